This design comes from an exercise in tuning for small area, a short achievable clock period and few clock cycles on the open sky130 flow, not from production work. RTL that was checked went through simulation tests only; none was proved equivalent to the original. The runs stand in the order in which they began. Some may have run side by side, so a run need not build on the results above it, and the first need not be the original design. The series may have gaps, and a smaller design here may also do less where the tests do not look. Function not checked in runs 2 to 7, 9 to 12 and 14: the RTL went through the layout flow alone. No activity file was given, so power comes from the tool's default toggle rates.

File: flow/config.mk
export PLATFORM = sky130hd
export DESIGN_NAME = axi_lite_slave
export DESIGN_NICKNAME = axi_lite_slave
export VERILOG_FILES = /design/flow/design.v
export SDC_FILE = /design/flow/constraint.sdc
export NUM_CORES = 4
export LEC_CHECK = 0
export CAP_MARGIN = 20
export CORE_MARGIN = 2
export CORE_UTILIZATION = 40
export SLEW_MARGIN = 20
File: flow/constraint.sdc
create_clock -name core_clock -period 5.0 [get_ports {clk}]
set_input_delay 1.0000 -clock core_clock [delete_from_list [all_inputs] [get_ports {clk}]]
set_output_delay 1.0000 -clock core_clock [all_outputs]
set_load 0.01 [all_outputs]
File: flow/design.v
module axi_lite_slave #(
    parameter ADDR_WIDTH = 6,
    parameter DATA_WIDTH = 32
)(
    input  logic                   clk,
    input  logic                   resetn,
    input  logic [ADDR_WIDTH-1:0]  AWADDR,
    input  logic                   AWVALID,
    output logic                   AWREADY,
    input  logic [DATA_WIDTH-1:0]  WDATA,
    input  logic                   WVALID,
    output logic                   WREADY,
    output logic [1:0]             BRESP,
    output logic                   BVALID,
    input  logic                   BREADY,
    input  logic [ADDR_WIDTH-1:0]  ARADDR,
    input  logic                   ARVALID,
    output logic                   ARREADY,
    output logic [DATA_WIDTH-1:0]  RDATA,
    output logic [1:0]             RRESP,
    output logic                   RVALID,
    input  logic                   RREADY
);
    logic [DATA_WIDTH-1:0] mem[0:(1<<ADDR_WIDTH)-1];
    assign BRESP = 2'b00;
    assign RRESP = 2'b00;
    logic [ADDR_WIDTH-1:0] wa_q;
    logic [DATA_WIDTH-1:0] wd_q;
    logic                  wa_v, wd_v;
    logic [2:0]            bcnt;        
    wire aw_hs = AWVALID && AWREADY;
    wire w_hs  = WVALID && WREADY;
    wire b_hs  = BVALID && BREADY;
    wire wgo   = wa_v && wd_v;          
    wire wa_v_n = aw_hs || (wa_v && !wgo);
    wire wd_v_n = w_hs  || (wd_v && !wgo);
    wire [2:0] bcnt_n = bcnt + {2'b00, wa_v_n && wd_v_n} - {2'b00, b_hs};
    always_ff @(posedge clk) begin
        if (aw_hs) wa_q <= AWADDR;
        if (w_hs)  wd_q <= WDATA;
        if (wgo)   mem[wa_q] <= wd_q;
    end
    always_ff @(posedge clk or negedge resetn) begin
        if (!resetn) begin
            wa_v    <= 1'b0;
            wd_v    <= 1'b0;
            bcnt    <= 3'd0;
            BVALID  <= 1'b0;
            AWREADY <= 1'b0;
            WREADY  <= 1'b0;
        end else begin
            wa_v    <= wa_v_n;
            wd_v    <= wd_v_n;
            bcnt    <= bcnt_n;
            BVALID  <= (bcnt_n != 3'd0);
            AWREADY <= (!wa_v_n || wd_v_n) && (bcnt_n < 3'd4);
            WREADY  <= (!wd_v_n || wa_v_n) && (bcnt_n < 3'd4);
        end
    end
    logic [ADDR_WIDTH-1:0] q0, q1;
    logic                  q0_v, q1_v;
    wire ar_hs = ARVALID && ARREADY;
    wire rload = q0_v && (!RVALID || RREADY);
    wire q0_v_n = rload ? (q1_v || ar_hs) : (q0_v || ar_hs);
    wire q1_v_n = rload ? (q1_v && ar_hs) : (q1_v || (q0_v && ar_hs));
    wire rvalid_n = rload || (RVALID && !RREADY);
    wire [1:0] occ_n = {1'b0, q0_v_n} + {1'b0, q1_v_n} + {1'b0, rvalid_n};
    always_ff @(posedge clk) begin
        if (rload) RDATA <= mem[q0];
        if (rload || !q0_v) q0 <= q1_v ? q1 : ARADDR;
        if (ar_hs) q1 <= ARADDR;
    end
    always_ff @(posedge clk or negedge resetn) begin
        if (!resetn) begin
            q0_v    <= 1'b0;
            q1_v    <= 1'b0;
            RVALID  <= 1'b0;
            ARREADY <= 1'b0;
        end else begin
            q0_v    <= q0_v_n;
            q1_v    <= q1_v_n;
            RVALID  <= rvalid_n;
            ARREADY <= (occ_n != 2'd3);
        end
    end
endmodule
File: flow/run.sh
#!/bin/bash
# synth_recipe.tcl (not shown) runs the flow's synth.tcl, then flattens the netlist and writes it again
# the make line also repeats each setting of config.mk as NAME=value (left out here)
make -C /OpenROAD-flow-scripts/flow DESIGN_CONFIG=/design/flow/config.mk WORK_HOME=/design/flow/orfs CLKGATE_MAP_FILE= SYNTH_SCRIPT=/design/flow/synth_recipe.tcl finish
==> summary.txt, run 1 <==
Power
  – Static Leak: between 20 and 30 nW
  – Pwr Density: between 500 and 600 mW/mm^2
  – Maximum vdd ir drop: between 0.3 and 0.4 mV

Synth
  – Ys flop type: edfxtp_1
  – Syn Std Cell Area: around 0.081 sq mm
  – Yosys reg bits: between 2,000 and 2,500
  – Yosys top cell by area: edfxtp_1
  – Post-synthesis sequential area ratio: 79.2%
  – Post-synth EDFFs: about 2,100
  – Synthesized area per cell: 23.8 sq um
  – Yosys cell types: 46
  – Yosys warning total: 1
  – Top post-synthesis cells by area: edfxtp_1 79%, mux4_2 15%, mux2i_1 0.70%
  – Synth async-reset ratio: less than 1%
  – Mapped Cells: between 3,000 and 4,000
  – Synth top area share: 78.9%

Clock tree
  – Clock transition at path regs: 0.06 ns
  – Hold-fix buffers at CTS: 0
  – CTS Root Cell: clkbuf_16
  – CTS H-tree depth: 4
  – CTS tree: built
  – CTS buffer count: about 210
  – Clock Tree Buf Depth: 3
  – Clock insertion delay at the later pin of the skew report: approximately 0.87 ns
  – Post-CTS Resized: 0
  – Clock sinks: approximately 2,100
  – Post-CTS Setup Bufs: 0

Worst setup path
  – CP Class: reg -> reg
  – Slowest stage delay, CP: between 0.8 and 0.9 ns
  – Critical path's top delay family: multiplexers
  – Buf+Inv Stages, Crit Path: 2
  – Crit-path slowest cell: edfxtp_1
  – Worst path most repeated cell: mux4_2
  – CP Launch Type: flop
  – CP Capture Type: flop
  – CP cell instances: buf_12, buf_4, mux4_2, mux4_2, o22ai_1, nor2_1
  – WP data required: 5.57 ns
  – Critical path arrival: about 4.2 ns
  – CP max FO: 40

Hold path
  – HP Class: reg -> reg

STA
  – Final Max Tran Viols: 0
  – Slew Limit Headroom: between 20% and 30%
  – Setup TNS: 0 ns
  – Final setup viols: 0
  – Slack of the critical path: roughly 1.4 ns
  – Worst Skew: slightly below 0.08 ns
  – Maximum clock rate: 278 MHz
  – Min cycle time layout: 3.60 ns
  – Worst-Margin Slew: around 1.2 ns
  – Hold Vio Cnt, Final: 0
  – Fin crit share: between 70% and 80%
  – RSZ-0062 raised after global routing: no

Placement
  – Final GP Congestion: just over 0.8
  – Pre-CTS setup slack: 1.21 ns
  – Number of port buffers: 87
  – Post-DP HPWL: 119 mm

Floorplanning
  – DIE HEIGHT: between 400 and 500 um
  – I/O pin total: 92
  – Initial Util: between 40% and 50%
  – # rows: 165
  – Core area: a little over 0.2 sq mm
  – Die width: ~450 um
  – Die area: 0.206 sq mm

Final layout
  – Nets: about 3,800
  – Fillers: 16,500
  – Share of layout cells above drive strength 1: 29.3%
  – P&R area growth vs syn: 14.9%

Global routing
  – GRT Total Usage: between 20% and 30%
  – Largest net degree at the start of global routing: 65
  – Initial antenna violation count: 10
  – First-pass GRT wire length: between 200 and 300 mm
  – Vias in the first global route: approximately 38,000
  – Remaining Overflow, GRT: 0

Detailed routing
  – Via Count: roughly 38,000
  – First-pass DRT Iterations: 7
  – Drt drc: 0
  – Via density: ~5.7
  – Initial detailed-routing violation count: around 4,500
  – Antenna Nets Post-Route: 0
  – Drt wl/cell: between 30 and 40 um
  – Total routed wirelength: between 200 and 250 mm

Run
  – Max-cap viol count: 0

Status
  – Status: no timing/DRC/antenna violations
cell families (layout without fill, tap and decap cells):
kind of cell,count (synthesis),in the layout,share of synthesized area [%]
other cells,1,5,0.00462
buf+inv,192,677,1.36
simple gates,224,224,1.25
compound gates,205,205,1.62
mux,632,632,16.4
flops,2142,2142,79.2
fa+ha+maj,4,4,0.0802
xor+xnor,2,2,0.0216
Yosys cell counts (13+ instances only):
| master | n |
|---|---|
| buf_1 | 22 |
| nand2_1 | 31 |
| buf_4 | 27 |
| buf_2 | 47 |
| mux4_2 | 557 |
| mux2_2 | 18 |
| mux2i_1 | 57 |
| edfxtp_1 | 2130 |
| nor2b_1 | 13 |
| clkbuf_1 | 57 |
| buf_6 | 25 |
| o22ai_1 | 91 |
| nor2_1 | 127 |
| o221ai_1 | 29 |
| a21oi_1 | 58 |
layout by cell type, fill, tap and decap left out, drive strengths merged, types with 4 or more instances in the layout:
| cell type | instances |
|---|---|
| edfxtp | 2130 |
| mux4 | 557 |
| clkbuf | 258 |
| buf | 195 |
| nor2 | 127 |
| clkinv | 98 |
| o22ai | 91 |
| clkdlybuf4s50 | 87 |
| a21oi | 58 |
| mux2i | 57 |
| nand2 | 31 |
| o221ai | 29 |
| mux2 | 18 |
| bufinv | 18 |
| inv | 15 |
| nor2b | 13 |
| dfrtp | 12 |
| nand2b | 12 |
| nand3 | 8 |
| nand3b | 6 |
| or3b | 6 |
| clkinvlp | 6 |
| or2 | 5 |
| and2 | 5 |
| o2111ai | 4 |
| o21ai | 4 |
| conb | 4 |
| nor3 | 4 |
path summary, 6_finish.rpt:
path / end / slack (ns) / start / cells past startpoint
setup / recovery: RDATA[21] / 1.40 / q0[1] / 6
hold / removal: bcnt[0] / 0.50 / bcnt[0] / 1
setup reg to reg: RDATA[21] / 1.40 / q0[1] / 6
hold reg to reg: bcnt[0] / 0.50 / bcnt[0] / 1
max in group asynchronous: q1_v / 4.08 / resetn / 1
min in group asynchronous: BVALID / 0.53 / resetn / 1
per-layer routing:
layer	share of wire, %	routed length [um]	vias up	track usage, %
li1	-	-	15200	-
met1	39	81400	20500	27.3
met2	50	104000	1627	33.4
met3	7.2	14800	285	3.06
met4	3.5	7260	0	7.05
met5	0	0	-	0
sequential cells by signal, summed over array words and instances (netlist names):
| register | count |
|---|---|
| ARREADY | 1 |
| AWREADY | 1 |
| BVALID | 1 |
| RDATA | 32 |
| RVALID | 1 |
| WREADY | 1 |
| bcnt | 3 |
| mem | 2048 |
| q0 | 6 |
| q0_v | 1 |
| q1 | 6 |
| q1_v | 1 |
| wa_q | 6 |
| wa_v | 1 |
| wd_q | 32 |
| wd_v | 1 |
area by class of cell:
| type | count | area (sq um) | share of cell area (%) |
|---|---|---|---|
| Sequential cell | 2142 | 64300 | 68.9 |
| Multi-Input combinational cell | 1071 | 16200 | 17.4 |
| Clock buffer | 258 | 5440 | 5.83 |
| Tap cell | 2672 | 3340 | 3.59 |
| Timing Repair Buffer | 282 | 2650 | 2.85 |
| Clock inverter | 126 | 1230 | 1.32 |
| Inverter | 11 | 41.3 | 0.0443 |
| Antenna cell | 1 | 2.50 | 0.00268 |
stage by stage:
step | util (%) | std cells | hold WS (ns) | total power [W] | instance area, sq um
6_report | 46.2 | 6563 | 0.501 | 0.0489 | 93200
5_1_grt | 46.2 | 6563 | 0.520 | 0.0504 | 93200
3_3_place_gp | 42.8 | 6169 | 0.496 | 0.0340 | 86400
3_5_place_dp | 42.8 | 6172 | 0.491 | 0.0340 | 86400
2_1_floorplan | - | 3405 | 0.471 | 0.0290 | 81100
4_1_cts | 46.1 | 6556 | 0.493 | 0.0493 | 93100
where the power goes:
part	total, W	switching, W	leakage [nW]	internal (W)
sequential	0.0213	0.000487	19.3	0.0208
combinational	0.0122	0.00716	6.18	0.00509
clock	0.0154	0.00670	3.24	0.00866
Testbench counts, summed over its fixed seeds: cycles 3,216.
==> run 2, diff against run 1 <==
--- a/flow/design.v
+++ b/flow/design.v
@@ -22,5 +22,6 @@
     input  logic                   RREADY
 );
-    logic [DATA_WIDTH-1:0] mem[0:(1<<ADDR_WIDTH)-1];
+    localparam NWORDS = 1 << ADDR_WIDTH;
+    logic [DATA_WIDTH-1:0] mem[0:NWORDS-1];
     assign BRESP = 2'b00;
     assign RRESP = 2'b00;
@@ -35,10 +36,24 @@
     wire wa_v_n = aw_hs || (wa_v && !wgo);
     wire wd_v_n = w_hs  || (wd_v && !wgo);
-    wire [2:0] bcnt_n = bcnt + {2'b00, wa_v_n && wd_v_n} - {2'b00, b_hs};
+    wire pair   = wa_v_n && wd_v_n;     
+    logic [2:0] bcnt_n;
+    always_comb begin
+        case ({pair, b_hs})
+            2'b10:   bcnt_n = bcnt + 3'd1;
+            2'b01:   bcnt_n = bcnt - 3'd1;
+            default: bcnt_n = bcnt;
+        endcase
+    end
     always_ff @(posedge clk) begin
         if (aw_hs) wa_q <= AWADDR;
         if (w_hs)  wd_q <= WDATA;
-        if (wgo)   mem[wa_q] <= wd_q;
     end
+    genvar gi;
+    generate
+        for (gi = 0; gi < NWORDS; gi = gi + 1) begin : g_word
+            always_ff @(posedge clk)
+                if (wgo && wa_q == gi) mem[gi] <= wd_q;
+        end
+    endgenerate
     always_ff @(posedge clk or negedge resetn) begin
         if (!resetn) begin
@@ -54,9 +69,10 @@
             bcnt    <= bcnt_n;
             BVALID  <= (bcnt_n != 3'd0);
-            AWREADY <= (!wa_v_n || wd_v_n) && (bcnt_n < 3'd4);
-            WREADY  <= (!wd_v_n || wa_v_n) && (bcnt_n < 3'd4);
+            AWREADY <= (!wa_v_n || wd_v_n) && !bcnt_n[2];
+            WREADY  <= (!wd_v_n || wa_v_n) && !bcnt_n[2];
         end
     end
-    logic [ADDR_WIDTH-1:0] q0, q1;
+    logic [NWORDS-1:0]     q0_oh;
+    logic [ADDR_WIDTH-1:0] q1;
     logic                  q0_v, q1_v;
     wire ar_hs = ARVALID && ARREADY;
@@ -66,7 +82,16 @@
     wire rvalid_n = rload || (RVALID && !RREADY);
     wire [1:0] occ_n = {1'b0, q0_v_n} + {1'b0, q1_v_n} + {1'b0, rvalid_n};
+    wire [ADDR_WIDTH-1:0] q0_src = q1_v ? q1 : ARADDR;
+    logic [DATA_WIDTH-1:0] rd;
+    always_comb begin
+        rd = '0;
+        for (int i = 0; i < NWORDS; i++)
+            rd = rd | ({DATA_WIDTH{q0_oh[i]}} & mem[i]);
+    end
     always_ff @(posedge clk) begin
-        if (rload) RDATA <= mem[q0];
-        if (rload || !q0_v) q0 <= q1_v ? q1 : ARADDR;
+        if (rload) RDATA <= rd;
+        if (rload || !q0_v)
+            for (int i = 0; i < NWORDS; i++)
+                q0_oh[i] <= (q0_src == i);
         if (ar_hs) q1 <= ARADDR;
     end
--- a/flow/config.mk
+++ b/flow/config.mk
@@ -6,6 +6,8 @@
 export NUM_CORES = 4
 export LEC_CHECK = 0
+export ABC_CLOCK_PERIOD_IN_PS = 2400
 export CAP_MARGIN = 20
 export CORE_MARGIN = 2
 export CORE_UTILIZATION = 40
+export SETUP_SLACK_MARGIN = 2.6
 export SLEW_MARGIN = 20
==> run 2 against run 1 <==
Compared with the run above:
- still clean
- clock power decreased by 3%
- setup slack improved by 0.61 ns
- clock skew decreased by 0.025 ns
- clock-buffer cell count is 1 higher
- total power shrank 3.1%
- synthesized cell count grew 13%
- maximum frequency is 20% higher
- highest routed layer is now met5
==> summary.txt, run 2 <==
Final layout
  – Largest regs: mem x2048, q0_oh x64
  – Area of the multi-input gates: around 0.013 sq mm
  – Number of flip-flops in the largest register: 2,048
  – Fin cells: between 7,000 and 8,000
  – FF+latch area: between 0.06 and 0.07 sq mm
  – Core Util, Final: between 40% and 50%
  – Nets: 4,365
  – Commonest non-fill, non-tap cells in the layout: 2,188 x edfxtp_1, 512 x a22o_1, 403 x a221oi_1
  – Share of layout cells above drive strength 1: roughly a fifth
  – Biggest register: mem
  – Fillers: around 16,000
  – P&R area growth vs syn: 19.3%
  – Most common cell after layout, fill and taps aside: edfxtp_1

Detailed routing
  – Antenna Nets Post-Route: 0
  – Drt drc: 0
  – Total routed wirelength: approximately 240 mm
  – Via Count: approximately 44,000
  – Via density: between 6 and 7
  – Initial detailed-routing violation count: between 5,000 and 6,000
  – Drt wl/cell: ~33 um
  – First-pass DRT Iterations: 6

STA
  – Worst Skew: roughly 0.054 ns
  – Min Hold Slack: slightly above 0.5 ns
  – Min cycle time layout: ~3 ns
  – Fin crit share: between 50 and 60%
  – Hold Vio Cnt, Final: 0
  – Worst-Margin Slew: between 1 and 1.5 ns
  – Setup TNS: 0 ns
  – Slack of the critical path: 2.01 ns
  – Final setup viols: 0
  – Slew Limit Headroom: approximately a third
  – Maximum clock rate: roughly 330 MHz
  – RSZ-0062 raised after global routing: yes
  – Final Max Tran Viols: 0

Worst setup path
  – RR Endpoint: RDATA[9]
  – Critical path's top delay family: simple AND/OR/NAND/NOR gates
  – CP cell instances: buf_12, buf_4, a22o_1, a221oi_1, nand4_1, or4_1
  – Internal reg-to-reg setup slack: around 2 ns
  – CP Class: reg -> reg
  – CP Launch Type: flop
  – Reg2reg start: q0_oh[59]
  – Buf+Inv Stages, Crit Path: 2
  – Slowest stage delay, CP: between 0.7 and 0.8 ns
  – Critical path arrival: roughly 3.6 ns
  – CP Capture Type: flop
  – Crit-path slowest cell: or4_1
  – CP max FO: 6
  – Worst Reg-to-Reg Cells: 6
  – WP data required: around 5.6 ns

Hold path
  – Hold endpoint: bcnt[0]
  – HP Class: reg -> reg
  – WHS Path Cells: 1
  – Hold Startpoint: bcnt[0]

Floorplanning
  – Core area: slightly below 0.2 sq mm
  – Die area: around 0.2 sq mm
  – Die width: around 450 um
  – Initial Util: between 40% and 50%
  – DIE HEIGHT: between 400 and 500 um
  – # rows: approximately 160
  – I/O pin total: 92

Synth
  – Post-synth EDFFs: around 2,200
  – Synth Area in Adders: less than 1%
  – Yosys warning total: 2
  – Proportion of synthesized area in mux cells: 0.0128%
  – Compound-Gate Fraction of Synth Area: about an eighth
  – Largest family of logic cells by synthesized area: compound AO/OA/AOI/OAI gates
  – Ys flop type: edfxtp_1
  – Most common cell in the netlist: edfxtp_1
  – Synth top area share: around 84%
  – Post-synthesis sequential area ratio: a little over four fifths
  – Yosys reg bits: ~2,200
  – Mapped Cells: around 3,800
  – Synth top cells by count: 2,188 x edfxtp_1, 512 x a22o_1, 511 x a221oi_1, 134 x nor2_1, 130 x nand4_1
  – XOR/XNOR share of the synthesized area: 0.0336%
  – Yosys cell types: 42
  – Syn Std Cell Area: between 0.07 and 0.08 sq mm
  – Synth async-reset ratio: less than 1%
  – Post-synthesis simple-gate area fraction: 2.36%
  – Yosys top cell by area: edfxtp_1
  – Synthesized area per cell: just over 20 sq um
  – Top post-synthesis cells by area: edfxtp_1 84%, a22o_1 5.7%, a221oi_1 5.7%

Power
  – Maximum vdd ir drop: between 0.5 and 0.6 mV
  – Static Leak: roughly 29 nW
  – Pwr Density: 508 mW/mm^2

Clock tree
  – CTS tree: built
  – Hold-fix buffers at CTS: 0
  – CTS H-tree depth: 4
  – Clock Tree Buf Depth: 3
  – CTS Root Cell: clkbuf_16
  – Clock insertion delay at the later pin of the skew report: 0.87 ns
  – CTS buffer count: 205
  – Clock transition at path regs: 0.06 ns
  – Clock sinks: around 2,200

Run
  – Max-cap viol count: 0

Global routing
  – Vias in the first global route: 41,800
  – GRT Total Usage: between 20% and 30%
  – Remaining Overflow, GRT: 0
  – Largest net degree at the start of global routing: between 60 and 70
  – Initial antenna violation count: 22
  – First-pass GRT wire length: 328 mm

Placement
  – Placed Instances: about 6,500
  – Final GP Congestion: roughly 0.9
  – Post-DP HPWL: approximately 130 mm
  – Pre-CTS setup slack: between 1 and 1.5 ns
  – Number of port buffers: between 80 and 90

Status
  – Status: no timing/DRC/antenna violations
## run 2: changes by cell type after synthesis, moves of 56 or more
cell,delta
a221oi_1,+509
a22o_1,+512
clkbuf_1,+56
edfxtp_1,+58
mux2i_1,-56
mux4_2,-557
nand4_1,+130
o22ai_1,-87
## run 2: what timing repair did
action,4_1_cts,5_1_grt
cloned,31,0
setup buffers,169,18
setup endpoints to repair,1799,1150
gates resized for setup,421,52
pin swaps,163,49
## run 2: worst max path at each step
stage	from	to	slack, ns	cells past startpoint
after detailed placement	WVALID	BVALID	1.47	11
after global placement	WVALID	BVALID	1.36	11
after global routing	q0_oh[30]	RDATA[9]	2.00	6
after CTS	q0_oh[38]	RDATA[6]	2.15	6
final	q0_oh[59]	RDATA[9]	2.01	6
after floorplan	wa_v	mem[15][0]	2.10	4
## run 2: through the flow
step                area (sq um)  power, W
finish                     93400    0.0474
detailed placement         83300    0.0310
global placement           83000    0.0309
global route               93400    0.0486
floorplan                  78500    0.0267
CTS                        93000    0.0472
## run 2: cells by family (layout without fill, tap and decap cells)
| logic type | Yosys count | in the layout |
|---|---|---|
| AO/OA/AOI/OAI | 1044 | 1044 |
| XOR/XNOR | 3 | 3 |
| adder cells (fa/ha/maj) | 3 | 3 |
| buffers and inverters | 223 | 858 |
| flip-flops | 2200 | 2200 |
| multiplexers | 1 | 1 |
| other | 1 | 14 |
| AND/OR/NAND/NOR | 356 | 367 |
## run 2: per-layer routing
layer	share of wire (%)	track usage (%)
met1	38	31.1
met2	47	36.9
met3	9.7	4.93
met4	5.9	12.5
met5	0.043	0
## run 2: final cells by class
class	count	area share, %
Antenna cell	10	0.0268
Multi-Input combinational cell	1422	13.4
Clock inverter	117	1.08
Sequential cell	2200	70.7
Tap cell	2624	3.51
Inverter	16	0.0643
Timing Repair Buffer	466	5.47
Clock buffer	259	5.78
## run 2: report_power, final
part,switching (W),leakage [nW],internal (W),total (W)
logic,0.00735,6.27,0.00349,0.0108
clock network,0.00676,3.10,0.00823,0.0150
registers,0.000275,19.9,0.0213,0.0216
total,0.0144,29.3,0.0330,0.0474
==> run 3, diff against run 2 <==
--- a/flow/config.mk
+++ b/flow/config.mk
@@ -6,8 +6,6 @@
 export NUM_CORES = 4
 export LEC_CHECK = 0
-export ABC_CLOCK_PERIOD_IN_PS = 2400
 export CAP_MARGIN = 20
 export CORE_MARGIN = 2
 export CORE_UTILIZATION = 40
-export SETUP_SLACK_MARGIN = 2.6
 export SLEW_MARGIN = 20
==> run 3 against run 2 <==
Compared with the run above:
- critical endpoint is now mem[9][1]
- first-iteration DRC count shrank 5.9%
- total power decreased by 2.4%
- clock skew fell by 0.012 ns
- sequential power is essentially flat
- hold slack got worse by 0.016 ns
- largest power group unchanged
==> summary.txt, run 3 <==
Status
  – Status: no timing/DRC/antenna violations

Placement
  – Number of port buffers: 87
  – Final GP Congestion: 0.852
  – Post-DP HPWL: between 100 and 150 mm

Global routing
  – Met3 Use GR: approximately 4.0%
  – Largest net degree at the start of global routing: between 60 and 70
  – Remaining Overflow, GRT: 0
  – Met1 Resource Use GR: 30.9%
  – GRT Total Usage: approximately a fifth
  – Met2 usage: 33.1%
  – Busiest grt layer: met2
  – First-pass GRT wire length: 302 mm
  – Vias in the first global route: 39,500
  – Initial antenna violation count: 27

Hold path
  – Hold Startpoint: bcnt[0]
  – HP Class: reg -> reg
  – Hold endpoint: bcnt[0]
  – WHS Path Cells: 1

Worst setup path
  – CP Capture Type: flop
  – CP max FO: 18
  – Slowest stage delay, CP: roughly 1.1 ns
  – RR Endpoint: mem[9][1]
  – CP Launch Type: flop
  – CP cell instances: inv_2, or4_2, nor2_4, buf_4
  – Crit-path slowest cell: or4_2
  – Internal reg-to-reg setup slack: approximately 1.8 ns
  – Critical path arrival: 3.70 ns
  – WP data required: ~5.5 ns
  – Worst Reg-to-Reg Cells: 4
  – Reg2reg start: wa_v
  – CP Class: reg -> reg

STA
  – RSZ-0062 raised after global routing: no
  – Fin crit share: 63.5%
  – Final setup viols: 0
  – Final Max Tran Viols: 0
  – Maximum clock rate: ~310 MHz
  – Min cycle time layout: 3.18 ns
  – Hold Vio Cnt, Final: 0
  – Worst Skew: roughly 0.042 ns
  – Slew Limit Headroom: approximately 22%
  – Worst-Margin Slew: ~1.2 ns
  – Setup TNS: 0 ns

Synth
  – Syn Std Cell Area: roughly 0.078 sq mm
  – Synth top area share: 83.9%
  – Largest family of logic cells by synthesized area: compound AO/OA/AOI/OAI gates
  – Post-synthesis simple-gate area fraction: about 2.4%
  – Synth async-reset ratio: less than 1%
  – Yosys cell types: 42
  – XOR/XNOR share of the synthesized area: 0.0336%
  – Proportion of synthesized area in mux cells: less than 1%
  – Yosys warning total: 2
  – Synth top cells by count: 2,188 x edfxtp_1, 512 x a22o_1, 511 x a221oi_1, 134 x nor2_1, 130 x nand4_1
  – Most common cell in the netlist: edfxtp_1
  – Mapped Cells: ~3,800
  – Compound-Gate Fraction of Synth Area: 11.7%
  – Top post-synthesis cells by area: edfxtp_1 84%, a22o_1 5.7%, a221oi_1 5.7%
  – Post-synthesis sequential area ratio: between 80% and 90%
  – Yosys reg bits: about 2,200
  – Synth Area in Adders: 0.0671%
  – Synthesized area per cell: about 20 sq um
  – Yosys top cell by area: edfxtp_1
  – Post-synth EDFFs: around 2,200
  – Ys flop type: edfxtp_1

Clock tree
  – Hold-fix buffers at CTS: 0
  – CTS H-tree depth: 4
  – Post-CTS Resized: 0
  – CTS Root Cell: clkbuf_16
  – Clock Tree Buf Depth: 3
  – Clock sinks: between 2,000 and 2,500
  – Clock insertion delay at the later pin of the skew report: ~0.85 ns
  – Post-CTS Setup Bufs: 0
  – Clock transition at path regs: about 0.060 ns
  – CTS buffer count: 213
  – CTS tree: built

Final layout
  – Biggest register: mem
  – Number of flip-flops in the largest register: about 2,000
  – P&R area growth vs syn: 15.0%
  – Largest regs: mem x2048, q0_oh x64
  – Most common cell after layout, fill and taps aside: edfxtp_1
  – Core Util, Final: roughly 46%
  – Commonest non-fill, non-tap cells in the layout: 2,188 x edfxtp_1, 512 x a22o_1, 511 x a221oi_1
  – Share of layout cells above drive strength 1: roughly an eighth
  – Nets: 4,153

Floorplanning
  – Die width: 446 um
  – Initial Util: 40.2%
  – DIE HEIGHT: between 400 and 500 um
  – I/O pin total: slightly above 90
  – # rows: between 150 and 200
  – Die area: about 0.2 sq mm
  – Core area: slightly below 0.2 sq mm

Detailed routing
  – Via Count: between 40,000 and 50,000
  – Antenna Nets Post-Route: 0
  – Initial detailed-routing violation count: about 5,600
  – Drt drc: 0
  – Via density: ~6
  – First-pass DRT Iterations: 6
  – Total routed wirelength: ~220 mm
  – Drt wl/cell: approximately 31 um

Power
  – Combinational power share: between 10% and 20%
  – Total internal power: between 0.03 and 0.04 W
  – Net switching power: between 0.01 and 0.015 W
  – Static Leak: 27.7 nW
  – Clk pwr share: 33.9%
  – Switching share of power: between 20% and 30%
  – Pwr Density: 514 mW/mm^2
  – Reg power frac: 46.6%
  – Maximum vdd ir drop: ~0.33 mV

Run
  – Max-cap viol count: 0
==> run 3: worst max path at each step <==
| stage | cells past startpoint | endpoint | start |
|---|---|---|---|
| 4_1_cts | 4 | mem[4][2] | wa_v |
| 6_report | 4 | mem[9][1] | wa_v |
| 5_1_grt | 4 | mem[9][5] | wa_v |
| 3_5_place_dp | 11 | BVALID | AWVALID |
| 2_1_floorplan | 10 | BVALID | WVALID |
| 3_3_place_gp | 11 | BVALID | AWVALID |
==> run 3: power groups by stage <==
stage	clock [W]	combinational, W	sequential [W]
global route	0.0166	0.00939	0.0216
global placement	0	0.00886	0.0219
detailed placement	0	0.00893	0.0219
floorplan	0	0.00438	0.0223
finish	0.0157	0.00903	0.0215
CTS	0.0159	0.00894	0.0216
==> run 3: critical path: cells and delay by family, from the launching register on <==
family,cells,cell delay [ns]
buf+inv,2,0.48
flops,1,0.42
simple gates,2,1.90
==> run 3: layout make-up <==
type | count | area (sq um)
tap | 2624 | 3280
clock inverter | 136 | 1280
inverter | 16 | 60.1
multi-input combinational | 1411 | 11600
antenna | 3 | 7.51
fill | 16100 | 105000
clock buffer | 258 | 5560
sequential | 2200 | 66000
timing repair buffer | 257 | 2290
==> run 3: kinds of logic after synthesis <==
logic type               after synthesis
XOR/XNOR                               3
AO/OA/AOI/OAI                       1044
multiplexers                           1
flip-flops                          2200
other                                  1
buffers and inverters                223
adder cells (fa/ha/maj)                3
AND/OR/NAND/NOR                      356
==> run 3: per-stage QoR <==
| stage | hold WS [ns] | total power [W] | setup WS, ns | cell area [sq um] | cells |
|---|---|---|---|---|---|
| global placement | 0.468 | 0.0308 | 1.49 | 83000 | 6499 |
| floorplan | 0.450 | 0.0267 | 1.72 | 78300 | 3834 |
| CTS | 0.499 | 0.0464 | 1.79 | 89900 | 6896 |
| finish | 0.499 | 0.0463 | 1.82 | 90000 | 6905 |
| detailed placement | 0.499 | 0.0309 | 1.54 | 83100 | 6502 |
| global route | 0.521 | 0.0476 | 1.74 | 90000 | 6902 |
==> run 3: per-layer routing <==
| layer | vias up | wire [um] |
|---|---|---|
| li1 | 17200 | - |
| met3 | 325 | 20100 |
| met5 | - | 42 |
| met4 | 6 | 5650 |
| met2 | 2138 | 101000 |
| met1 | 21800 | 89700 |
==> run 4, diff against run 3 <==
--- a/flow/design.v
+++ b/flow/design.v
@@ -90,9 +90,16 @@
     end
     always_ff @(posedge clk) begin
-        if (rload) RDATA <= rd;
-        if (rload || !q0_v)
-            for (int i = 0; i < NWORDS; i++)
-                q0_oh[i] <= (q0_src == i);
         if (ar_hs) q1 <= ARADDR;
+    end
+    always_ff @(posedge clk or negedge resetn) begin
+        if (!resetn) begin
+            RDATA <= '0;
+            q0_oh <= '0;
+        end else begin
+            if (rload) RDATA <= rd;
+            if (rload || !q0_v)
+                for (int i = 0; i < NWORDS; i++)
+                    q0_oh[i] <= (q0_src == i);
+        end
     end
     always_ff @(posedge clk or negedge resetn) begin
--- a/flow/config.mk
+++ b/flow/config.mk
@@ -6,6 +6,8 @@
 export NUM_CORES = 4
 export LEC_CHECK = 0
+export ABC_CLOCK_PERIOD_IN_PS = 2300
 export CAP_MARGIN = 20
 export CORE_MARGIN = 2
 export CORE_UTILIZATION = 40
+export SETUP_SLACK_MARGIN = 2.7
 export SLEW_MARGIN = 20
==> run 4 against run 3 <==
Compared with the run above:
- still clean on timing, DRC and antenna
- non-clock buffer count up 277
- sequential power about the same
- area after synthesis increased by 0.33%
- final cell count up 7.8%
- setup slack gained 0.54 ns
- total power shrank 9.1%
==> summary.txt, run 4 <==
Detailed routing
  – Total routed wirelength: around 340 mm
  – Drt drc: 0
  – Via Count: ~52,000
  – M1 wire length: between 100 and 150 mm
  – Antenna Nets Post-Route: 0
  – Met2 routed WL: around 140 mm
  – Via density: approximately 7.0
  – Met3 Wirelength: between 50 and 60 mm
  – Top routing layer in use: met5
  – First-pass DRT Iterations: 6
  – Drt wl/cell: roughly 46 um
  – Initial detailed-routing violation count: 10,600

Final layout
  – Final instance area: around 0.094 sq mm
  – Fillers: 15,900
  – Share of layout cells above drive strength 1: a little over a fifth
  – Number of flip-flops in the largest register: around 2,000
  – Commonest non-fill, non-tap cells in the layout: 2,092 x edfxtp_1, 511 x a22oi_1, 303 x buf_4
  – Nets: ~4,700
  – Largest regs: mem x2048, q0_oh x64
  – Biggest register: mem
  – P&R area growth vs syn: 19.7%
  – Most common cell after layout, fill and taps aside: edfxtp_1

Hold path
  – HP Class: in -> async

Placement
  – Placement Cell Area: between 0.08 and 0.09 sq mm
  – Post-DP HPWL: 186 mm
  – Final GP Congestion: 0.888
  – Number of port buffers: 87
  – Pre-CTS setup slack: approximately 1.5 ns

Worst setup path
  – CP cell instances: buf_6
  – Critical path origin: RDATA[3]
  – CP Capture Type: output pin
  – Slowest stage delay, CP: about 0.60 ns
  – Worst Reg-to-Reg Cells: 6
  – Critical path arrival: around 1.6 ns
  – Crit-path slowest cell: dfrtp_2
  – Internal reg-to-reg setup slack: 2.57 ns
  – RR Endpoint: RDATA[5]
  – CP Launch Type: flop
  – WP data required: about 4 ns
  – Reg2reg start: q0_oh[33]
  – CP Class: reg -> out
  – CP max FO: 3
  – Buf+Inv Stages, Crit Path: 1
  – Critical path's top delay family: flip-flops

Clock tree
  – Clock insertion delay at the later pin of the skew report: slightly below 0.9 ns
  – CTS tree: built
  – Clock transition at path regs: around 0.06 ns
  – Hold-fix buffers at CTS: 0
  – CTS H-tree depth: 4
  – Clock sinks: between 2,000 and 2,500
  – CTS buffer count: 208
  – Clock Tree Buf Depth: 3
  – CTS Root Cell: clkbuf_16

Synth
  – Yosys top cell by area: edfxtp_1
  – Most common cell in the netlist: edfxtp_1
  – Synth top area share: 80.0%
  – Post-synthesis sequential area ratio: between 80 and 90%
  – Yosys reg bits: 2,200
  – Synth async-reset ratio: under 10%
  – Synthesized area per cell: roughly 19 sq um
  – Yosys cell types: 46
  – Post-synth EDFFs: about 2,100
  – Yosys warning total: 2
  – Mapped Cells: just over 4,000
  – Top post-synthesis cells by area: edfxtp_1 80%, a22oi_1 4.9%, dfrtp_1 3.4%
  – Ys flop type: edfxtp_1
  – Synth top cells by count: 2,092 x edfxtp_1, 512 x a22oi_1, 277 x a22o_1, 230 x a221oi_1, 130 x nand4_1
  – Syn Std Cell Area: around 0.08 sq mm

STA
  – Min Hold Slack: between 0.15 and 0.2 ns
  – Worst-Margin Slew: 1.13 ns
  – Fin crit share: around 53%
  – Hold Vio Cnt, Final: 0
  – Final Max Tran Viols: 0
  – Worst Skew: between 0.05 and 0.06 ns
  – Setup TNS: 0 ns
  – Slew Limit Headroom: between 20% and 30%
  – RSZ-0062 raised after global routing: yes
  – Slack of the critical path: about 2.4 ns
  – Maximum clock rate: roughly 380 MHz
  – Final setup viols: 0
  – Min cycle time layout: 2.64 ns

Power
  – Total Power: roughly 0.042 W
  – Maximum vdd ir drop: 0.359 mV
  – Static Leak: 29.8 nW
  – Pwr Density: 448 mW/mm^2

Floorplanning
  – I/O pin total: 92
  – DIE HEIGHT: roughly 450 um
  – # rows: roughly 160
  – Initial Util: 40.3%
  – Die area: approximately 0.2 sq mm
  – Die width: 447 um
  – Core area: ~0.2 sq mm

Global routing
  – Largest net degree at the start of global routing: 70
  – Initial antenna violation count: 19
  – Remaining Overflow, GRT: 0
  – First-pass GRT wire length: ~440 mm
  – GRT Total Usage: around a third
  – Vias in the first global route: about 47,000

Run
  – Max-cap viol count: 0

Status
  – Status: no timing/DRC/antenna violations
==> run 4: changes by cell type after synthesis, moves of 39 or more <==
cell      before   now
o21ai_0        1    40
a221oi_1     511   230
dfrtp_1       12   108
nand3_1        6   102
edfxtp_1    2188  2092
a22o_1       512   277
buf_2         49   117
a22oi_1        1   512
nand2_1       33    74
==> run 4: power breakdown <==
part | leakage, nW | total [W] | internal (W) | switching [W]
clock network | 3.21 | 0.0155 | 0.00854 | 0.00697
registers | 20.1 | 0.0218 | 0.0211 | 0.000674
logic | 6.50 | 0.00475 | 0.00145 | 0.00330
==> run 4: layer usage <==
metal | track usage, % | vias up
li1 | - | 18500
met1 | 42.3 | 26300
met2 | 49.0 | 5735
met3 | 12.1 | 1310
met4 | 23.6 | 10
met5 | 0 | -
==> run 4: layout make-up <==
class / count / area [sq um] / share of cell area, %
sequential: 2200 / 65700 / 69.9
multi-input combinational: 1656 / 12600 / 13.4
clock buffer: 290 / 5750 / 6.11
timing repair buffer: 534 / 5670 / 6.03
tap: 2624 / 3280 / 3.49
clock inverter: 100 / 868 / 0.924
inverter: 18 / 67.6 / 0.0719
antenna: 21 / 52.6 / 0.0559
==> run 4: metrics by stage <==
| step | instances | utilization (%) |
|---|---|---|
| after floorplan | 4110 | - |
| after global placement | 6821 | 43.2 |
| after detailed placement | 6830 | 43.3 |
| after CTS | 7371 | 47.8 |
| after global routing | 7424 | 48.2 |
| final | 7443 | 48.2 |
==> run 4: worst max-delay path by stage <==
stage,cells after the start,endpoint
floorplan,10,BVALID
global placement,11,BVALID
finish,1,RDATA[3]
CTS,1,RDATA[3]
global route,1,RDATA[3]
detailed placement,5,mem[14][27]
==> run 4: cells by family after synthesis <==
logic type      count (synthesis)  synth area share, %
buf+inv                       254                 1.49
compound gates               1137                 11.7
flops                        2200                 83.4
xor+xnor                        3               0.0335
fa+ha+maj                       3               0.0669
simple gates                  508                 3.26
mux                             1               0.0127
other cells                     1              0.00478
==> run 4: worst register-to-register path: stages (launching register included) <==
cell,delay [ns]
dfrtp_2,0.62
buf_4,0.38
a22o_1,0.30
a221oi_1,0.33
nand3_1,0.23
nor4_4,0.37
a21oi_1,0.11
==> run 4: timing repair <==
action                                  in CTS  in global routing
endpoints found under the setup margin    1753                813
gates cloned                                 0                  2
gates resized for setup                    314                 95
pin swaps                                   57                 15
buffers inserted                           151                 49
==> run 5, diff against run 4 <==
--- a/flow/design.v
+++ b/flow/design.v
@@ -49,9 +49,25 @@
         if (w_hs)  wd_q <= WDATA;
     end
+    localparam LO_W = ADDR_WIDTH / 2;
+    localparam HI_W = ADDR_WIDTH - LO_W;
+    wire [ADDR_WIDTH-1:0] wa_n = aw_hs ? AWADDR : wa_q;
+    logic [(1<<HI_W)-1:0] we_hi;        
+    logic [(1<<LO_W)-1:0] we_lo;        
+    always_ff @(posedge clk or negedge resetn) begin
+        if (!resetn) begin
+            we_hi <= '0;
+            we_lo <= '0;
+        end else begin
+            for (int j = 0; j < (1<<HI_W); j++)
+                we_hi[j] <= pair && (wa_n[ADDR_WIDTH-1:LO_W] == j);
+            for (int j = 0; j < (1<<LO_W); j++)
+                we_lo[j] <= (wa_n[LO_W-1:0] == j);
+        end
+    end
     genvar gi;
     generate
         for (gi = 0; gi < NWORDS; gi = gi + 1) begin : g_word
             always_ff @(posedge clk)
-                if (wgo && wa_q == gi) mem[gi] <= wd_q;
+                if (we_hi[gi >> LO_W] && we_lo[gi % (1<<LO_W)]) mem[gi] <= wd_q;
         end
     endgenerate
--- a/flow/config.mk
+++ b/flow/config.mk
@@ -9,5 +9,7 @@
 export CAP_MARGIN = 20
 export CORE_MARGIN = 2
-export CORE_UTILIZATION = 40
+export CORE_UTILIZATION = 70
+export CTS_CLUSTER_DIAMETER = 50
+export CTS_CLUSTER_SIZE = 30
 export SETUP_SLACK_MARGIN = 2.7
 export SLEW_MARGIN = 20
==> run 5 against run 4 <==
Compared with the run above:
- largest cell class unchanged
- core utilization up 31 points
- clock power down 13%
- still clean on timing, DRC and antenna
- via count up 1.7%
- critical path depth unchanged
- total power down 3.6%
==> summary.txt, run 5 <==
Placement
  – Post-DP HPWL: 169 mm
  – Final GP Congestion: ~0.9
  – Number of port buffers: 87
  – Placed Instances: 5,675
  – Pre-CTS setup slack: 1.53 ns

Floorplanning
  – Initial Util: a little over two thirds
  – DIE HEIGHT: between 300 and 400 um
  – I/O pin total: between 90 and 100
  – Die area: around 0.12 sq mm
  – # rows: approximately 120
  – Core area: about 0.11 sq mm
  – Die width: 340 um

Power
  – Net switching power: approximately 0.011 W
  – Maximum vdd ir drop: 0.477 mV
  – Static Leak: 28.5 nW
  – Reg power frac: between 50% and 60%
  – Combinational power share: 12.0%
  – Clk pwr share: about a third
  – Total internal power: 0.0295 W
  – Switching share of power: between 20% and 30%
  – Pwr Density: between 400 and 500 mW/mm^2
  – Total Power: 0.0406 W

Final layout
  – Most common cell after layout, fill and taps aside: edfxtp_1
  – Number of flip-flops in the largest register: between 2,000 and 2,500
  – P&R area growth vs syn: 13.0%
  – Biggest register: mem
  – Core Util, Final: roughly four fifths
  – Share of layout cells above drive strength 1: between 15 and 20%
  – Fin cells: roughly 6,000
  – Commonest non-fill, non-tap cells in the layout: 2,086 x edfxtp_1, 513 x a22oi_1, 277 x a22o_1
  – Nets: between 4,000 and 5,000
  – Largest regs: mem x2048, q0_oh x64

Worst setup path
  – WP data required: roughly 4 ns
  – Internal reg-to-reg setup slack: approximately 2.6 ns
  – Slowest stage delay, CP: between 0.5 and 0.6 ns
  – CP Launch Type: flop
  – Worst Reg-to-Reg Cells: 2
  – CP Capture Type: output pin
  – RR Endpoint: mem[49][28]
  – Buf+Inv Stages, Crit Path: 1
  – CP Class: reg -> out
  – CP max FO: 2
  – Crit-path slowest cell: dfrtp_2
  – Critical path origin: RDATA[2]
  – Critical path arrival: 1.53 ns
  – Reg2reg start: we_hi[6]
  – Critical path's top delay family: flip-flops
  – CP cell instances: buf_6

Clock tree
  – Clock sinks: 2,216
  – Clock transition at path regs: roughly 0.09 ns
  – Hold-fix buffers at CTS: 0
  – CTS Root Cell: clkbuf_16
  – CTS buffer count: about 150
  – CTS tree: built
  – Clock Tree Buf Depth: 3
  – Clock insertion delay at the later pin of the skew report: 0.81 ns
  – CTS H-tree depth: 4

Synth
  – Ys flop type: edfxtp_1
  – Synth top area share: slightly below 80%
  – Yosys top cell by area: edfxtp_1
  – Post-synthesis sequential area ratio: a little over four fifths
  – Synthesized area per cell: around 19 sq um
  – Post-synth EDFFs: 2,086
  – Top post-synthesis cells by area: edfxtp_1 79%, a22oi_1 4.9%, dfrtp_1 3.9%
  – Yosys cell types: 46
  – Yosys reg bits: ~2,200
  – Syn Std Cell Area: ~0.08 sq mm
  – Synth async-reset ratio: 5.60%
  – Yosys warning total: 2
  – Mapped Cells: ~4,100
  – Most common cell in the netlist: edfxtp_1
  – Synth top cells by count: 2,086 x edfxtp_1, 513 x a22oi_1, 277 x a22o_1, 239 x a221oi_1, 128 x nand4_1

Run
  – Max-cap viol count: 0

STA
  – Hold Vio Cnt, Final: 0
  – Fin crit share: between 50% and 60%
  – Maximum clock rate: roughly 400 MHz
  – Setup TNS: 0 ns
  – RSZ-0062 raised after global routing: yes
  – Worst-Margin Slew: 1.20 ns
  – Final Max Tran Viols: 0
  – Slack of the critical path: approximately 2.5 ns
  – Min cycle time layout: around 2.5 ns
  – Slew Limit Headroom: about a fifth
  – Worst Skew: around 0.030 ns
  – Final setup viols: 0

Hold path
  – HP Class: in -> async

Detailed routing
  – Total routed wirelength: approximately 320 mm
  – Via density: 8.67
  – Antenna Nets Post-Route: 0
  – First-pass DRT Iterations: 10
  – Via Count: between 50,000 and 60,000
  – Drt drc: 0
  – Initial detailed-routing violation count: ~13,000
  – Drt wl/cell: ~53 um

Global routing
  – Largest net degree at the start of global routing: 73
  – Initial antenna violation count: 16
  – GRT Total Usage: between 50% and 60%
  – Vias in the first global route: between 40,000 and 50,000
  – Remaining Overflow, GRT: 0
  – First-pass GRT wire length: approximately 420 mm

Status
  – Status: no timing/DRC/antenna violations
-- run 5: power groups by stage --
stage / Combinational [W] / Sequential, W / Clock [W]
CTS: 0.00428 / 0.0221 / 0.0133
floorplan: 0.00174 / 0.0224 / 0
global route: 0.00488 / 0.0221 / 0.0140
global placement: 0.00385 / 0.0225 / 0
detailed placement: 0.00398 / 0.0225 / 0
finish: 0.00488 / 0.0221 / 0.0135
-- run 5: timing repair --
action	CTS	global route
setup buffers	56	53
cloned	1	1
resized for setup	297	47
pin swaps	4	10
endpoints found under the setup margin	323	247
-- run 5: layer usage --
layer  share of wire, %  global-route usage [%]  up-vias
li1                   -                       -    18100
met1                 28                    70.0    25400
met2                 40                    74.8     7202
met3                 22                    28.2     2006
met4                 10                    40.4       20
met5               0.10                       0        -
-- run 5: area by class of cell --
type	instances	area, sq um
sequential	2216	66100
fill	5620	22900
multi-input combinational	1661	12300
clock buffer	166	4050
timing repair buffer	388	3590
tap	1500	1880
clock inverter	103	1300
inverter	21	78.8
antenna	26	65.1
-- run 5: stage by stage --
stage                     cell area (sq um)  hold WS (ns)
after global placement                82400         0.469
final                                 89300         0.279
after CTS                             88500         0.322
after global routing                  89200         0.317
after floorplan                       79100         0.450
after detailed placement              82400         0.476
-- run 5: logic make-up (layout without fill, tap and decap cells) --
logic type               after synthesis  count (layout)  synth area share [%]
multiplexers                           7               7                0.0902
buffers and inverters                251             678                  1.52
AND/OR/NAND/NOR                      505             506                  3.39
other                                  1              30               0.00474
adder cells (fa/ha/maj)                3               3                0.0665
AO/OA/AOI/OAI                       1138            1138                  11.6
flip-flops                          2216            2216                  83.3
XOR/XNOR                               3               3                0.0333
-- run 5: worst max path at each step --
stage                endpoint  slack, ns  depth (start not counted)
finish               RDATA[2]       2.47                          1
global route        RDATA[18]       2.49                          1
CTS                 RDATA[18]       2.49                          1
detailed placement   RDATA[8]       1.53                          7
global placement       BVALID       1.46                         12
floorplan              BVALID       2.27                         11
==> run 6, diff against run 5 <==
--- a/flow/config.mk
+++ b/flow/config.mk
@@ -9,7 +9,7 @@
 export CAP_MARGIN = 20
 export CORE_MARGIN = 2
-export CORE_UTILIZATION = 70
-export CTS_CLUSTER_DIAMETER = 50
-export CTS_CLUSTER_SIZE = 30
+export CORE_UTILIZATION = 65
+export CTS_CLUSTER_DIAMETER = 60
+export CTS_CLUSTER_SIZE = 20
 export SETUP_SLACK_MARGIN = 2.7
 export SLEW_MARGIN = 20
==> run 6 against run 5 <==
Compared with the run above:
- flip-flop and latch count unchanged
- cell area down 0.94%
- total power fell by 3.6%
- via count fell by 1.7%
- largest power group unchanged
- combinational power shrank 3%
- final cell count up 1.1%
- die area increased by 7.6%
- clock-buffer cell count up 27
- non-clock buffer count is 16 lower
- highest routed layer unchanged
- area after synthesis is the same
- register-to-register slack about the same
- sequential power barely moved
- still clean
==> summary.txt, run 6 <==
Status
  – Status: no timing/DRC/antenna violations

Power
  – Combinational power share: approximately 12%
  – Switching share of power: approximately a quarter
  – Static Leak: ~28 nW
  – Reg power frac: 56.7%
  – Clk pwr share: a little under a third
  – Total Power: between 0.03 and 0.04 W
  – Total internal power: around 0.029 W
  – Pwr Density: roughly 440 mW/mm^2
  – Maximum vdd ir drop: about 0.41 mV
  – Net switching power: 0.0103 W

Clock tree
  – Clock transition at path regs: roughly 0.090 ns
  – Clock sinks: 2,216
  – CTS tree: built
  – Clock Tree Buf Depth: 3
  – Hold-fix buffers at CTS: 0
  – Clock insertion delay at the later pin of the skew report: 0.80 ns
  – CTS buffer count: 143
  – CTS Root Cell: clkbuf_16
  – CTS H-tree depth: 4

Worst setup path
  – Reg2reg start: q0_oh[9]
  – Crit-path slowest cell: dfrtp_2
  – WP data required: 4.00 ns
  – CP Launch Type: flop
  – Buf+Inv Stages, Crit Path: 1
  – RR Endpoint: RDATA[24]
  – CP cell instances: buf_6
  – CP Class: reg -> out
  – Internal reg-to-reg setup slack: around 2.6 ns
  – Critical path's top delay family: flip-flops
  – Stages on worst setup path: 1
  – CP Capture Type: output pin
  – CP max FO: 2
  – Slowest stage delay, CP: a little under 0.6 ns
  – Critical path arrival: about 1.5 ns
  – Worst Reg-to-Reg Cells: 5

Detailed routing
  – Drt wl/cell: around 53 um
  – First-pass DRT Iterations: 7
  – Via density: roughly 8.4
  – Drt drc: 0
  – Initial detailed-routing violation count: 12,600
  – Via Count: 51,800
  – Antenna Nets Post-Route: 0
  – Total routed wirelength: approximately 330 mm

STA
  – Maximum clock rate: 396 MHz
  – Worst Skew: roughly 0.023 ns
  – Final setup viols: 0
  – Slack of the critical path: about 2.5 ns
  – Fin crit share: 50.5%
  – Hold Vio Cnt, Final: 0
  – Worst-Margin Slew: 1.17 ns
  – Slew Limit Headroom: between 20 and 25%
  – Final Max Tran Viols: 0
  – RSZ-0062 raised after global routing: yes
  – Min cycle time layout: approximately 2.5 ns
  – Setup TNS: 0 ns

Final layout
  – Most common cell after layout, fill and taps aside: edfxtp_1
  – P&R area growth vs syn: 11.9%
  – Largest regs: mem x2048, q0_oh x64
  – Number of flip-flops in the largest register: 2,048
  – Nets: 4,468
  – Biggest register: mem
  – Share of layout cells above drive strength 1: 16.0%
  – Core Util, Final: about 74%
  – Commonest non-fill, non-tap cells in the layout: 2,086 x edfxtp_1, 513 x a22oi_1, 277 x a22o_1

Placement
  – Final GP Congestion: approximately 0.9
  – Post-DP HPWL: 172 mm
  – Pre-CTS setup slack: approximately 1.5 ns
  – Number of port buffers: 87

Hold path
  – HP Class: in -> async

Global routing
  – Vias in the first global route: around 47,000
  – Initial antenna violation count: 17
  – First-pass GRT wire length: approximately 420 mm
  – Largest net degree at the start of global routing: 90
  – Remaining Overflow, GRT: 0
  – GRT Total Usage: around 52%

Floorplanning
  – DIE HEIGHT: between 300 and 400 um
  – Core area: 0.120 sq mm
  – Die width: roughly 350 um
  – Die area: roughly 0.12 sq mm
  – Initial Util: about two thirds
  – I/O pin total: 92
  – # rows: about 130

Synth
  – Synth async-reset ratio: 5.60%
  – Syn Std Cell Area: 0.0790 sq mm
  – Synthesized area per cell: about 19 sq um
  – Post-synth EDFFs: about 2,100
  – Post-synthesis sequential area ratio: between 80% and 90%
  – Synth top area share: between 70% and 80%
  – Yosys warning total: 2
  – Yosys cell types: 46
  – Most common cell in the netlist: edfxtp_1
  – Ys flop type: edfxtp_1
  – Yosys reg bits: 2,216
  – Yosys top cell by area: edfxtp_1
  – Mapped Cells: between 4,000 and 5,000
  – Synth top cells by count: 2,086 x edfxtp_1, 513 x a22oi_1, 277 x a22o_1, 239 x a221oi_1, 128 x nand4_1
  – Top post-synthesis cells by area: edfxtp_1 79%, a22oi_1 4.9%, dfrtp_1 3.9%

Run
  – Max-cap viol count: 0
run 6: cell counts after synthesis:
No cell type changed its count.
run 6: how the worst max path moves through the flow:
stage | from | end | slack (ns)
6_report | RDATA[23] | RDATA[23] | 2.47
5_1_grt | RDATA[23] | RDATA[23] | 2.49
4_1_cts | RDATA[23] | RDATA[23] | 2.49
3_5_place_dp | AWVALID | BVALID | 1.55
3_3_place_gp | AWVALID | BVALID | 1.46
2_1_floorplan | AWVALID | BVALID | 2.27
run 6: logic make-up (layout without fill, tap and decap cells):
group	Yosys count	after routing	synth area share [%]
flops	2216	2216	83.3
compound gates	1138	1138	11.6
simple gates	505	505	3.39
buf+inv	251	640	1.52
mux	7	7	0.0902
fa+ha+maj	3	3	0.0665
xor+xnor	3	3	0.0333
other cells	1	21	0.00474
run 6: final cells by class:
| cell class | count | area (sq um) |
|---|---|---|
| well taps | 1612 | 2020 |
| clock buffers | 193 | 4010 |
| multi-input cells | 1660 | 12200 |
| diodes | 17 | 42.5 |
| fillers | 7204 | 31800 |
| inverters | 21 | 78.8 |
| clock inverters | 54 | 498 |
| repair buffers | 372 | 3540 |
| flip-flops and latches | 2216 | 66100 |
run 6: metal layers:
| metal | track usage, % | wire length [um] | vias to the layer above |
|---|---|---|---|
| met2 | 70.2 | 132000 | 6444 |
| met3 | 24.2 | 68600 | 1706 |
| li1 | - | - | 17900 |
| met5 | 0.269 | 203 | - |
| met1 | 67.7 | 97200 | 25700 |
| met4 | 35.7 | 30600 | 26 |
run 6: power by group through the flow:
| stage | logic (W) | clock network (W) | registers, W |
|---|---|---|---|
| floorplan | 0.00174 | 0 | 0.0224 |
| global placement | 0.00385 | 0 | 0.0225 |
| detailed placement | 0.00397 | 0 | 0.0225 |
| CTS | 0.00414 | 0.0120 | 0.0221 |
| global route | 0.00479 | 0.0127 | 0.0221 |
| finish | 0.00474 | 0.0122 | 0.0222 |
run 6: metrics by stage:
step | cells | hold WS, ns | cell area (sq um)
after global placement | 5790 | 0.469 | 82600
after detailed placement | 5791 | 0.484 | 82600
after global routing | 6128 | 0.325 | 88400
after CTS | 6073 | 0.303 | 87700
final | 6145 | 0.264 | 88500
after floorplan | 4127 | 0.450 | 79100
run 6: repair_timing:
item                       CTS  global route
cloned                       0             2
setup endpoints to repair  284           204
pin swaps                    5             8
setup buffers               35            52
gates resized for setup    272            58
==> run 7, diff against run 6 <==
--- a/flow/design.v
+++ b/flow/design.v
@@ -89,14 +89,18 @@
         end
     end
+    logic [ADDR_WIDTH-1:0] q0, q1;
     logic [NWORDS-1:0]     q0_oh;
-    logic [ADDR_WIDTH-1:0] q1;
     logic                  q0_v, q1_v;
+    logic [DATA_WIDTH-1:0] rd_q;
+    logic                  rd_v;
     wire ar_hs = ARVALID && ARREADY;
-    wire rload = q0_v && (!RVALID || RREADY);
+    wire rmove = rd_v && (!RVALID || RREADY);      
+    wire rload = q0_v && (!rd_v || rmove);         
     wire q0_v_n = rload ? (q1_v || ar_hs) : (q0_v || ar_hs);
     wire q1_v_n = rload ? (q1_v && ar_hs) : (q1_v || (q0_v && ar_hs));
-    wire rvalid_n = rload || (RVALID && !RREADY);
-    wire [1:0] occ_n = {1'b0, q0_v_n} + {1'b0, q1_v_n} + {1'b0, rvalid_n};
-    wire [ADDR_WIDTH-1:0] q0_src = q1_v ? q1 : ARADDR;
+    wire rd_v_n = rload || (rd_v && !rmove);
+    wire rvalid_n = rmove || (RVALID && !RREADY);
+    wire [2:0] occ_n = {2'b00, q0_v_n} + {2'b00, q1_v_n} + {2'b00, rd_v_n} + {2'b00, rvalid_n};
+    wire [ADDR_WIDTH-1:0] q0_n = (rload || !q0_v) ? (q1_v ? q1 : ARADDR) : q0;
     logic [DATA_WIDTH-1:0] rd;
     always_comb begin
@@ -106,16 +110,15 @@
     end
     always_ff @(posedge clk) begin
+        q0 <= q0_n;
+        for (int i = 0; i < NWORDS; i++)
+            q0_oh[i] <= (q0_n == i);
         if (ar_hs) q1 <= ARADDR;
+        if (rload) rd_q <= rd;
     end
     always_ff @(posedge clk or negedge resetn) begin
-        if (!resetn) begin
+        if (!resetn)
             RDATA <= '0;
-            q0_oh <= '0;
-        end else begin
-            if (rload) RDATA <= rd;
-            if (rload || !q0_v)
-                for (int i = 0; i < NWORDS; i++)
-                    q0_oh[i] <= (q0_src == i);
-        end
+        else if (rmove)
+            RDATA <= rd_q;
     end
     always_ff @(posedge clk or negedge resetn) begin
@@ -123,4 +126,5 @@
             q0_v    <= 1'b0;
             q1_v    <= 1'b0;
+            rd_v    <= 1'b0;
             RVALID  <= 1'b0;
             ARREADY <= 1'b0;
@@ -128,6 +132,7 @@
             q0_v    <= q0_v_n;
             q1_v    <= q1_v_n;
+            rd_v    <= rd_v_n;
             RVALID  <= rvalid_n;
-            ARREADY <= (occ_n != 2'd3);
+            ARREADY <= (occ_n != 3'd4);
         end
     end
==> run 7 against run 6 <==
Compared with the run above:
- clock power barely moved
- total power rose by 6.1%
- final cell count fell by 2.6%
==> summary.txt, run 7 <==
Synth
  – Syn Std Cell Area: slightly below 0.08 sq mm
  – Yosys cell types: 43
  – Synth top area share: 80.0%
  – Largest family of logic cells by synthesized area: compound AO/OA/AOI/OAI gates
  – Mapped Cells: just under 4,000
  – XOR/XNOR share of the synthesized area: less than 1%
  – Most common cell in the netlist: edfxtp_1
  – Yosys reg bits: ~2,300
  – Ys flop type: edfxtp_1
  – Post-synthesis sequential area ratio: 83.9%
  – Yosys warning total: 2
  – Yosys top cell by area: edfxtp_1
  – Synth async-reset ratio: under 10%
  – Proportion of synthesized area in mux cells: 0.664%
  – Synth top cells by count: 2,118 x edfxtp_1, 512 x a221oi_1, 512 x a22o_1, 128 x nand4_1, 110 x clkbuf_1
  – Post-synthesis simple-gate area fraction: roughly 2.6%
  – Top post-synthesis cells by area: edfxtp_1 80%, a221oi_1 5.6%, a22o_1 5.6%
  – Compound-Gate Fraction of Synth Area: 11.5%
  – Synthesized area per cell: just over 20 sq um
  – Synth Area in Adders: 0.0976%
  – Post-synth EDFFs: 2,118

Clock tree
  – Clock Tree Buf Depth: 3
  – Clock sinks: around 2,300
  – CTS buffer count: 143
  – CTS Root Cell: clkbuf_16
  – Clock insertion delay at the later pin of the skew report: 0.79 ns
  – CTS H-tree depth: 4
  – CTS tree: built
  – Clock transition at path regs: roughly 0.08 ns
  – Hold-fix buffers at CTS: 0

Power
  – Static Leak: about 29 nW
  – Maximum vdd ir drop: 0.480 mV
  – Pwr Density: roughly 460 mW/mm^2

Placement
  – Final GP Congestion: 0.897
  – Number of port buffers: slightly below 90
  – Pre-CTS setup slack: between 1.5 and 2 ns
  – Post-DP HPWL: about 150 mm

Detailed routing
  – Drt drc: 0
  – Via density: roughly 8.6
  – Total routed wirelength: 325 mm
  – First-pass DRT Iterations: 7
  – Initial detailed-routing violation count: between 10,000 and 15,000
  – Antenna Nets Post-Route: 0
  – Via Count: about 50,000
  – Drt wl/cell: ~54 um

STA
  – Hold Vio Cnt, Final: 0
  – Worst-Margin Slew: approximately 1.3 ns
  – Min cycle time layout: around 2.6 ns
  – Fin crit share: just over 50%
  – RSZ-0062 raised after global routing: yes
  – Maximum clock rate: 392 MHz
  – Final setup viols: 0
  – Final Max Tran Viols: 0
  – Setup TNS: 0 ns
  – Slew Limit Headroom: between 10% and 20%
  – Slack of the critical path: about 2.4 ns
  – Worst Skew: roughly 0.022 ns

Worst setup path
  – Crit path to: mem[55][7]
  – Critical path arrival: 2.98 ns
  – Reg2reg start: we_hi[6]
  – CP Class: reg -> reg
  – WP data required: 5.43 ns
  – CP Capture Type: flop
  – CP Launch Type: flop
  – CP max FO: 20
  – RR Endpoint: mem[55][7]
  – Internal reg-to-reg setup slack: approximately 2.4 ns
  – Worst Reg-to-Reg Cells: 2
  – Critical path origin: we_hi[6]

Floorplanning
  – Die area: ~0.13 sq mm
  – Die width: about 350 um
  – # rows: about 130
  – I/O pin total: 92
  – Initial Util: 65.4%
  – DIE HEIGHT: between 300 and 400 um
  – Core area: around 0.12 sq mm

Global routing
  – Largest net degree at the start of global routing: 65
  – Initial antenna violation count: 20
  – Remaining Overflow, GRT: 0
  – GRT Total Usage: 51.3%
  – Vias in the first global route: 46,700
  – First-pass GRT wire length: roughly 420 mm

Final layout
  – P&R area growth vs syn: 12.9%
  – Commonest non-fill, non-tap cells in the layout: 2,118 x edfxtp_1, 511 x a22o_1, 468 x a221oi_1
  – Most common cell after layout, fill and taps aside: edfxtp_1
  – Nets: about 4,300
  – Biggest register: mem
  – Share of layout cells above drive strength 1: ~17%
  – Largest regs: mem x2048, q0_oh x64
  – Number of flip-flops in the largest register: around 2,000

Run
  – Max-cap viol count: 0

Hold path
  – HP Class: in -> async

Status
  – Status: no timing/DRC/antenna violations
[run 7: cell count changes after synthesis, sizes merged, moves of 32 or more]
cell    before   now
o21ai       45     1
dfrtp      124    61
or4          0    32
mux2         1    37
nor4        32     0
buf        141    99
dfxtp        6    76
nand2       72    12
a221oi     256   512
a22oi      513     0
nand3       97     0
edfxtp    2086  2118
a22o       277   512
[run 7: critical path: stages, from the launching register on]
cell,delay [ns]
dfrtp_1,0.75
and2_4,0.81
buf_4,0.54
[run 7: repair_timing]
action / in CTS / in global routing
cloned: 4 / 8
pin swaps: 16 / 18
gates resized for setup: 384 / 105
setup endpoints to repair: 501 / 261
buffers inserted: 41 / 35
[run 7: per-stage QoR]
stage	cell area, sq um	std cells	hold slack, ns	power (W)	util (%)
floorplan	79600	3948	0.432	0.0257	-
global placement	83000	5619	0.448	0.0286	68.3
detailed placement	83000	5622	0.465	0.0287	68.3
CTS	88600	5906	0.196	0.0405	72.9
global route	89700	5954	0.205	0.0419	73.8
finish	89800	5986	0.193	0.0415	73.8
[run 7: area by class of cell]
type / count / area [sq um]
inverters: 15 / 58.8
well taps: 1625 / 2030
diodes: 37 / 92.6
flip-flops and latches: 2255 / 66800
clock buffers: 187 / 3840
fillers: 6920 / 31800
multi-input cells: 1469 / 12400
clock inverters: 52 / 507
repair buffers: 346 / 3980
[run 7: worst min path at each step]
stage | from | end | cells past startpoint
finish | resetn | WREADY | 1
global route | resetn | WREADY | 1
CTS | resetn | bcnt[0] | 1
detailed placement | rd_q[0] | RDATA[0] | 1
global placement | rd_q[6] | RDATA[6] | 1
floorplan | rd_q[6] | RDATA[6] | 1
[run 7: where the power goes]
group	switching [W]	leakage (nW)	internal (W)
clock network	0.00618	2.11	0.00583
logic	0.00461	6.03	0.00224
registers	0.000551	20.5	0.0221
[run 7: logic make-up after synthesis]
kind of cell               after synthesis
DFF                                   2255
AOI/OAI and AO/OA                     1052
and+or+nand+nor                        357
buffers and inverters                  225
muxes                                   47
adders and majority gates                5
xor gates and xnor gates                 3
other                                    1
[run 7: layer usage]
metal	global-route usage (%)	vias up	wire length [um]
met4	32.1	16	28600
met1	68.0	25300	97500
li1	-	17600	-
met5	0.566	-	410
met2	69.3	6805	131000
met3	23.7	1655	68100
==> run 8, diff against run 7 <==
--- a/flow/design.v
+++ b/flow/design.v
@@ -92,14 +92,10 @@
     logic [NWORDS-1:0]     q0_oh;
     logic                  q0_v, q1_v;
-    logic [DATA_WIDTH-1:0] rd_q;
-    logic                  rd_v;
     wire ar_hs = ARVALID && ARREADY;
-    wire rmove = rd_v && (!RVALID || RREADY);      
-    wire rload = q0_v && (!rd_v || rmove);         
+    wire rload = q0_v && (!RVALID || RREADY);
     wire q0_v_n = rload ? (q1_v || ar_hs) : (q0_v || ar_hs);
     wire q1_v_n = rload ? (q1_v && ar_hs) : (q1_v || (q0_v && ar_hs));
-    wire rd_v_n = rload || (rd_v && !rmove);
-    wire rvalid_n = rmove || (RVALID && !RREADY);
-    wire [2:0] occ_n = {2'b00, q0_v_n} + {2'b00, q1_v_n} + {2'b00, rd_v_n} + {2'b00, rvalid_n};
+    wire rvalid_n = rload || (RVALID && !RREADY);
+    wire [1:0] occ_n = {1'b0, q0_v_n} + {1'b0, q1_v_n} + {1'b0, rvalid_n};
     wire [ADDR_WIDTH-1:0] q0_n = (rload || !q0_v) ? (q1_v ? q1 : ARADDR) : q0;
     logic [DATA_WIDTH-1:0] rd;
@@ -114,11 +110,10 @@
             q0_oh[i] <= (q0_n == i);
         if (ar_hs) q1 <= ARADDR;
-        if (rload) rd_q <= rd;
     end
     always_ff @(posedge clk or negedge resetn) begin
         if (!resetn)
             RDATA <= '0;
-        else if (rmove)
-            RDATA <= rd_q;
+        else if (rload)
+            RDATA <= rd;
     end
     always_ff @(posedge clk or negedge resetn) begin
@@ -126,5 +121,4 @@
             q0_v    <= 1'b0;
             q1_v    <= 1'b0;
-            rd_v    <= 1'b0;
             RVALID  <= 1'b0;
             ARREADY <= 1'b0;
@@ -132,7 +126,6 @@
             q0_v    <= q0_v_n;
             q1_v    <= q1_v_n;
-            rd_v    <= rd_v_n;
             RVALID  <= rvalid_n;
-            ARREADY <= (occ_n != 3'd4);
+            ARREADY <= (occ_n != 2'd3);
         end
     end
==> run 8 against run 7 <==
Compared with the run above:
- setup slack gained 0.054 ns
- clock power is 7% higher
- wire length shrank 1.2%
- still clean on timing, DRC and antenna
- area after synthesis decreased by 0.91%
- global-route usage up 0.37 points
- total power about the same
- sequential share of layout area increased by 0.46 points
- synthesized cell count grew 3.1%
- combinational power shrank 14%
==> summary.txt, run 8 <==
Worst setup path
  – CP max FO: 2
  – CP cell instances: buf_6
  – RR Endpoint: RDATA[27]
  – Worst Reg-to-Reg Cells: 6
  – WP data required: 4.00 ns
  – CP Capture Type: output pin
  – CP Launch Type: flop
  – Slowest stage delay, CP: between 0.5 and 0.6 ns
  – Internal reg-to-reg setup slack: roughly 2.6 ns
  – Critical path arrival: ~1.5 ns
  – Buf+Inv Stages, Crit Path: 1
  – Reg2reg start: q0_oh[19]
  – Crit-path slowest cell: dfrtp_2
  – Critical path's top delay family: flip-flops
  – CP Class: reg -> out

Detailed routing
  – Total routed wirelength: around 320 mm
  – Initial detailed-routing violation count: around 12,000
  – First-pass DRT Iterations: 6
  – Via Count: between 50,000 and 60,000
  – Via density: roughly 8.4
  – Antenna Nets Post-Route: 0
  – Drt wl/cell: between 50 and 60 um
  – Drt drc: 0

Floorplanning
  – Core area: about 0.12 sq mm
  – Initial Util: 65.6%
  – Die area: 0.124 sq mm
  – I/O pin total: around 90
  – DIE HEIGHT: approximately 350 um
  – # rows: 127
  – Die width: 352 um

Final layout
  – Largest regs: mem x2048, q0_oh x64
  – Most common cell after layout, fill and taps aside: edfxtp_1
  – P&R area growth vs syn: 11.6%
  – Share of layout cells above drive strength 1: roughly 16%
  – Commonest non-fill, non-tap cells in the layout: 2,086 x edfxtp_1, 512 x a22oi_1, 256 x a22o_1
  – Number of flip-flops in the largest register: between 2,000 and 2,500
  – Biggest register: mem
  – Nets: ~4,400

Clock tree
  – Hold-fix buffers at CTS: 0
  – Clock transition at path regs: roughly 0.080 ns
  – Clock sinks: between 2,000 and 2,500
  – CTS tree: built
  – CTS buffer count: between 100 and 150
  – Clock Tree Buf Depth: 3
  – Clock insertion delay at the later pin of the skew report: about 0.8 ns
  – CTS Root Cell: clkbuf_16
  – CTS H-tree depth: 4

Synth
  – Most common cell in the netlist: edfxtp_1
  – Synth top cells by count: 2,086 x edfxtp_1, 512 x a22oi_1, 256 x a22o_1, 216 x a221oi_1, 128 x nand4_1
  – Yosys cell types: 44
  – Yosys reg bits: 2,222
  – Yosys top cell by area: edfxtp_1
  – Post-synth EDFFs: between 2,000 and 2,500
  – Synth top area share: 79.5%
  – Synthesized area per cell: 19.4 sq um
  – Mapped Cells: roughly 4,000
  – Yosys warning total: 2
  – Syn Std Cell Area: 0.0788 sq mm
  – Post-synthesis sequential area ratio: roughly 83%
  – Ys flop type: edfxtp_1
  – Synth async-reset ratio: under 10%
  – Top post-synthesis cells by area: edfxtp_1 80%, a22oi_1 4.9%, a22o_1 2.8%

STA
  – Setup TNS: 0 ns
  – Fin crit share: between 40 and 50%
  – Maximum clock rate: 400 MHz
  – Worst Skew: about 0.030 ns
  – Slack of the critical path: ~2.5 ns
  – RSZ-0062 raised after global routing: yes
  – Final Max Tran Viols: 0
  – Worst-Margin Slew: about 1.2 ns
  – Min cycle time layout: between 2 and 2.5 ns
  – Slew Limit Headroom: roughly a fifth
  – Final setup viols: 0
  – Hold Vio Cnt, Final: 0

Power
  – Reg power frac: around 55%
  – Switching share of power: approximately 28%
  – Combinational power share: between 10 and 15%
  – Pwr Density: between 400 and 500 mW/mm^2
  – Total internal power: approximately 0.03 W
  – Static Leak: about 28 nW
  – Clk pwr share: 31.1%
  – Maximum vdd ir drop: approximately 0.47 mV
  – Net switching power: between 0.01 and 0.015 W

Run
  – Max-cap viol count: 0

Placement
  – Final GP Congestion: 0.933
  – Post-DP HPWL: between 150 and 200 mm
  – Pre-CTS setup slack: around 1.5 ns
  – Number of port buffers: 87

Status
  – Status: no timing/DRC/antenna violations

Global routing
  – First-pass GRT wire length: approximately 420 mm
  – GRT Total Usage: about half
  – Vias in the first global route: 46,700
  – Initial antenna violation count: 15
  – Largest net degree at the start of global routing: 65
  – Remaining Overflow, GRT: 0

Hold path
  – HP Class: in -> async
==> run 8: kinds of logic after synthesis <==
logic type	Yosys count	synth area share (%)
compound gates	1081	11.5
flops	2222	83.4
fa+ha+maj	3	0.0667
mux	14	0.183
xor+xnor	3	0.0334
simple gates	512	3.40
other cells	1	0.00476
buf+inv	230	1.46
==> run 8: final cells by class <==
cell class	instances	area (sq um)
Sequential cell	2222	65800
Clock inverter	71	771
Inverter	20	75.1
Tap cell	1612	2020
Antenna cell	23	57.6
Multi-Input combinational cell	1621	12300
Timing Repair Buffer	309	2770
Clock buffer	187	4140
Fill cell	7144	32200
==> run 8: worst max-delay path by stage <==
| stage | from | to | depth (start not counted) |
|---|---|---|---|
| 2_1_floorplan | AWVALID | BVALID | 11 |
| 3_3_place_gp | AWVALID | BVALID | 12 |
| 3_5_place_dp | AWVALID | BVALID | 12 |
| 4_1_cts | RDATA[14] | RDATA[14] | 1 |
| 5_1_grt | RDATA[1] | RDATA[1] | 1 |
| 6_report | RDATA[7] | RDATA[7] | 1 |
==> run 8: power groups by stage <==
stage / sequential, W / clock, W / combinational [W]
6_report: 0.0227 / 0.0129 / 0.00592
3_3_place_gp: 0.0229 / 0 / 0.00511
5_1_grt: 0.0226 / 0.0134 / 0.00601
4_1_cts: 0.0225 / 0.0128 / 0.00548
3_5_place_dp: 0.0229 / 0 / 0.00523
2_1_floorplan: 0.0226 / 0 / 0.00252
==> run 8: layer usage <==
| layer | part of all wire, % | global-route usage [%] | vias to the layer above |
|---|---|---|---|
| met2 | 41 | 70.4 | 6637 |
| met5 | 0.019 | 0 | - |
| met4 | 9.3 | 35.8 | 10 |
| li1 | - | - | 17700 |
| met3 | 20 | 23.4 | 1680 |
| met1 | 30 | 66.7 | 25100 |
==> run 8: through the flow <==
stage	power [W]	cells	hold slack (ns)	area (sq um)	utilization (%)
final	0.0415	6065	0.378	87900	73.2
after global routing	0.0420	6042	0.384	87800	73.1
after CTS	0.0407	6032	0.365	87600	72.9
after detailed placement	0.0281	5752	0.475	82300	68.5
after global placement	0.0280	5751	0.466	82300	68.5
after floorplan	0.0251	4069	0.455	78800	-
==> run 8: repair_timing <==
item | CTS | global route
pin swaps | 4 | 1
cloned | 3 | 1
endpoints found under the setup margin | 434 | 211
resized for setup | 258 | 51
buffers inserted | 19 | 9
hold endpoints to repair | 0 | 0
Testbench counts for the RTL of run 8, summed over its fixed seeds: cycles 3,216.
==> run 9, diff against run 8 <==
--- a/flow/design.v
+++ b/flow/design.v
@@ -99,10 +99,29 @@
     wire [1:0] occ_n = {1'b0, q0_v_n} + {1'b0, q1_v_n} + {1'b0, rvalid_n};
     wire [ADDR_WIDTH-1:0] q0_n = (rload || !q0_v) ? (q1_v ? q1 : ARADDR) : q0;
+    localparam NG = (NWORDS + 2) / 3;
     logic [DATA_WIDTH-1:0] rd;
-    always_comb begin
-        rd = '0;
-        for (int i = 0; i < NWORDS; i++)
-            rd = rd | ({DATA_WIDTH{q0_oh[i]}} & mem[i]);
-    end
+    logic [NG-1:0]         rd_n [DATA_WIDTH];
+    genvar gb, gg;
+    generate
+        for (gb = 0; gb < DATA_WIDTH; gb = gb + 1) begin : g_rbit
+            for (gg = 0; gg < NG; gg = gg + 1) begin : g_grp
+                if (3*gg + 2 < NWORDS) begin : g3
+                    rd_aoi3 u_aoi (
+                        .s0(q0_oh[3*gg]),   .d0(mem[3*gg][gb]),
+                        .s1(q0_oh[3*gg+1]), .d1(mem[3*gg+1][gb]),
+                        .s2(q0_oh[3*gg+2]), .d2(mem[3*gg+2][gb]),
+                        .y(rd_n[gb][gg]));
+                end else if (3*gg + 1 < NWORDS) begin : g2
+                    rd_aoi2 u_aoi (
+                        .s0(q0_oh[3*gg]),   .d0(mem[3*gg][gb]),
+                        .s1(q0_oh[3*gg+1]), .d1(mem[3*gg+1][gb]),
+                        .y(rd_n[gb][gg]));
+                end else begin : g1
+                    assign rd_n[gb][gg] = !(q0_oh[3*gg] && mem[3*gg][gb]);
+                end
+            end
+            assign rd[gb] = !(&rd_n[gb]);
+        end
+    endgenerate
     always_ff @(posedge clk) begin
         q0 <= q0_n;
@@ -131,2 +150,14 @@
     end
 endmodule
+module rd_aoi3 (
+    input  logic s0, d0, s1, d1, s2, d2,
+    output logic y
+);
+    assign y = !((s0 && d0) || (s1 && d1) || (s2 && d2));
+endmodule
+module rd_aoi2 (
+    input  logic s0, d0, s1, d1,
+    output logic y
+);
+    assign y = !((s0 && d0) || (s1 && d1));
+endmodule
--- a/flow/config.mk
+++ b/flow/config.mk
@@ -14,2 +14,3 @@
 export SETUP_SLACK_MARGIN = 2.7
 export SLEW_MARGIN = 20
+export SYNTH_HIERARCHICAL = 1
==> run 9 against run 8 <==
Compared with the run above:
- final cell count shrank 9.5%
- register-to-register slack lost 0.10 ns
- cell area shrank 2.2%
- setup slack lost 0.027 ns
- combinational power grew 24%
==> summary.txt, run 9 <==
Status
  – Status: no timing/DRC/antenna violations

Final layout
  – Nets: around 4,000
  – Final instance area: 0.0859 sq mm
  – Number of flip-flops in the largest register: 2,048
  – Most common cell after layout, fill and taps aside: edfxtp_1
  – P&R area growth vs syn: 12.4%
  – Biggest register: mem
  – Largest regs: mem x2048, q0_oh x64
  – Share of layout cells above drive strength 1: around 15%
  – Commonest non-fill, non-tap cells in the layout: 2,086 x edfxtp_1, 736 x a222oi_1, 150 x clkbuf_16

Floorplanning
  – Die area: 0.120 sq mm
  – # rows: about 130
  – DIE HEIGHT: approximately 350 um
  – Core area: roughly 0.12 sq mm
  – Initial Util: roughly two thirds
  – I/O pin total: slightly above 90
  – Die width: approximately 350 um

Worst setup path
  – CP max FO: 16
  – Crit path to: RDATA[15]
  – CP Class: reg -> reg
  – Critical path arrival: 3.14 ns
  – Worst Reg-to-Reg Cells: 6
  – RR Endpoint: RDATA[15]
  – CP Capture Type: flop
  – CP Launch Type: flop
  – Critical path origin: q0_oh[32]
  – WP data required: approximately 5.6 ns
  – Internal reg-to-reg setup slack: around 2.5 ns
  – Reg2reg start: q0_oh[32]

STA
  – Maximum clock rate: 396 MHz
  – Worst-Margin Slew: roughly 1.2 ns
  – Min cycle time layout: roughly 2.5 ns
  – Final Max Tran Viols: 0
  – Fin crit share: around half
  – Slew Limit Headroom: roughly 23%
  – Hold Vio Cnt, Final: 0
  – RSZ-0062 raised after global routing: yes
  – Setup TNS: 0 ns
  – Worst Skew: roughly 0.034 ns
  – Final setup viols: 0

Global routing
  – First-pass GRT wire length: approximately 300 mm
  – Vias in the first global route: 40,500
  – Remaining Overflow, GRT: 0
  – GRT Total Usage: 36.9%
  – Initial antenna violation count: 8
  – Largest net degree at the start of global routing: 65

Synth
  – Yosys top cell by area: edfxtp_1
  – Synth async-reset ratio: under 10%
  – Syn Std Cell Area: between 0.07 and 0.08 sq mm
  – Most common cell in the netlist: edfxtp_1
  – Mapped Cells: roughly 3,500
  – Synth top area share: around 82%
  – Post-synth EDFFs: between 2,000 and 2,500
  – Yosys cell types: between 40 and 50
  – Synth top cells by count: 2,086 x edfxtp_1, 736 x a222oi_1, 128 x nand4_1, 76 x dfxtp_1, 69 x and2_1
  – Post-synthesis sequential area ratio: between 80% and 90%
  – Synthesized area per cell: roughly 22 sq um
  – Ys flop type: edfxtp_1
  – Top post-synthesis cells by area: edfxtp_1 82%, a222oi_1 9.6%, dfxtp_1 2.0%
  – Yosys warning total: 11
  – Yosys reg bits: ~2,200

Detailed routing
  – Initial detailed-routing violation count: between 10,000 and 15,000
  – First-pass DRT Iterations: 14
  – Drt drc: 0
  – Total routed wirelength: between 200 and 250 mm
  – Antenna Nets Post-Route: 0
  – Drt wl/cell: 41.3 um
  – Via density: a little under 8
  – Via Count: approximately 43,000

Power
  – Pwr Density: 481 mW/mm^2
  – Static Leak: 26.7 nW
  – Maximum vdd ir drop: 0.414 mV

Clock tree
  – Clock Tree Buf Depth: 3
  – Clock transition at path regs: 0.08 ns
  – Clock sinks: between 2,000 and 2,500
  – CTS buffer count: ~140
  – CTS H-tree depth: 4
  – CTS tree: built
  – Clock insertion delay at the later pin of the skew report: slightly below 0.8 ns
  – Hold-fix buffers at CTS: 0
  – CTS Root Cell: clkbuf_16

Hold path
  – HP Class: in -> async

Placement
  – Post-DP HPWL: ~120 mm
  – Number of port buffers: between 80 and 90
  – Placement Cell Area: 0.0799 sq mm
  – Final GP Congestion: ~0.90

Run
  – Max-cap viol count: 0
run 9: where the power goes:
group          internal [W]  total [W]  switching, W  leakage [nW]
Clock               0.00587     0.0117       0.00583          2.10
Sequential           0.0216     0.0223      0.000744          20.1
Combinational       0.00218    0.00733       0.00515          4.50
Total                0.0296     0.0414        0.0117          26.7
run 9: per-layer routing:
| layer | track usage (%) | vias up | wire [um] |
|---|---|---|---|
| met5 | 0 | - | 8 |
| met4 | 14.4 | 2 | 9780 |
| met3 | 10.5 | 480 | 35400 |
| met2 | 55.3 | 3755 | 103000 |
| met1 | 52.3 | 21800 | 78000 |
| li1 | - | 17000 | - |
run 9: worst min path at each step:
stage	slack (ns)	endpoint	start
CTS	0.35	bcnt[2]	resetn
floorplan	0.49	q0[1]	q0[1]
global route	0.40	wd_v	resetn
global placement	0.51	q0[1]	q0[1]
detailed placement	0.51	q0[5]	q0[5]
finish	0.36	bcnt[2]	resetn
run 9: cell families after synthesis:
logic type / synth area share [%]
multiplexers: 0.224
other: 0.00491
AND/OR/NAND/NOR: 2.66
buffers and inverters: 0.494
flip-flops: 85.9
XOR/XNOR: 0.0229
AO/OA/AOI/OAI: 10.6
adder cells (fa/ha/maj): 0.0687
run 9: cell type report:
class                   instances  area, sq um
clock buffers                 177         3790
repair buffers                275         2800
flip-flops and latches       2222        65700
fillers                      6620        30400
multi-input cells            1225        11100
inverters                       9         33.8
diodes                          4         10.0
well taps                    1524         1910
clock inverters                50          548
run 9: worst max-delay path, stage by stage (launching register included):
cell,delay (ns)
dfxtp_4,0.37
buf_12,0.14
clkbuf_16,0.19
a222oi_1,0.35
nand4_1,0.61
nor4_4,0.50
a31oi_1,0.16
run 9: timing repair:
action,in CTS,in global routing
buffers inserted,37,25
pin swaps,85,73
resized for setup,305,71
endpoints found under the setup margin,139,118
gates cloned,1,12
run 9: per-module statistics from Yosys (local to each module, per instance):
module | times used | cells
axi_lite_slave | 1 | 2838
rd_aoi3 | 672 | 1
run 9: through the flow:
stage / cells / power (W) / setup WS [ns] / utilization [%] / hold WS [ns]
finish: 5486 / 0.0414 / 2.48 / 73.9 / 0.364
global placement: 5174 / 0.0286 / 1.13 / 68.6 / 0.514
detailed placement: 5177 / 0.0288 / 1.13 / 68.7 / 0.509
global route: 5483 / 0.0422 / 2.50 / 73.9 / 0.401
floorplan: 3513 / 0.0252 / 1.88 / - / 0.494
CTS: 5442 / 0.0408 / 2.58 / 73.1 / 0.347
==> run 10, diff against run 9 <==
--- a/flow/config.mk
+++ b/flow/config.mk
@@ -12,4 +12,5 @@
 export CTS_CLUSTER_DIAMETER = 60
 export CTS_CLUSTER_SIZE = 20
+export PLACE_DENSITY = 0.8
 export SETUP_SLACK_MARGIN = 2.7
 export SLEW_MARGIN = 20
==> run 10 against run 9 <==
Compared with the run above:
- non-clock buffer count increased by 46
- clock-buffer cell count increased by 11
- cell area increased by 0.27%
- largest cell class unchanged
- sequential power about the same
- sequential share of layout area decreased by 0.14 points
- highest routed layer unchanged
- hold slack improved by 0.0032 ns
- setup slack got worse by 0.19 ns
- critical path depth decreased by 1
- core utilization increased by 0.20 points
- clock power decreased by 3%
- still clean on timing, DRC and antenna
==> summary.txt, run 10 <==
Detailed routing
  – Via Count: between 40,000 and 50,000
  – First-pass DRT Iterations: 17
  – Initial detailed-routing violation count: between 10,000 and 15,000
  – Antenna Nets Post-Route: 0
  – Drt wl/cell: approximately 42 um
  – Drt drc: 0
  – Via density: approximately 8
  – Total routed wirelength: ~230 mm

Placement
  – Final GP Congestion: 0.872
  – Placed Instances: 5,170
  – Post-DP HPWL: approximately 110 mm
  – Number of port buffers: just under 90

Global routing
  – GRT Total Usage: between 30% and 40%
  – Initial antenna violation count: 13
  – Remaining Overflow, GRT: 0
  – Vias in the first global route: about 42,000
  – Largest net degree at the start of global routing: 65
  – First-pass GRT wire length: ~300 mm

Hold path
  – HP Class: in -> async

Status
  – Status: no timing/DRC/antenna violations

Floorplanning
  – Die area: ~0.12 sq mm
  – Core area: 0.116 sq mm
  – DIE HEIGHT: 347 um
  – Initial Util: around two thirds
  – # rows: 125
  – Die width: about 350 um
  – I/O pin total: 92

Synth
  – Mapped Cells: between 3,000 and 4,000
  – Yosys top cell by area: edfxtp_1
  – Yosys warning total: 11
  – Top post-synthesis cells by area: edfxtp_1 82%, a222oi_1 9.6%, dfxtp_1 2.0%
  – Yosys reg bits: roughly 2,200
  – Synthesized area per cell: 21.8 sq um
  – Synth top cells by count: 2,086 x edfxtp_1, 736 x a222oi_1, 128 x nand4_1, 76 x dfxtp_1, 69 x and2_1
  – Ys flop type: edfxtp_1
  – Most common cell in the netlist: edfxtp_1
  – Yosys cell types: between 40 and 50
  – Synth async-reset ratio: 2.70%
  – Post-synthesis sequential area ratio: between 80% and 90%
  – Synth top area share: between 80% and 90%
  – Post-synth EDFFs: 2,086
  – Syn Std Cell Area: 0.0764 sq mm

Worst setup path
  – Crit-path slowest cell: nor4_4
  – CP cell instances: buf_8, a222oi_1, nand4_1, nor4_4, a31oi_1
  – WP data required: around 5.6 ns
  – Slowest stage delay, CP: between 0.7 and 0.8 ns
  – CP max FO: 32
  – CP Class: reg -> reg
  – CP Capture Type: flop
  – Critical path arrival: 3.32 ns
  – CP Launch Type: flop

STA
  – Hold Vio Cnt, Final: 0
  – Setup TNS: 0 ns
  – Final Max Tran Viols: 0
  – Final setup viols: 0
  – Maximum clock rate: ~370 MHz
  – Worst Skew: between 0.04 and 0.05 ns
  – Slew Limit Headroom: around 23%
  – RSZ-0062 raised after global routing: yes
  – Worst-Margin Slew: between 1 and 1.5 ns
  – Min Hold Slack: ~0.37 ns
  – Fin crit share: 54.2%
  – Min cycle time layout: 2.71 ns

Final layout
  – Commonest non-fill, non-tap cells in the layout: 2,086 x edfxtp_1, 736 x a222oi_1, 163 x buf_4
  – Nets: 3,965
  – Number of flip-flops in the largest register: about 2,000
  – P&R area growth vs syn: 12.7%
  – Fillers: ~6,000
  – Biggest register: mem
  – Share of layout cells above drive strength 1: between 10% and 20%
  – Most common cell after layout, fill and taps aside: edfxtp_1
  – Fin cells: 5,517
  – Largest regs: mem x2048, q0_oh x64

Power
  – Static Leak: 26.9 nW
  – Pwr Density: 480 mW/mm^2
  – Maximum vdd ir drop: ~0.44 mV

Clock tree
  – Clock Tree Buf Depth: 3
  – CTS Root Cell: clkbuf_16
  – CTS tree: built
  – CTS buffer count: around 130
  – Clock insertion delay at the later pin of the skew report: 0.80 ns
  – Clock transition at path regs: 0.09 ns
  – Clock sinks: 2,222
  – Hold-fix buffers at CTS: 0
  – CTS H-tree depth: 4

Run
  – Max-cap viol count: 0
run 10: report_power, final:
group / internal, W / total, W / switching (W)
clock network: 0.00534 / 0.0113 / 0.00592
logic: 0.00230 / 0.00776 / 0.00546
registers: 0.0216 / 0.0224 / 0.000756
run 10: what timing repair did:
item | CTS | global route
buffers inserted | 39 | 76
pin swaps | 70 | 109
gates cloned | 3 | 11
gates resized for setup | 300 | 157
endpoints found under the setup margin | 139 | 212
run 10: cell type report:
cell class / instances / area [sq um] / area share (%)
inverter: 9 / 33.8 / 0.0392
antenna: 3 / 7.51 / 0.00871
multi-input combinational: 1224 / 11200 / 13.0
timing repair buffer: 321 / 3310 / 3.85
tap: 1524 / 1910 / 2.21
sequential: 2222 / 65800 / 76.3
clock inverter: 26 / 289 / 0.335
clock buffer: 188 / 3680 / 4.27
run 10: worst max-delay path, delay by kind of cell (launching register included):
family	cells	cell delay (ns)
AND/OR/NAND/NOR	2	1.29
buffers and inverters	1	0.21
AO/OA/AOI/OAI	2	0.67
flip-flops	1	0.33
run 10: path summary, 6_finish.rpt:
path	slack (ns)	cells past startpoint	from	endpoint
worst max-delay path	2.29	5	q0_oh[39]	RDATA[3]
worst min-delay path	0.37	1	resetn	WREADY
worst max register to register	2.29	5	q0_oh[39]	RDATA[3]
worst min register to register	0.55	1	bcnt[0]	bcnt[0]
max in group asynchronous	3.93	1	resetn	RDATA[19]
min in group core_clock	0.55	1	bcnt[0]	bcnt[0]
run 10: cells by family after synthesis:
kind of cell | Yosys count | synth area share [%]
other cells | 1 | 0.00491
xor+xnor | 2 | 0.0229
simple gates | 347 | 2.66
compound gates | 854 | 10.6
flops | 2222 | 85.9
mux | 13 | 0.224
buf+inv | 68 | 0.494
fa+ha+maj | 3 | 0.0687
run 10: layer usage:
metal  part of all wire, %  vias up  wire length, um  GRT usage (%)
li1                      -    17100                -              -
met1                    30    22000            68300           48.9
met2                    44     5199           101000           53.3
met3                    19      977            43800           11.4
met4                   6.9        6            15800           17.5
met5                 0.020        -               45              0
run 10: through the flow:
step | setup slack, ns | total power (W) | utilization (%) | instance area, sq um
after floorplan | 1.88 | 0.0252 | - | 76500
after global placement | 1.17 | 0.0285 | 68.6 | 79800
after detailed placement | 1.12 | 0.0287 | 68.6 | 79800
after CTS | 2.53 | 0.0400 | 72.8 | 84700
after global routing | 2.38 | 0.0418 | 74.1 | 86200
final | 2.29 | 0.0414 | 74.1 | 86200
run 10: per-module statistics from Yosys (local to each module, per instance):
| module | flops+latches | cell area [sq um] |
|---|---|---|
| rd_aoi3 | 0 | 10.0 |
| axi_lite_slave | 2222 | 69700 |
==> run 11, diff against run 10 <==
==> flow/design.v (replaced) <==
module axi_lite_slave #(
    parameter ADDR_WIDTH = 6,
    parameter DATA_WIDTH = 32
)(
    input  logic                   clk,
    input  logic                   resetn,
    input  logic [ADDR_WIDTH-1:0]  AWADDR,
    input  logic                   AWVALID,
    output logic                   AWREADY,
    input  logic [DATA_WIDTH-1:0]  WDATA,
    input  logic                   WVALID,
    output logic                   WREADY,
    output logic [1:0]             BRESP,
    output logic                   BVALID,
    input  logic                   BREADY,
    input  logic [ADDR_WIDTH-1:0]  ARADDR,
    input  logic                   ARVALID,
    output logic                   ARREADY,
    output logic [DATA_WIDTH-1:0]  RDATA,
    output logic [1:0]             RRESP,
    output logic                   RVALID,
    input  logic                   RREADY
);
    localparam NWORDS = 1 << ADDR_WIDTH;
    logic [DATA_WIDTH-1:0] mem[0:NWORDS-1];
    assign BRESP = 2'b00;
    assign RRESP = 2'b00;
    localparam LO_W = ADDR_WIDTH / 2;
    localparam HI_W = ADDR_WIDTH - LO_W;
    logic                  wh_v;        
    logic [(1<<HI_W)-1:0]  we_hi;       
    logic [(1<<LO_W)-1:0]  we_lo;       
    logic [ADDR_WIDTH-1:0] wa1;
    logic                  wa1_v;
    logic [2:0]            bcnt;        
    wire aw_hs = AWVALID && AWREADY;
    wire w_hs  = WVALID && WREADY;
    wire b_hs  = BVALID && BREADY;
    logic [2:0] bcnt_n;
    always_comb begin
        case ({w_hs, b_hs})
            2'b10:   bcnt_n = bcnt + 3'd1;
            2'b01:   bcnt_n = bcnt - 3'd1;
            default: bcnt_n = bcnt;
        endcase
    end
    wire wpop    = w_hs || !wh_v;       
    wire wh_v_n  = wpop ? (wa1_v || aw_hs) : 1'b1;
    wire wa1_v_n = wpop ? (wa1_v && aw_hs) : (wa1_v || aw_hs);
    wire [ADDR_WIDTH-1:0] wh_a_n = wa1_v ? wa1 : AWADDR;
    wire wready_n = wh_v_n && !bcnt_n[2];
    always_ff @(posedge clk) begin
        if (aw_hs && !(wpop && !wa1_v)) wa1 <= AWADDR;
    end
    always_ff @(posedge clk or negedge resetn) begin
        if (!resetn) begin
            we_hi <= '0;
            we_lo <= '0;
        end else if (wpop) begin
            for (int j = 0; j < (1<<HI_W); j++)
                we_hi[j] <= (wh_a_n[ADDR_WIDTH-1:LO_W] == j);
            for (int j = 0; j < (1<<LO_W); j++)
                we_lo[j] <= (wh_a_n[LO_W-1:0] == j);
        end
    end
    genvar gi;
    generate
        for (gi = 0; gi < NWORDS; gi = gi + 1) begin : g_word
            always_ff @(posedge clk)
                if (w_hs && we_hi[gi >> LO_W] && we_lo[gi % (1<<LO_W)]) mem[gi] <= WDATA;
        end
    endgenerate
    always_ff @(posedge clk or negedge resetn) begin
        if (!resetn) begin
            wh_v    <= 1'b0;
            wa1_v   <= 1'b0;
            bcnt    <= 3'd0;
            BVALID  <= 1'b0;
            AWREADY <= 1'b0;
            WREADY  <= 1'b0;
        end else begin
            wh_v    <= wh_v_n;
            wa1_v   <= wa1_v_n;
            bcnt    <= bcnt_n;
            BVALID  <= (bcnt_n != 3'd0);
            AWREADY <= !wa1_v_n;
            WREADY  <= wready_n;
        end
    end
    logic [ADDR_WIDTH-1:0] q0, q1;
    logic [NWORDS-1:0]     q0_oh;
    logic                  q0_v, q1_v;
    wire ar_hs = ARVALID && ARREADY;
    wire rload = q0_v && (!RVALID || RREADY);
    wire q0_v_n = rload ? (q1_v || ar_hs) : (q0_v || ar_hs);
    wire q1_v_n = rload ? (q1_v && ar_hs) : (q1_v || (q0_v && ar_hs));
    wire rvalid_n = rload || (RVALID && !RREADY);
    wire [1:0] occ_n = {1'b0, q0_v_n} + {1'b0, q1_v_n} + {1'b0, rvalid_n};
    wire [ADDR_WIDTH-1:0] q0_n = (rload || !q0_v) ? (q1_v ? q1 : ARADDR) : q0;
    logic [DATA_WIDTH-1:0] rd;
    always_comb begin
        rd = '0;
        for (int i = 0; i < NWORDS; i++)
            rd = rd | ({DATA_WIDTH{q0_oh[i]}} & mem[i]);
    end
    always_ff @(posedge clk) begin
        q0 <= q0_n;
        for (int i = 0; i < NWORDS; i++)
            q0_oh[i] <= (q0_n == i);
        if (ar_hs) q1 <= ARADDR;
    end
    always_ff @(posedge clk or negedge resetn) begin
        if (!resetn)
            RDATA <= '0;
        else if (rload)
            RDATA <= rd;
    end
    always_ff @(posedge clk or negedge resetn) begin
        if (!resetn) begin
            q0_v    <= 1'b0;
            q1_v    <= 1'b0;
            RVALID  <= 1'b0;
            ARREADY <= 1'b0;
        end else begin
            q0_v    <= q0_v_n;
            q1_v    <= q1_v_n;
            RVALID  <= rvalid_n;
            ARREADY <= (occ_n != 2'd3);
        end
    end
endmodule
--- a/flow/config.mk
+++ b/flow/config.mk
@@ -12,6 +12,4 @@
 export CTS_CLUSTER_DIAMETER = 60
 export CTS_CLUSTER_SIZE = 20
-export PLACE_DENSITY = 0.8
 export SETUP_SLACK_MARGIN = 2.7
 export SLEW_MARGIN = 20
-export SYNTH_HIERARCHICAL = 1
==> run 11 against run 10 <==
Compared with the run above:
- synthesized cell count rose by 16%
- still clean on timing, DRC and antenna
- non-clock buffer count is 53 lower
- highest routed layer unchanged
- register-to-register slack better by 0.099 ns
- flip-flop and latch count down 32
- clock power grew 11%
==> summary.txt, run 11 <==
STA
  – Worst-Margin Slew: 1.33 ns
  – Final setup viols: 0
  – Final Max Tran Viols: 0
  – Maximum clock rate: 383 MHz
  – Fin crit share: 52.2%
  – Setup TNS: 0 ns
  – Worst Skew: about 0.025 ns
  – Slew Limit Headroom: around 11%
  – Hold Vio Cnt, Final: 0
  – Min cycle time layout: 2.61 ns
  – RSZ-0062 raised after global routing: yes

Power
  – Static Leak: 27.5 nW
  – Pwr Density: approximately 460 mW/mm^2
  – Total Power: 0.0402 W
  – Maximum vdd ir drop: between 0.3 and 0.4 mV

Synth
  – Synthesized area per cell: approximately 19 sq um
  – Syn Std Cell Area: 0.0780 sq mm
  – Yosys cell types: 45
  – Mapped Cells: approximately 4,100
  – Top post-synthesis cells by area: edfxtp_1 79%, a22oi_1 4.9%, a22o_1 3.0%
  – Ys flop type: edfxtp_1
  – Yosys top cell by area: edfxtp_1
  – Post-synthesis sequential area ratio: 83.0%
  – Most common cell in the netlist: edfxtp_1
  – Post-synth EDFFs: about 2,000
  – Synth top area share: around four fifths
  – Synth async-reset ratio: around 2.7%
  – Synth top cells by count: 2,060 x edfxtp_1, 512 x a22oi_1, 268 x a22o_1, 213 x a221oi_1, 131 x buf_2
  – Yosys warning total: 2
  – Yosys reg bits: roughly 2,200

Worst setup path
  – Slowest stage delay, CP: 1.12 ns
  – WP data required: between 5 and 6 ns
  – CP max FO: 17
  – Critical path origin: we_hi[1]
  – Buf+Inv Stages, Crit Path: 0
  – CP cell instances: and3_2
  – Crit-path slowest cell: dfrtp_1
  – CP Capture Type: flop
  – Critical path's top delay family: flip-flops
  – CP Class: reg -> reg
  – Critical path arrival: just over 3 ns
  – Worst Reg-to-Reg Cells: 1
  – Reg2reg start: we_hi[1]
  – CP Launch Type: flop
  – RR Endpoint: mem[14][18]
  – Internal reg-to-reg setup slack: between 2 and 2.5 ns

Floorplanning
  – I/O pin total: a little over 90
  – Die area: 0.123 sq mm
  – DIE HEIGHT: 350 um
  – # rows: between 100 and 150
  – Die width: approximately 350 um
  – Initial Util: ~65%
  – Core area: approximately 0.12 sq mm

Detailed routing
  – Antenna Nets Post-Route: 0
  – Drt drc: 0
  – Initial detailed-routing violation count: 12,400
  – M1 wire length: roughly 98 mm
  – Via Count: around 52,000
  – Drt wl/cell: 54.2 um
  – Via density: between 8 and 9
  – Met3 Wirelength: about 67 mm
  – Met2 routed WL: ~130 mm
  – Top routing layer in use: met5
  – Total routed wirelength: roughly 330 mm
  – First-pass DRT Iterations: 14

Clock tree
  – Clock Tree Buf Depth: 3
  – Clock sinks: 2,190
  – CTS buffer count: about 140
  – Clock insertion delay at the later pin of the skew report: about 0.81 ns
  – CTS Root Cell: clkbuf_16
  – CTS tree: built
  – CTS H-tree depth: 4
  – Clock transition at path regs: approximately 0.080 ns

Placement
  – Final GP Congestion: between 0.9 and 1
  – Post-DP HPWL: 161 mm
  – Number of port buffers: 87

Global routing
  – Largest net degree at the start of global routing: between 60 and 70
  – Remaining Overflow, GRT: 0
  – Vias in the first global route: 46,500
  – First-pass GRT wire length: 415 mm
  – Initial antenna violation count: 23
  – GRT Total Usage: a little over half

Status
  – Status: no timing/DRC/antenna violations

Final layout
  – Number of flip-flops in the largest register: just over 2,000
  – Most common cell after layout, fill and taps aside: edfxtp_1
  – Commonest non-fill, non-tap cells in the layout: 2,060 x edfxtp_1, 510 x a22oi_1, 268 x a22o_1
  – Largest regs: mem x2048, q0_oh x64, RDATA x32
  – Biggest register: mem
  – Share of layout cells above drive strength 1: between 15 and 20%
  – P&R area growth vs syn: 12.3%
  – Nets: about 4,400

Hold path
  – HP Class: in -> async

Run
  – Max-cap viol count: 0
run 11: cell count changes in the layout (fill, tap and decap cells not counted), sizes merged, moves of 33 or more:
cell | previous run | this run
and2 | 70 | 12
a221oi | 0 | 256
a22oi | 0 | 512
a222oi | 736 | 0
and3 | 0 | 122
a22o | 0 | 268
nor2 | 8 | 103
a211oi | 34 | 0
nand3 | 38 | 96
a31oi | 33 | 0
run 11: how the worst max path moves through the flow:
stage	cells past startpoint	endpoint	slack, ns
floorplan	9	BVALID	2.46
global placement	4	mem[61][23]	1.19
detailed placement	4	mem[61][23]	1.11
CTS	6	RDATA[26]	2.30
global route	1	RDATA[30]	2.49
finish	1	mem[14][18]	2.39
run 11: cells by family (layout without fill, tap and decap cells):
kind of cell	Yosys count	count (layout)	share of synthesized area, %
xor gates and xnor gates	3	3	0.0337
DFF	2190	2190	83.0
muxes	11	11	0.144
buffers and inverters	240	538	1.51
AOI/OAI and AO/OA	1103	1103	11.8
other	1	22	0.00481
and+or+nand+nor	505	570	3.41
adders and majority gates	3	3	0.0674
run 11: metal layers:
| metal | GRT usage, % | vias up |
|---|---|---|
| li1 | - | 17800 |
| met1 | 67.0 | 25600 |
| met2 | 70.5 | 6533 |
| met3 | 25.8 | 1712 |
| met4 | 35.5 | 51 |
| met5 | 0.510 | - |
run 11: area by class of cell:
type,count,area [sq um]
Clock inverter,71,701
Tap cell,1612,2020
Multi-Input combinational cell,1694,13300
Clock buffer,181,3980
Inverter,18,70.1
Timing Repair Buffer,268,2590
Sequential cell,2190,64900
Antenna cell,18,45.0
Fill cell,7135,31800
run 11: report_power, final:
part           total [W]  internal (W)  switching (W)
clock             0.0125       0.00622        0.00626
sequential        0.0219        0.0206        0.00137
combinational    0.00582       0.00187        0.00395
total             0.0402        0.0287         0.0116
run 11: timing repair:
item                                    4_1_cts  5_1_grt
gates cloned                                 48       18
hold buffers                                  0        0
endpoints found under the setup margin     2184      906
buffers inserted                             38       21
pin swaps                                     5       25
resized for setup                           246      100
run 11: stage by stage:
stage | setup WS, ns | hold WS [ns] | std cells | utilization [%] | instance area [sq um]
after floorplan | 2.46 | 0.442 | 4059 | - | 78400
after global placement | 1.19 | 0.467 | 5655 | 67.9 | 81100
after detailed placement | 1.11 | 0.470 | 5655 | 67.9 | 81100
after CTS | 2.30 | 0.344 | 5993 | 72.7 | 86800
after global routing | 2.49 | 0.324 | 6039 | 73.3 | 87600
final | 2.39 | 0.355 | 6052 | 73.4 | 87700
==> run 12, diff against run 11 <==
--- a/flow/config.mk
+++ b/flow/config.mk
@@ -12,4 +12,4 @@
 export CTS_CLUSTER_DIAMETER = 60
 export CTS_CLUSTER_SIZE = 20
-export SETUP_SLACK_MARGIN = 2.7
+export SETUP_SLACK_MARGIN = 2.55
 export SLEW_MARGIN = 20
==> run 12 against run 11 <==
Compared with the run above:
- maximum frequency decreased by 1.1%
- synthesized cell count did not move
- combinational power is 7.7% lower
- setup slack got worse by 0.028 ns
- flip-flop and latch count stayed put
- register-to-register slack hardly changed
- die area unchanged
- final cell count fell by 1.6%
- global-route usage down 2.2 points
- critical path depth is 2 higher
- wire length fell by 6.9%
- critical path type is now in -> reg
- critical endpoint is now mem[58][5]
==> summary.txt, run 12 <==
Status
  – Status: no timing/DRC/antenna violations

Global routing
  – Initial antenna violation count: 23
  – GRT Total Usage: between 50% and 60%
  – First-pass GRT wire length: about 400 mm
  – Vias in the first global route: roughly 46,000
  – Largest net degree at the start of global routing: 65
  – Remaining Overflow, GRT: 0

Worst setup path
  – CP Launch Type: input port
  – CP Capture Type: flop
  – CP max FO: 32
  – WP data required: ~5.4 ns
  – Critical path arrival: approximately 3.1 ns
  – CP Class: in -> reg

Synth
  – Synth top cells by count: 2,060 x edfxtp_1, 512 x a22oi_1, 268 x a22o_1, 213 x a221oi_1, 131 x buf_2
  – Yosys top cell by area: edfxtp_1
  – Syn Std Cell Area: about 0.078 sq mm
  – Synthesized area per cell: between 15 and 20 sq um
  – Mapped Cells: 4,056
  – Yosys cell types: 45
  – Post-synth EDFFs: between 2,000 and 2,500
  – Ys flop type: edfxtp_1
  – Post-synthesis sequential area ratio: 83.0%
  – Yosys reg bits: between 2,000 and 2,500
  – Yosys warning total: 2
  – Most common cell in the netlist: edfxtp_1
  – Top post-synthesis cells by area: edfxtp_1 79%, a22oi_1 4.9%, a22o_1 3.0%
  – Synth async-reset ratio: 2.74%
  – Synth top area share: approximately four fifths

Clock tree
  – CTS H-tree depth: 4
  – Clock Tree Buf Depth: 3
  – CTS Root Cell: clkbuf_16
  – Clock sinks: ~2,200
  – CTS buffer count: about 140
  – Clock insertion delay at the later pin of the skew report: 0.82 ns
  – Clock transition at path regs: about 0.08 ns
  – Hold-fix buffers at CTS: 0
  – CTS tree: built

Detailed routing
  – Drt wl/cell: 51.3 um
  – Antenna Nets Post-Route: 0
  – Via Count: slightly below 50,000
  – Initial detailed-routing violation count: roughly 11,000
  – Total routed wirelength: approximately 310 mm
  – Drt drc: 0
  – Via density: 8.28
  – First-pass DRT Iterations: 8

Final layout
  – Number of flip-flops in the largest register: 2,048
  – P&R area growth vs syn: 10.4%
  – Biggest register: mem
  – Nets: between 4,000 and 5,000
  – Final instance area: approximately 0.086 sq mm
  – Share of layout cells above drive strength 1: roughly 15%
  – Commonest non-fill, non-tap cells in the layout: 2,060 x edfxtp_1, 511 x a22oi_1, 268 x a22o_1
  – Largest regs: mem x2048, q0_oh x64, RDATA x32
  – Most common cell after layout, fill and taps aside: edfxtp_1

Floorplanning
  – Die area: 0.123 sq mm
  – Die width: about 350 um
  – Core area: between 0.1 and 0.15 sq mm
  – # rows: around 130
  – Initial Util: 65.3%
  – I/O pin total: between 90 and 100
  – DIE HEIGHT: 350 um

STA
  – Worst-Margin Slew: around 1.2 ns
  – Slack of the critical path: around 2.4 ns
  – RSZ-0062 raised after global routing: yes
  – Setup TNS: 0 ns
  – Slew Limit Headroom: about a fifth
  – Final Max Tran Viols: 0
  – Hold Vio Cnt, Final: 0
  – Final setup viols: 0
  – Maximum clock rate: between 300 and 400 MHz
  – Fin crit share: approximately 53%
  – Min cycle time layout: ~2.6 ns
  – Worst Skew: about 0.03 ns

Placement
  – Placement Cell Area: 0.0810 sq mm
  – Number of port buffers: 87
  – Pre-CTS setup slack: roughly 1.2 ns
  – Final GP Congestion: 0.899
  – Post-DP HPWL: 159 mm

Run
  – Max-cap viol count: 0

Hold path
  – HP Class: in -> async

Power
  – Maximum vdd ir drop: approximately 0.42 mV
  – Pwr Density: about 460 mW/mm^2
  – Total Power: 0.0395 W
  – Static Leak: around 27 nW
## run 12: cell types whose count changed in the layout (fill, tap and decap cells not counted), moves of 9 or more
cell / delta
and3_4: -45
buf_12: -26
buf_6: -23
dfxtp_2: +20
dfxtp_4: -20
buf_2: +14
buf_4: -9
## run 12: timing repair
action,4_1_cts,5_1_grt
gates cloned,12,1
pin swaps,5,2
gates resized for setup,189,25
setup buffers,11,2
endpoints found under the setup margin,2123,254
## run 12: cell type report
cell class	instances	area, sq um
flip-flops and latches	2190	64900
fillers	7328	33300
multi-input cells	1642	12700
clock buffers	191	4130
well taps	1612	2020
repair buffers	223	1770
clock inverters	64	589
inverters	18	70.1
diodes	16	40.0
## run 12: path summary, 6_finish.rpt
path | start | slack (ns) | cells past startpoint | to
max in group asynchronous | resetn | 3.47 | 2 | RDATA[28]
min in group core_clock | bcnt[2] | 0.50 | 1 | bcnt[2]
hold / removal | resetn | 0.29 | 1 | RDATA[15]
hold reg to reg | bcnt[2] | 0.50 | 1 | bcnt[2]
setup / recovery | WVALID | 2.36 | 3 | mem[58][5]
setup reg to reg | q0_oh[12] | 2.40 | 6 | RDATA[8]
## run 12: kinds of logic after synthesis
logic type	after synthesis	synth area share, %
AOI/OAI and AO/OA	1103	11.8
muxes	11	0.144
DFF	2190	83.0
buffers and inverters	240	1.51
and+or+nand+nor	505	3.41
xor gates and xnor gates	3	0.0337
other	1	0.00481
adders and majority gates	3	0.0674
## run 12: report_power, final
| group | internal, W | total [W] | switching [W] |
|---|---|---|---|
| logic | 0.00160 | 0.00537 | 0.00378 |
| clock network | 0.00623 | 0.0125 | 0.00626 |
| registers | 0.0206 | 0.0216 | 0.00107 |
## run 12: stage by stage
| step | utilization (%) | hold slack [ns] | cells |
|---|---|---|---|
| 2_1_floorplan | - | 0.442 | 4059 |
| 5_1_grt | 72.1 | 0.274 | 5945 |
| 3_5_place_dp | 67.8 | 0.477 | 5657 |
| 4_1_cts | 71.9 | 0.228 | 5935 |
| 3_3_place_gp | 67.8 | 0.475 | 5656 |
| 6_report | 72.1 | 0.290 | 5956 |
## run 12: worst max-delay path, stage by stage
cell and delay, ns:
dlygate4sd2_1 0.35, and2_2 0.66, and3_4 1.00
## run 12: per-layer routing
layer | share of wire [%] | GRT usage, %
met5 | 0.042 | 0
met4 | 7.8 | 29.9
met2 | 41 | 69.3
met1 | 32 | 66.6
met3 | 19 | 21.5
==> run 13, diff against run 12 <==
==> flow/design.v: back to that of run 8 <==
--- a/flow/config.mk
+++ b/flow/config.mk
@@ -9,5 +9,5 @@
 export CAP_MARGIN = 20
 export CORE_MARGIN = 2
-export CORE_UTILIZATION = 65
+export CORE_UTILIZATION = 60
 export CTS_CLUSTER_DIAMETER = 60
 export CTS_CLUSTER_SIZE = 20
==> run 13 against run 12 <==
Compared with the run above:
- total power increased by 4.1%
- via count rose by 2.6%
- synthesized cell count up 0.25%
- core utilization shrank 4.6 points
- clock-buffer cell count grew 15
- largest cell class unchanged
- area after synthesis up 0.93%
- final cell count up 3.7%
- critical path depth down 1
- register-to-register slack better by 0.02 ns
- still clean on timing, DRC and antenna
==> summary.txt, run 13 <==
Status
  – Status: no timing/DRC/antenna violations

Worst setup path
  – WP data required: 5.44 ns
  – CP Launch Type: flop
  – CP Class: reg -> reg
  – CP max FO: 17
  – RR Endpoint: mem[31][17]
  – Critical path arrival: 3.02 ns
  – Worst Reg-to-Reg Cells: 2
  – Internal reg-to-reg setup slack: around 2.4 ns
  – Reg2reg start: we_lo[7]
  – CP Capture Type: flop

Clock tree
  – Clock Tree Buf Depth: 3
  – Clock transition at path regs: ~0.08 ns
  – CTS H-tree depth: 4
  – CTS buffer count: about 140
  – CTS tree: built
  – Clock sinks: around 2,200
  – Hold-fix buffers at CTS: 0
  – Clock insertion delay at the later pin of the skew report: approximately 0.82 ns
  – CTS Root Cell: clkbuf_16

STA
  – Setup TNS: 0 ns
  – Worst Skew: ~0.024 ns
  – Hold Vio Cnt, Final: 0
  – Slack of the critical path: roughly 2.4 ns
  – Fin crit share: just over 50%
  – Min cycle time layout: around 2.6 ns
  – RSZ-0062 raised after global routing: yes
  – Final Max Tran Viols: 0
  – Worst-Margin Slew: 1.37 ns
  – Maximum clock rate: between 300 and 400 MHz
  – Final setup viols: 0
  – Slew Limit Headroom: under 10%

Global routing
  – Largest net degree at the start of global routing: 65
  – First-pass GRT wire length: 424 mm
  – Remaining Overflow, GRT: 0
  – GRT Total Usage: roughly 49%
  – Initial antenna violation count: 16
  – Vias in the first global route: 46,000

Power
  – Combinational power share: about 14%
  – Static Leak: roughly 28 nW
  – Maximum vdd ir drop: about 0.4 mV
  – Pwr Density: about 470 mW/mm^2
  – Net switching power: about 0.011 W
  – Clk pwr share: 31.1%
  – Switching share of power: between 20% and 30%
  – Reg power frac: between 50% and 60%
  – Total internal power: 0.0297 W

Placement
  – Pre-CTS setup slack: ~1.5 ns
  – Number of port buffers: just under 90
  – Placed Instances: 5,882
  – Final GP Congestion: around 0.91
  – Post-DP HPWL: about 180 mm

Final layout
  – Share of layout cells above drive strength 1: 15.5%
  – Commonest non-fill, non-tap cells in the layout: 2,086 x edfxtp_1, 512 x a22oi_1, 256 x a22o_1
  – FF+latch area: around 0.066 sq mm
  – P&R area growth vs syn: 11.3%
  – Fin cells: about 6,000
  – Nets: about 4,400
  – Most common cell after layout, fill and taps aside: edfxtp_1
  – Area of the multi-input gates: 0.0121 sq mm
  – Fillers: 8,585
  – Largest regs: mem x2048, q0_oh x64
  – Number of flip-flops in the largest register: 2,048
  – Biggest register: mem

Detailed routing
  – Via Count: 50,600
  – Antenna Nets Post-Route: 0
  – Initial detailed-routing violation count: 12,400
  – Via density: approximately 8.2
  – Drt drc: 0
  – First-pass DRT Iterations: 9
  – Total routed wirelength: ~330 mm
  – Drt wl/cell: between 50 and 60 um

Floorplanning
  – DIE HEIGHT: 366 um
  – Die width: around 370 um
  – Die area: 0.134 sq mm
  – Initial Util: approximately three fifths
  – Core area: 0.130 sq mm
  – I/O pin total: slightly above 90
  – # rows: 132

Synth
  – Yosys cell types: 44
  – Syn Std Cell Area: 0.0788 sq mm
  – Yosys reg bits: between 2,000 and 2,500
  – Synth async-reset ratio: roughly 2.7%
  – Synth top area share: about four fifths
  – Synth top cells by count: 2,086 x edfxtp_1, 512 x a22oi_1, 256 x a22o_1, 216 x a221oi_1, 128 x nand4_1
  – Top post-synthesis cells by area: edfxtp_1 80%, a22oi_1 4.9%, a22o_1 2.8%
  – Post-synth EDFFs: 2,086
  – Most common cell in the netlist: edfxtp_1
  – Synthesized area per cell: ~19 sq um
  – Yosys top cell by area: edfxtp_1
  – Ys flop type: edfxtp_1
  – Post-synthesis sequential area ratio: 83.4%
  – Mapped Cells: ~4,100
  – Yosys warning total: 2

Hold path
  – HP Class: in -> async

Run
  – Max-cap viol count: 0
## run 13: cells by family after synthesis
logic type / synth area share (%)
adders and majority gates: 0.0667
xor gates and xnor gates: 0.0334
muxes: 0.183
and+or+nand+nor: 3.40
DFF: 83.4
AOI/OAI and AO/OA: 11.5
buffers and inverters: 1.46
other: 0.00476
## run 13: metal layers
layer	GRT usage (%)	vias to the layer above	wire (um)
met5	0	-	431
met4	32.3	22	28300
met3	16.2	1367	57800
met2	68.7	5947	138000
met1	64.8	25600	103000
li1	-	17600	-
## run 13: how the worst max path moves through the flow
stage,startpoint,endpoint,slack (ns),cells after the start
global placement,AWVALID,BVALID,1.40,12
global route,RDATA[30],RDATA[30],2.48,1
CTS,RDATA[11],RDATA[11],2.43,1
detailed placement,RREADY,q0_oh[57],1.49,6
floorplan,AWVALID,BVALID,2.27,11
finish,we_lo[7],mem[31][17],2.42,2
## run 13: power groups by stage
stage / sequential (W) / combinational, W / clock, W
after floorplan: 0.0226 / 0.00252 / 0
after global placement: 0.0229 / 0.00520 / 0
after detailed placement: 0.0229 / 0.00531 / 0
after CTS: 0.0225 / 0.00540 / 0.0127
after global routing: 0.0226 / 0.00580 / 0.0133
final: 0.0226 / 0.00568 / 0.0128
## run 13: area by class of cell
| class | count | area share (%) |
|---|---|---|
| tap | 1742 | 2.49 |
| clock buffer | 206 | 4.79 |
| inverter | 20 | 0.0856 |
| timing repair buffer | 292 | 2.95 |
| clock inverter | 57 | 0.742 |
| multi-input combinational | 1619 | 13.8 |
| sequential | 2222 | 75.0 |
| antenna | 19 | 0.0542 |
## run 13: repair_timing
action                     CTS  global route
gates cloned                 2             0
gates resized for setup    201            21
pin swaps                    1             3
buffers inserted             8             2
setup endpoints to repair  141           106
## run 13: critical path, cell delays in order, from the launching register on
cell and delay, ns:
dfrtp_1 0.53, and2_2 0.99, buf_4 0.65
## run 13: metrics by stage
step	area, sq um	hold slack (ns)	power [W]	util [%]
after detailed placement	82600	0.489	0.0282	63.6
final	87700	0.312	0.0411	67.5
after floorplan	78800	0.455	0.0251	-
after global routing	87600	0.308	0.0417	67.5
after CTS	87500	0.291	0.0406	67.4
after global placement	82600	0.472	0.0281	63.6
Testbench counts for the RTL of run 13, summed over its fixed seeds: cycles 3,216.
==> run 14, diff against run 13 <==
==> flow/design.v: back to that of run 11 <==
--- a/flow/config.mk
+++ b/flow/config.mk
@@ -9,7 +9,7 @@
 export CAP_MARGIN = 20
 export CORE_MARGIN = 2
-export CORE_UTILIZATION = 60
+export CORE_UTILIZATION = 65
 export CTS_CLUSTER_DIAMETER = 60
 export CTS_CLUSTER_SIZE = 20
-export SETUP_SLACK_MARGIN = 2.55
+export SETUP_SLACK_MARGIN = 3.0
 export SLEW_MARGIN = 20
==> run 14 against run 13 <==
Compared with the run above:
- via count is 6.2% higher
- final cell count is 1.6% higher
- critical path type is now reg -> out
- setup slack lost 0.031 ns
- largest cell class unchanged
==> summary.txt, run 14 <==
Placement
  – Placement Cell Area: approximately 0.081 sq mm
  – Number of port buffers: 87
  – Post-DP HPWL: around 160 mm
  – Final GP Congestion: 0.921
  – Pre-CTS setup slack: between 1 and 1.5 ns

Clock tree
  – Clock transition at path regs: roughly 0.090 ns
  – CTS H-tree depth: 4
  – Clock insertion delay at the later pin of the skew report: about 0.84 ns
  – CTS Root Cell: clkbuf_16
  – Clock Tree Buf Depth: 3
  – Clock sinks: 2,190
  – CTS buffer count: about 140
  – CTS tree: built
  – Hold-fix buffers at CTS: 0

Power
  – Pwr Density: roughly 450 mW/mm^2
  – Maximum vdd ir drop: around 0.52 mV
  – Static Leak: 29.5 nW

Synth
  – Synth top area share: around four fifths
  – Synth async-reset ratio: under 10%
  – Post-synth EDFFs: just over 2,000
  – Synthesized area per cell: ~19 sq um
  – Yosys reg bits: roughly 2,200
  – Yosys warning total: 2
  – Mapped Cells: a little over 4,000
  – Syn Std Cell Area: about 0.078 sq mm
  – Yosys top cell by area: edfxtp_1
  – Synth top cells by count: 2,060 x edfxtp_1, 512 x a22oi_1, 268 x a22o_1, 213 x a221oi_1, 131 x buf_2
  – Post-synthesis sequential area ratio: 83.0%
  – Top post-synthesis cells by area: edfxtp_1 79%, a22oi_1 4.9%, a22o_1 3.0%
  – Most common cell in the netlist: edfxtp_1
  – Ys flop type: edfxtp_1
  – Yosys cell types: between 40 and 50

Final layout
  – Nets: 4,589
  – Most common cell after layout, fill and taps aside: edfxtp_1
  – P&R area growth vs syn: 18.4%
  – Largest regs: mem x2048, q0_oh x64, RDATA x32
  – Commonest non-fill, non-tap cells in the layout: 2,060 x edfxtp_1, 506 x a22oi_1, 266 x a22o_1
  – Share of layout cells above drive strength 1: approximately a quarter
  – Final instance area: between 0.09 and 0.1 sq mm
  – Number of flip-flops in the largest register: just over 2,000
  – Fillers: 6,522
  – Biggest register: mem

Status
  – Status: no timing/DRC/antenna violations

Worst setup path
  – Reg2reg start: WREADY
  – Critical path's top delay family: flip-flops
  – Internal reg-to-reg setup slack: roughly 2.8 ns
  – Critical path arrival: ~1.6 ns
  – Crit-path slowest cell: dfrtp_2
  – Stages on worst setup path: 1
  – Slowest stage delay, CP: ~0.59 ns
  – CP Launch Type: flop
  – WP data required: ~4 ns
  – CP Class: reg -> out
  – CP Capture Type: output pin
  – Worst Reg-to-Reg Cells: 5
  – RR Endpoint: mem[8][3]
  – Crit path to: RDATA[23]
  – Critical path origin: RDATA[23]
  – CP max FO: 2
  – CP cell instances: buf_6
  – Buf+Inv Stages, Crit Path: 1

STA
  – Final Max Tran Viols: 0
  – Fin crit share: between 50% and 60%
  – Final setup viols: 0
  – Worst-Margin Slew: 1.18 ns
  – Maximum clock rate: ~380 MHz
  – Slack of the critical path: ~2.4 ns
  – Hold Vio Cnt, Final: 0
  – Min cycle time layout: between 2 and 3 ns
  – RSZ-0062 raised after global routing: yes
  – Setup TNS: 0 ns
  – Worst Skew: between 0.04 and 0.05 ns
  – Slew Limit Headroom: between 20% and 30%

Global routing
  – Largest net degree at the start of global routing: 65
  – Remaining Overflow, GRT: 0
  – GRT Total Usage: between 50% and 60%
  – Vias in the first global route: 48,400
  – Initial antenna violation count: 24
  – First-pass GRT wire length: 436 mm

Detailed routing
  – Drt drc: 0
  – Antenna Nets Post-Route: 0
  – Initial detailed-routing violation count: 12,900
  – Drt wl/cell: roughly 54 um
  – Via Count: 53,700
  – Total routed wirelength: ~340 mm
  – First-pass DRT Iterations: 14
  – Via density: between 8 and 9

Floorplanning
  – Die area: around 0.12 sq mm
  – I/O pin total: 92
  – Die width: around 350 um
  – DIE HEIGHT: between 300 and 400 um
  – Initial Util: approximately 65%
  – Core area: between 0.1 and 0.15 sq mm
  – # rows: roughly 130

Run
  – Max-cap viol count: 0

Hold path
  – HP Class: in -> async
run 14: how the worst min path moves through the flow:
stage	endpoint	from
2_1_floorplan	bcnt[2]	bcnt[2]
5_1_grt	RDATA[2]	resetn
3_5_place_dp	bcnt[2]	bcnt[2]
4_1_cts	RDATA[27]	resetn
3_3_place_gp	bcnt[0]	bcnt[0]
6_report	RDATA[17]	resetn
run 14: layer usage:
| layer | GRT usage [%] | up-vias | wire length, um |
|---|---|---|---|
| met5 | 6.75 | - | 1520 |
| met4 | 41.1 | 57 | 35300 |
| met3 | 31.0 | 2065 | 71200 |
| met2 | 72.9 | 7008 | 134000 |
| met1 | 67.2 | 26300 | 98300 |
| li1 | - | 18300 | - |
run 14: layout make-up:
type | instances | area, sq um | area share (%)
repair buffers | 477 | 6110 | 6.62
clock inverters | 70 | 779 | 0.843
multi-input cells | 1704 | 14300 | 15.4
flip-flops and latches | 2190 | 65000 | 70.3
clock buffers | 182 | 4100 | 4.43
well taps | 1612 | 2020 | 2.18
inverters | 18 | 72.6 | 0.0785
diodes | 22 | 55.1 | 0.0596
run 14: per-stage QoR:
step / cells / total power, W / utilization [%] / hold slack, ns
global route: 6258 / 0.0419 / 77.3 / 0.382
CTS: 6167 / 0.0403 / 75.8 / 0.328
detailed placement: 5656 / 0.0269 / 67.9 / 0.464
finish: 6275 / 0.0417 / 77.3 / 0.421
floorplan: 4059 / 0.0240 / - / 0.442
global placement: 5656 / 0.0268 / 67.9 / 0.475
run 14: logic make-up after synthesis:
kind of cell | after synthesis | share of synthesized area [%]
flops | 2190 | 83.0
compound gates | 1103 | 11.8
simple gates | 505 | 3.41
buf+inv | 240 | 1.51
mux | 11 | 0.144
fa+ha+maj | 3 | 0.0674
xor+xnor | 3 | 0.0337
other cells | 1 | 0.00481
run 14: report_power, final:
part           total, W  internal [W]  switching [W]  leakage, nW
Combinational   0.00690       0.00233        0.00457         7.30
Sequential       0.0219        0.0206        0.00135         19.8
Clock            0.0129       0.00657        0.00632         2.35
run 14: what timing repair did:
item,CTS,global route
setup buffers,185,81
gates resized for setup,493,120
pin swaps,62,49
endpoints found under the setup margin,2214,495
gates cloned,74,3
==> run 15, diff against run 14 <==
==> flow/design.v: back to that of run 8 <==
==> run 15 against run 14 <==
Compared with the run above:
- critical path type unchanged
- flip-flop and latch count rose by 32
- via count down 1.3%
- sequential share of layout area up 2.3 points
- cell area shrank 1.9%
- final cell count down 0.27%
- critical endpoint is now RDATA[7]
- first-iteration DRC count is 1.9% higher
- hold slack got worse by 0.074 ns
- clock skew fell by 0.026 ns
- sequential power is 3% higher
- setup slack gained 0.10 ns
- global-route usage fell by 1.9 points
- critical path depth unchanged
==> summary.txt, run 15 <==
Status
  – Status: no timing/DRC/antenna violations

Synth
  – Post-synth EDFFs: roughly 2,100
  – Syn Std Cell Area: approximately 0.079 sq mm
  – Yosys top cell by area: edfxtp_1
  – Most common cell in the netlist: edfxtp_1
  – Top post-synthesis cells by area: edfxtp_1 80%, a22oi_1 4.9%, a22o_1 2.8%
  – Proportion of synthesized area in mux cells: less than 1%
  – Synth Area in Adders: 0.0667%
  – Mapped Cells: 4,066
  – Yosys warning total: 2
  – Synthesized area per cell: just under 20 sq um
  – Synth top cells by count: 2,086 x edfxtp_1, 512 x a22oi_1, 256 x a22o_1, 216 x a221oi_1, 128 x nand4_1
  – Yosys reg bits: roughly 2,200
  – Synth top area share: between 70% and 80%
  – Ys flop type: edfxtp_1
  – Compound-Gate Fraction of Synth Area: between 10% and 20%
  – Yosys cell types: between 40 and 50
  – Largest family of logic cells by synthesized area: compound AO/OA/AOI/OAI gates
  – Post-synthesis simple-gate area fraction: 3.40%
  – Post-synthesis sequential area ratio: between 80% and 90%
  – XOR/XNOR share of the synthesized area: 0.0334%
  – Synth async-reset ratio: under 10%

Final layout
  – Share of layout cells above drive strength 1: around a fifth
  – Most common cell after layout, fill and taps aside: edfxtp_1
  – Nets: about 4,600
  – Biggest register: mem
  – P&R area growth vs syn: 15.2%
  – Commonest non-fill, non-tap cells in the layout: 2,086 x edfxtp_1, 512 x a22oi_1, 258 x buf_4
  – Core Util, Final: roughly three quarters
  – Largest regs: mem x2048, q0_oh x64
  – Number of flip-flops in the largest register: between 2,000 and 2,500

Worst setup path
  – RR Endpoint: mem[17][30]
  – Internal reg-to-reg setup slack: between 2 and 3 ns
  – Stages on worst setup path: 1
  – Reg2reg start: we_lo[1]
  – Crit-path slowest cell: dfrtp_2
  – Critical path arrival: approximately 1.5 ns
  – Critical path origin: RDATA[7]
  – CP cell instances: buf_6
  – Buf+Inv Stages, Crit Path: 1
  – Crit path to: RDATA[7]
  – Critical path's top delay family: flip-flops
  – CP Launch Type: flop
  – CP Capture Type: output pin
  – Slowest stage delay, CP: about 0.55 ns
  – Worst Reg-to-Reg Cells: 2
  – CP Class: reg -> out
  – CP max FO: 2
  – WP data required: 4.00 ns

Power
  – Maximum vdd ir drop: approximately 0.43 mV
  – Pwr Density: approximately 460 mW/mm^2
  – Switching share of power: approximately 28%
  – Net switching power: between 0.01 and 0.015 W
  – Combinational power share: about 16%
  – Total internal power: ~0.03 W
  – Clk pwr share: a little under a third
  – Static Leak: 29.1 nW
  – Reg power frac: a little over half
  – Total Power: roughly 0.042 W

STA
  – RSZ-0062 raised after global routing: yes
  – Setup TNS: 0 ns
  – Final Max Tran Viols: 0
  – Fin crit share: about half
  – Worst-Margin Slew: roughly 1.2 ns
  – Slew Limit Headroom: between 10% and 20%
  – Min cycle time layout: roughly 2.5 ns
  – Hold Vio Cnt, Final: 0
  – Maximum clock rate: 399 MHz
  – Min Hold Slack: approximately 0.35 ns
  – Final setup viols: 0
  – Worst Skew: 0.0211 ns

Clock tree
  – Clock sinks: between 2,000 and 2,500
  – CTS H-tree depth: 4
  – CTS buffer count: 144
  – Clock transition at path regs: 0.08 ns
  – Hold-fix buffers at CTS: 0
  – Clock insertion delay at the later pin of the skew report: 0.79 ns
  – CTS Root Cell: clkbuf_16
  – Clock Tree Buf Depth: 3
  – CTS tree: built

Global routing
  – Met3 Use GR: 25.8%
  – Met2 usage: a little over 70%
  – GRT Total Usage: a little over half
  – Vias in the first global route: 47,700
  – Busiest grt layer: met2
  – Initial antenna violation count: 19
  – Remaining Overflow, GRT: 0
  – Largest net degree at the start of global routing: 65
  – Met1 Resource Use GR: around 67%
  – First-pass GRT wire length: about 430 mm

Floorplanning
  – Die width: ~350 um
  – Die area: approximately 0.12 sq mm
  – Core area: about 0.12 sq mm
  – # rows: between 100 and 150
  – Initial Util: roughly 66%
  – DIE HEIGHT: approximately 350 um
  – I/O pin total: 92

Placement
  – Number of port buffers: 87
  – Final GP Congestion: roughly 0.94
  – Post-DP HPWL: 175 mm

Detailed routing
  – Total routed wirelength: roughly 340 mm
  – First-pass DRT Iterations: 7
  – Antenna Nets Post-Route: 0
  – Drt drc: 0
  – Initial detailed-routing violation count: 13,100
  – Drt wl/cell: 54.1 um
  – Via density: ~8.5
  – Via Count: between 50,000 and 60,000

Run
  – Max-cap viol count: 0

Hold path
  – HP Class: in -> async
run 15: cell types whose count changed after synthesis, sizes merged, moves of 7 or more:
cell    delta
edfxtp    +26
and2      +60
buf        -7
and3      -64
a22o      -12
run 15: how the worst min path moves through the flow:
stage | startpoint | to | slack [ns] | depth (start not counted)
after global routing | resetn | wd_v | 0.37 | 1
after detailed placement | wa_q[5] | wa_q[5] | 0.49 | 1
after CTS | resetn | bcnt[2] | 0.36 | 1
final | resetn | BVALID | 0.35 | 1
after global placement | wa_q[5] | wa_q[5] | 0.47 | 1
after floorplan | bcnt[2] | bcnt[2] | 0.45 | 1
run 15: layout make-up:
| class | instances | area [sq um] |
|---|---|---|
| repair buffers | 489 | 5240 |
| clock inverters | 63 | 614 |
| diodes | 27 | 67.6 |
| multi-input cells | 1631 | 12600 |
| inverters | 20 | 81.3 |
| well taps | 1612 | 2020 |
| clock buffers | 194 | 4150 |
| flip-flops and latches | 2222 | 65900 |
| fillers | 6782 | 29400 |
run 15: per-stage QoR:
stage | cell area (sq um) | std cells | setup slack [ns]
after global placement | 82400 | 5754 | 1.42
after detailed placement | 82500 | 5757 | 1.40
after floorplan | 78900 | 4069 | 2.27
final | 90700 | 6258 | 2.49
after CTS | 88900 | 6088 | 2.50
after global routing | 90600 | 6232 | 2.51
run 15: logic make-up after synthesis:
logic type / count (synthesis)
flip-flops: 2222
AO/OA/AOI/OAI: 1081
AND/OR/NAND/NOR: 512
buffers and inverters: 230
multiplexers: 14
adder cells (fa/ha/maj): 3
XOR/XNOR: 3
other: 1
run 15: power groups by stage:
stage / combinational (W) / clock [W] / sequential, W
after global routing: 0.00683 / 0.0131 / 0.0225
after CTS: 0.00583 / 0.0125 / 0.0225
after floorplan: 0.00258 / 0 / 0.0226
after global placement: 0.00517 / 0 / 0.0229
final: 0.00680 / 0.0126 / 0.0225
after detailed placement: 0.00531 / 0 / 0.0229
run 15: routing by layer:
metal | vias up | part of all wire, %
met5 | - | 0.17
met4 | 14 | 10
met3 | 1892 | 21
met2 | 7073 | 40
met1 | 26000 | 29
li1 | 18100 | -
run 15: repair_timing:
action,4_1_cts,5_1_grt
resized for setup,457,99
endpoints found under the setup margin,1188,580
pin swaps,22,32
gates cloned,7,12
buffers inserted,67,131
Testbench counts for the RTL of run 15, summed over its fixed seeds: cycles 3,216.

[separate check: timing with driven ports]
In the flow no input, the clock included, has a driving cell. The finished layouts below were timed again as built, in two steps. Step 1 (the two cells are an assumption about what drives the block):
set clk [get_ports {clk}]
set_driving_cell -lib_cell sky130_fd_sc_hd__clkbuf_16 $clk
set_driving_cell -lib_cell sky130_fd_sc_hd__buf_2 [delete_from_list [all_inputs] $clk]
Step 2 times the ports against the registers' clock, not the clock port: input delays grow and output delays shrink by t, the midpoint of the rising clock arrivals with the driver on. Slacks: no drivers / after step 1 / after step 2; pairs: no drivers / after step 1.
| run | shift t [ns] | slack for setup (ns) | worst hold slack (ns) |
|---|---|---|---|
| run 1 | 0.921 | 1.404 / 1.404 / 1.247 | 0.501 / 0.459 / 0.501 |
| run 2 | 0.935 | 2.013 / 2.013 / 1.884 | 0.515 / 0.442 / 0.515 |
| run 3 | 0.921 | 1.824 / 1.824 / 1.511 | 0.499 / 0.467 / 0.499 |
| run 4 | 0.947 | 2.360 / 2.273 / 1.786 | 0.190 / 0.142 / 0.511 |
| run 5 | 0.876 | 2.473 / 2.393 / 1.886 | 0.279 / 0.238 / 0.500 |
| run 6 | 0.869 | 2.473 / 2.393 / 1.939 | 0.264 / 0.224 / 0.492 |
| run 7 | 0.859 | 2.449 / 2.449 / 1.933 | 0.193 / 0.148 / 0.475 |
| run 8 | 0.861 | 2.503 / 2.420 / 1.802 | 0.378 / 0.320 / 0.494 |
| run 9 | 0.844 | 2.475 / 2.475 / 1.827 | 0.364 / 0.304 / 0.557 |
| run 10 | 0.856 | 2.289 / 2.289 / 1.683 | 0.367 / 0.309 / 0.554 |
| run 11 | 0.879 | 2.389 / 2.389 / 1.697 | 0.355 / 0.297 / 0.493 |
| run 12 | 0.887 | 2.361 / 2.400 / 1.536 | 0.290 / 0.238 / 0.497 |
| run 13 | 0.885 | 2.425 / 2.385 / 1.798 | 0.312 / 0.258 / 0.510 |
| run 14 | 0.901 | 2.394 / 2.310 / 1.985 | 0.421 / 0.366 / 0.524 |
| run 15 | 0.865 | 2.494 / 2.410 / 1.908 | 0.348 / 0.289 / 0.535 |
After both steps every run listed still meets setup and hold. For run 12, which loses most, drivers alone change the setup slack by +0.039 ns; drivers and shift together by -0.825 ns.
